This design comes from an exercise in tuning for small area, a short achievable clock period and few clock cycles per item on the open sky130 flow, not from production work.
At most, simulation tests tie the RTL to the original design; equivalence was not proved.
The runs stand in the order in which they began. Some may have run side by side, so a run need not build on the results above it, and the first need not be the original design.
The series may have gaps, and a smaller design here may also do less where the tests do not look.
Function not checked in runs 4 to 10: the RTL went through the layout flow alone.
Power and IR drop assume default switching activity.

<file path="flow/run.sh">
#!/bin/bash
# synth_recipe.tcl (not shown) runs the flow's synth.tcl, then flattens the netlist and writes it again
# the make line also repeats each setting of config.mk as NAME=value (left out here)
make -C /OpenROAD-flow-scripts/flow DESIGN_CONFIG=/design/flow/config.mk WORK_HOME=/design/flow/orfs CLKGATE_MAP_FILE= SYNTH_SCRIPT=/design/flow/synth_recipe.tcl finish
</file>
<file path="flow/config.mk">
export PLATFORM = sky130hd
export DESIGN_NAME = MGU
export DESIGN_NICKNAME = MGU
export VERILOG_FILES = /design/flow/design.v
export SDC_FILE = /design/flow/constraint.sdc
export NUM_CORES = 4
export LEC_CHECK = 0
export CAP_MARGIN = 20
export CORE_AREA = 10 10 290 290
export DIE_AREA = 0 0 300 300
export PLACE_DENSITY = 0.6
export SLEW_MARGIN = 20
</file>
<file path="flow/constraint.sdc">
create_clock -name core_clock -period 4.0 [get_ports {clk}]
set_input_delay 0.8000 -clock core_clock [delete_from_list [all_inputs] [get_ports {clk}]]
set_output_delay 0.8000 -clock core_clock [all_outputs]
set_load 0.01 [all_outputs]
</file>
<file path="flow/design.v">
`timescale 1ns / 10ps
module MGU #(
	parameter VPropWidth   = 32,   
	parameter EIndexWidth  = 32,   
	parameter EDegreeWidth = 30,   
	parameter DataWidth    = 512,  
	parameter MsgWidth     = 64,   
	parameter VMUDataWidth = 94    
)(
    input 						 clk,             
	input 						 resetn,          
	output reg    [MsgWidth-1:0] FIFO_data_msg,   
	output reg                   FIFO_write_msg,  
    input                        FIFO_full_msg,  
	input     [VMUDataWidth-1:0] FIFO_data_vmu_a,   
	output reg                   FIFO_read_vmu_a,   
	input                        FIFO_empty_vmu_a,  
	input                        FIFO_read_valid_vmu_a,
	input     [VMUDataWidth-1:0] FIFO_data_vmu_b,   
	output reg                   FIFO_read_vmu_b,   
	input                        FIFO_empty_vmu_b,  
	input                        FIFO_read_valid_vmu_b,
	output reg [EIndexWidth-1:0] read_addr,       
	input	     [DataWidth-1:0] read_data,       
	output reg	   			     start_rd,        
	input                        end_rd           
);
reg     [DataWidth-1:0] store_read_data;  
reg               [2:0] current_edge;     
wire              [3:0] next_edge;        
reg  [EDegreeWidth-1:0] completed_edges;
wire [EDegreeWidth-1:0] completed_edges_plusone;
reg  [EDegreeWidth-1:0] total_edges;
reg    [VPropWidth-1:0] new_value;        
reg    [VPropWidth-1:0] prop;             
wire             [15:0] weight[7:0];     
wire             [47:0] neighbor[7:0];   
reg              [15:0] active_weight;
reg              [47:0] active_neighbor;
wire  [EIndexWidth-1:0] next_addr;        
reg                     fifo_a;
genvar i;
assign next_edge               = current_edge + 1'b1;
assign completed_edges_plusone = completed_edges + 1'b1;
assign next_addr               = {read_addr[31:20], (read_addr[19:6] + 1'b1), 6'b000000};
generate 
for (i=0; i < 8; i=i+1) begin
assign weight[i] = {store_read_data[55+(64*i):48+(64*i)], store_read_data[63+(64*i):56+(64*i)]};  
assign neighbor[i] = {store_read_data[7+(64*i):0+(64*i)], store_read_data[15+(64*i):8+(64*i)], store_read_data[23+(64*i):16+(64*i)],
                      store_read_data[31+(64*i):24+(64*i)], store_read_data[39+(64*i):32+(64*i)], store_read_data[47+(64*i):40+(64*i)]};  
end
endgenerate
reg [3:0] state;
localparam [3:0]
    IDLE          = 4'd0,
    READ          = 4'd1,
    READ_WAIT     = 4'd2,
    STORE_READ    = 4'd3,
    CHECK_EDGES   = 4'd4,
    COMPUTE       = 4'd5,
    PROPOGATE     = 4'd6;
localparam [2:0]
    ONE           = 3'd0,
    TWO           = 3'd1,
    THREE         = 3'd2,
    FOUR          = 3'd3,
    FIVE          = 3'd4,
    SIX           = 3'd5,
    SEVEN         = 3'd6,
    EIGHT         = 3'd7;
always @(posedge clk)
begin
if (~resetn)  
begin
    FIFO_read_vmu_a <= 1'b0;
    FIFO_read_vmu_b <= 1'b0;
    FIFO_write_msg <= 1'b0;
    FIFO_data_msg <= {MsgWidth{1'b0}};
    read_addr      <= {EIndexWidth{1'b0}};
    start_rd       <= 1'b0;
    state          <= IDLE;
end
else
begin
    case(state)
    IDLE:          
	begin
	    FIFO_write_msg      <= 1'b0;
	    FIFO_data_msg <= {MsgWidth{1'b0}};
		if(~FIFO_empty_vmu_a)  
		begin
		    FIFO_read_vmu_a  <= 1'b1;
		    fifo_a           <= 1'b1;
		    state            <= READ;
		end
		else if (~FIFO_empty_vmu_b)
		begin
		    FIFO_read_vmu_b  <= 1'b1;
		    fifo_a           <= 1'b0;
		    state            <= READ;
		end
	end
	READ:          
	begin
	   FIFO_read_vmu_a      <= 1'b0;
	   FIFO_read_vmu_b      <= 1'b0;
	   if (FIFO_read_valid_vmu_a || FIFO_read_valid_vmu_b) begin
		start_rd            <= 1'b1;
		if(fifo_a) begin
            prop                <= FIFO_data_vmu_a[93:62];
            read_addr           <= {12'h44a, FIFO_data_vmu_a[46:33], 6'b000000};  
            current_edge        <= FIFO_data_vmu_a[32:30];  
            total_edges         <= FIFO_data_vmu_a[29:0];
	    end
	    else begin
            prop                <= FIFO_data_vmu_b[93:62];
            read_addr           <= {12'h44a, FIFO_data_vmu_b[46:33], 6'b000000};  
            current_edge        <= FIFO_data_vmu_b[32:30];  
            total_edges         <= FIFO_data_vmu_b[29:0];
	    end
	    completed_edges     <= {EDegreeWidth{1'b0}};
		state               <= READ_WAIT;
		end
	end
	READ_WAIT:     
	begin
	    FIFO_write_msg      <= 1'b0;
	    FIFO_data_msg <= {MsgWidth{1'b0}};
		start_rd            <= 1'b0;
		if (end_rd) state   <= STORE_READ;
	end
	STORE_READ:
	begin
	    store_read_data <= read_data;
		state           <= CHECK_EDGES;
	end
    CHECK_EDGES:
    begin
            FIFO_write_msg  <= 1'b0;
            FIFO_data_msg <= {MsgWidth{1'b0}};
            state           <= COMPUTE;
            case(current_edge[2:0])
            ONE:
            begin
                active_weight <= weight[0];
                active_neighbor <= neighbor[0];
            end
            TWO:
            begin
                active_weight <= weight[1];
                active_neighbor <= neighbor[1];
            end 
            THREE:
            begin
                active_weight <= weight[2];
                active_neighbor <= neighbor[2];
            end 
            FOUR:
            begin
                active_weight <= weight[3];
                active_neighbor <= neighbor[3];
            end 
            FIVE:
            begin
                active_weight <= weight[4];
                active_neighbor <= neighbor[4];
            end 
            SIX:
            begin
                active_weight <= weight[5];
                active_neighbor <= neighbor[5];
            end 
            SEVEN:
            begin
                active_weight <= weight[6];
                active_neighbor <= neighbor[6];
            end 
            EIGHT:
            begin
                active_weight <= weight[7];
                active_neighbor <= neighbor[7];
            end
            default:
            begin
                state       <= IDLE;  
            end
            endcase
    end
    COMPUTE:
    begin
        new_value           <= prop + active_weight;
        state               <= PROPOGATE;
    end
    PROPOGATE:
    begin
        if(~FIFO_full_msg) begin
        FIFO_data_msg       <= {active_neighbor[32:0], new_value[30:0]};
        FIFO_write_msg      <= 1'b1;
        if (completed_edges_plusone == total_edges)
        begin
            state           <= IDLE;  
        end
        else if (next_edge[3] == 1'b1)
        begin
            start_rd        <= 1'b1;
            read_addr       <= next_addr; 
            current_edge    <= 3'b000;
            completed_edges <= completed_edges_plusone;
            state           <= READ_WAIT;
        end
        else 
        begin 
            current_edge    <= next_edge;
            completed_edges <= completed_edges_plusone;
            state           <= CHECK_EDGES;
        end
        end
    end
    default: state <= IDLE;
    endcase
end
end
endmodule
</file>
==> results.cfg, run 1 <==
[detailed_routing]
drtAntennaViolNets = 0
drtIter0Drc = 1438
drt_pass1_iterations = 6
drc = 0
wire_per_inst_um = 25.7
routed_wl_um = 93300
vias = 18500
via_per_inst = 5.10

[clock_network]
post_cts_buffers = 0
clkSinkCount = 653
ctsHtreeMaxLevel = 3
tritoncts = yes
clk_path_buf_depth = 3
postCtsHoldBufs = 0
post_cts_resized = 0
path_clk_slew_ps = 60
clock_latency_ps = 630
cts_made_buffers = 73
root_buffer = clkbuf_16

[placement]
dp_hpwl_um = 69700
port_buffers = 641
globalplace.congestion = 0.865

[global_routing]
met1_usage = 0.249
grt_pass1_vias = 19200
grtUsageMet2 = 0.337
grt_max_degree = 103
grt_use_total = 0.199
grt_overflow_total = 0
antenna_found_initial = 32
grt_pass1_wl_um = 133000
busiest_layer = met2
grt_util_met3 = 0.0611

[critical_path]
critPathLaunchType = flip-flop
crit_required_ps = 4330
slowest_delay_ps = 450
worstPathMaxFanout = 33
worst-setup-path-type = reg -> reg
endpoint_kind = flip-flop
cp.arrival_ps = 4000
cp_slowest_cell = nor4_1
path_cells = ha_1 -> nand3_2 -> nor3_1 -> mux2_2 -> a31oi_1 -> o2111ai_1 -> nor4_1 -> buf_4 -> and2_2 -> o21ai_0 -> and3_1 -> buf_12
reg2reg_slack_ps = 330

[pwr]
worst_ir_drop_vdd_mv = 0.351
cellPowerDensity_nw_per_um2 = 432
p_leak_nw = 12.3

[worst_hold_path]
hold_path_class = reg -> reg

[synthesis]
ys_seq_area_frac = 0.689
synthArstFlopShare = 0
yosys_warnings = 1
ys_seq_elements = 653
syn_inst = 1877
synth_area_um2 = 27200
ys_types = 80
ys.flop_type = edfxtp_1
synth-edff-count = 567
avgSynthCellArea_um2 = 14.5

[floorplanning]
dieArea_um2 = 90000
initial_core_util = 0.351
die_width_um = 300
ios = 808
core_um2 = 77600
die_h_um = 300
num_rows = 102

[sta]
timing.final.crit_share = 0.918
tns_ps = 0
hold_slack_ps = 485
worst_pin_slew_ps = 971
timing.clock.skew_ps = 40.3
max_slew_margin = 0.352
setup_viol = 0
period_needed_ps = 3670
finalHoldViolations = 0
clock.fmax_ghz = 0.272
slew_viol_final = 0
rsz0062_at_grt = false

[layout]
fill_cells = 6797
area_growth_syn_to_layout_pct = 36.7
drive_gt1_frac = 0.132
final_common_cell = clkdlybuf4s50_1
fin_nets = 3248
final_cell_mix = clkdlybuf4s50_1 (640), edfxtp_1 (567), mux2_2 (159)

[flow_run]
maxCapViolations = 0

[outcome]
status = complete, no violations
[layer usage]
metal	vias to the layer above	share of wire
li1	8467	-
met1	9088	0.41
met2	773	0.49
met3	131	0.085
met4	24	0.015
met5	-	0.0020
[cell families after synthesis]
kind of cell | synth area share
other | 0.000138
XOR/XNOR | 0.0278
buffers and inverters | 0.0271
flip-flops | 0.689
adder cells (fa/ha/maj) | 0.0118
AO/OA/AOI/OAI | 0.0841
AND/OR/NAND/NOR | 0.0874
multiplexers | 0.0728
[worst max-delay path, delay by kind of cell (launching register included)]
| kind | cells | cell delay (ps) |
|---|---|---|
| AO/OA/AOI/OAI | 3 | 480 |
| adder cells (fa/ha/maj) | 1 | 240 |
| buffers and inverters | 2 | 390 |
| flip-flops | 1 | 430 |
| multiplexers | 1 | 400 |
| AND/OR/NAND/NOR | 5 | 1440 |
[cell usage after synthesis, drive strengths merged (2+ instances only)]
| cell | n | share of area |
|---|---|---|
| nor2b | 69 | 0.016 |
| o2111ai | 5 | 0.0016 |
| ha | 24 | 0.011 |
| buf | 44 | 0.011 |
| xnor2 | 57 | 0.018 |
| o211ai | 7 | 0.0019 |
| o31a | 2 | 0.00064 |
| and2 | 12 | 0.0028 |
| inv | 26 | 0.0036 |
| nand4 | 11 | 0.0039 |
| dfxtp | 86 | 0.063 |
| and4 | 5 | 0.0016 |
| a21o | 11 | 0.0031 |
| nor3b | 4 | 0.0011 |
| o221ai | 2 | 0.00064 |
| a41oi | 49 | 0.016 |
| nand2 | 155 | 0.021 |
| xnor3 | 3 | 0.0025 |
| nor2 | 131 | 0.018 |
| a222oi | 49 | 0.018 |
| o31ai | 2 | 0.00055 |
| or3 | 6 | 0.0014 |
| a21boi | 3 | 0.00083 |
| or2 | 3 | 0.00069 |
| xor2 | 19 | 0.0061 |
| a31oi | 9 | 0.0021 |
| nand3 | 29 | 0.0059 |
| o22ai | 3 | 0.00069 |
| a22oi | 66 | 0.018 |
| nor3 | 21 | 0.0044 |
| or4 | 3 | 0.00083 |
| o21bai | 4 | 0.0011 |
| o21ai | 39 | 0.0072 |
| mux2 | 159 | 0.066 |
| a211oi | 3 | 0.00083 |
| o311ai | 8 | 0.0026 |
| edfxtp | 567 | 0.63 |
| nor4 | 7 | 0.0023 |
| mux2i | 19 | 0.0070 |
| a32oi | 2 | 0.00064 |
| a21oi | 28 | 0.0051 |
| clkbuf | 85 | 0.012 |
| and3 | 23 | 0.0056 |
[sequential cells by signal (all words and copies together) (netlist names)]
| name | cells |
|---|---|
| FIFO_read_vmu_b | 1 |
| total_edges | 30 |
| start_rd | 1 |
| completed_edges | 30 |
| active_weight | 16 |
| fifo_a | 1 |
| FIFO_data_msg | 64 |
| state | 3 |
| store_read_data | 392 |
| read_addr | 15 |
| prop | 31 |
| new_value | 31 |
| FIFO_write_msg | 1 |
| current_edge | 3 |
| FIFO_read_vmu_a | 1 |
| active_neighbor | 33 |
[area by class of cell]
class	instances	area (um2)	share of cell area
sequential	653	18700	0.504
multi-input combinational	1081	7840	0.211
timing repair buffer	680	6810	0.183
clock buffer	94	1980	0.0532
tap	1040	1300	0.0350
clock inverter	40	418	0.0112
inverter	26	97.6	0.00262
antenna	11	27.5	0.000740
[stage by stage]
stage | std cells | worst slack (ps) | utilization | cell area [um2] | power (mW)
6_report | 3625 | 327 | 0.480 | 37200 | 16.1
5_1_grt | 3617 | 42.4 | 0.479 | 37200 | 16.7
4_1_cts | 3614 | 295 | 0.479 | 37200 | 16.3
3_5_place_dp | 3480 | 308 | 0.448 | 34800 | 9.57
3_3_place_gp | 3480 | 249 | 0.448 | 34800 | 9.55
2_1_floorplan | 1890 | -233 | - | 27300 | 8.59
[final timing paths]
check,from,to,cells past startpoint
max,completed_edges[0],completed_edges[29],12
min,FIFO_read_vmu_a,FIFO_read_vmu_a,2
max reg2reg,completed_edges[0],completed_edges[29],12
min reg2reg,FIFO_read_vmu_a,FIFO_read_vmu_a,2
[power breakdown]
part	internal, mW	switching, mW	leakage (nW)
Clock	3.82	2.83	1.17
Sequential	7.63	0.128	5.82
Combinational	0.883	0.772	5.30
Testbench counts, summed over its fixed seeds: cycles 42,662, messages 9,789.
==> run 2: changes to the inputs <==
==> flow/design.v (replaced) <==
`timescale 1ns / 10ps
module MGU #(
	parameter VPropWidth   = 32,
	parameter EIndexWidth  = 32,
	parameter EDegreeWidth = 30,
	parameter DataWidth    = 512,
	parameter MsgWidth     = 64,
	parameter VMUDataWidth = 94
)(
    input 						 clk,
	input 						 resetn,
	output reg    [MsgWidth-1:0] FIFO_data_msg,
	output                       FIFO_write_msg,
    input                        FIFO_full_msg,
	input     [VMUDataWidth-1:0] FIFO_data_vmu_a,
	output                       FIFO_read_vmu_a,
	input                        FIFO_empty_vmu_a,
	input                        FIFO_read_valid_vmu_a,
	input     [VMUDataWidth-1:0] FIFO_data_vmu_b,
	output                       FIFO_read_vmu_b,
	input                        FIFO_empty_vmu_b,
	input                        FIFO_read_valid_vmu_b,
	output       [EIndexWidth-1:0] read_addr,
	input	     [DataWidth-1:0] read_data,
	output	   			         start_rd,
	input                        end_rd
);
localparam [1:0] S_RST = 2'd0, S_IDLE = 2'd1, S_WAIT = 2'd2, S_DATA = 2'd3;
reg  [1:0]  state;
reg  [30:0] prop;        
reg  [13:0] blk;         
reg  [7:0]  slot;        
reg  [29:0] rem;         
reg         msg_v;       
reg         full_q;      
wire        rv  = FIFO_read_valid_vmu_a | FIFO_read_valid_vmu_b;
wire [93:0] rec = ({94{FIFO_read_valid_vmu_a}} & FIFO_data_vmu_a) |
                  ({94{FIFO_read_valid_vmu_b}} & FIFO_data_vmu_b);
wire data    = (state == S_DATA);
wire cap     = data & (~msg_v | ~full_q);    
wire rem1    = (rem == 30'd1);
wire rem2    = (rem == 30'd2);
wire newrec  = rv & state[0];                
wire nextblk = cap & slot[7] & ~rem1;
assign FIFO_write_msg = msg_v & ~full_q;
assign start_rd       = newrec | nextblk;
assign read_addr      = {12'h44a, rv ? rec[46:33] : blk + 14'd1, 6'b000000};
wire msg_v_n = cap | (msg_v & full_q);
wire cap_n   = ~FIFO_full_msg | ~msg_v_n;
wire last_n  = (data & cap & ~slot[7] & rem2) |
               (data & ~cap & rem1) |
               ((state == S_WAIT) & end_rd & rem1);
wire want    = resetn & (((state == S_IDLE) & ~rv) | (last_n & cap_n));
assign FIFO_read_vmu_a = want & ~FIFO_empty_vmu_a;
assign FIFO_read_vmu_b = want & FIFO_empty_vmu_a & ~FIFO_empty_vmu_b;
reg [63:0] e;
integer i;
always @* begin
    e = 64'd0;
    for (i = 0; i < 8; i = i + 1)
        e = e | ({64{slot[i]}} & read_data[64*i +: 64]);
end
wire [15:0] weight   = {e[55:48], e[63:56]};
wire [32:0] neighbor = {e[8], e[23:16], e[31:24], e[39:32], e[47:40]};
wire [16:0] sum_lo   = {1'b0, prop[15:0]} + {1'b0, weight};
wire [14:0] sum_hi   = sum_lo[16] ? prop[30:16] + 15'd1 : prop[30:16];
always @(posedge clk) begin
    full_q <= FIFO_full_msg;
    if (cap)
        FIFO_data_msg <= {neighbor, sum_hi, sum_lo[15:0]};
    if (newrec) begin
        prop <= rec[92:62];
        blk  <= rec[46:33];
        slot <= 8'd1 << rec[32:30];
        rem  <= rec[29:0];
    end else if (cap) begin
        rem  <= rem - 30'd1;
        slot <= {slot[6:0], slot[7]};
        if (slot[7]) blk <= blk + 14'd1;
    end
    if (~resetn) begin
        state <= S_RST;
        msg_v <= 1'b0;
    end else begin
        msg_v <= msg_v_n;
        case (state)
        S_RST:  state <= S_IDLE;
        S_IDLE: if (rv) state <= S_WAIT;
        S_WAIT: if (end_rd) state <= S_DATA;
        S_DATA: if (cap & (slot[7] | rem1)) state <= (rem1 & ~rv) ? S_IDLE : S_WAIT;
        endcase
    end
end
endmodule
==> results.cfg, run 2 <==
[layout]
drive_gt1_frac = 0.0738
area_growth_syn_to_layout_pct = 84.3
top_regs = FIFO_data_msg: 64 flops, prop: 31 flops, rem: 30 flops
top_register = FIFO_data_msg
final_cell_mix = clkdlybuf4s50_1 (632), a22oi_1 (203), edfxtp_1 (147)
fin_nets = 2330
largest_reg_flops = 64
final_cells = 2669
final_common_cell = clkdlybuf4s50_1

[critical_path]
crit_top_cell = or4_4
critPathLaunchType = flip-flop
slowest_delay_ps = 580
crit_family = simple AND/OR/NAND/NOR gates
path_cells = or4_4 -> or4_4 -> and4b_2 -> a21boi_2 -> o21ai_2 -> nor3b_2 -> clkdlybuf4s15_2
crit_required_ps = 3200
worst-path-buf-inv = 1
cp_slowest_cell = or4_4
reg2reg_slack_ps = 200
cp.arrival_ps = 3040
worst-setup-path-type = reg -> out
endpoint_kind = output pin
worstPathMaxFanout = 4

[floorplanning]
num_rows = 102
die_width_um = 300
core_um2 = 77600
ios = 808
die_h_um = 300
initial_core_util = 0.129
dieArea_um2 = 90000

[detailed_routing]
drtIter0Drc = 822
wire_per_inst_um = 28.2
drc = 0
drtAntennaViolNets = 0
vias = 11700
wl_met1_um = 30100
top_layer = met5
via_per_inst = 4.37
routed_wl_um = 75300
wl_met3_um = 7420
wl_met2_um = 35300
drt_pass1_iterations = 7

[sta]
timing.final.crit_share = 0.960
clock.fmax_ghz = 0.260
tns_ps = 0
timing.clock.skew_ps = 15.1
worst_pin_slew_ps = 975
final.setup.worst_slack_ps = 161
period_needed_ps = 3840
setup_viol = 0
rsz0062_at_grt = false
slew_viol_final = 0
max_slew_margin = 0.350
finalHoldViolations = 0

[placement]
place_ws_ps = -115
port_buffers = 637
placed_cells = 2618
globalplace.congestion = 0.895
dp_hpwl_um = 63800

[global_routing]
grt_overflow_total = 0
grt_pass1_wl_um = 101000
antenna_found_initial = 50
grt_use_total = 0.160
grt_pass1_vias = 12300
grt_max_degree = 68

[synthesis]
synth-edff-count = 147
synthArstFlopShare = 0
synth.most_common_cell = a22oi_1
ys_seq_area_frac = 0.449
netlist_top_cells_area = edfxtp_1 (44%), a22oi_1 (15%), a22o_1 (4.4%)
ys_seq_elements = 151
ys_types = 64
synth_top_area_share = 0.441
syn_inst = 966
yosys_warnings = 1
yosys-top-cells-count = a22oi_1 (203), edfxtp_1 (147), clkbuf_1 (68), nand4_1 (62), a22o_1 (50)
synth_area_um2 = 10000
ys.flop_type = edfxtp_1
avgSynthCellArea_um2 = 10.4
synth_top_area_cell = edfxtp_1

[pwr]
finalPower_mw = 5.94
cellPowerDensity_nw_per_um2 = 322
p_leak_nw = 6.32
worst_ir_drop_vdd_mv = 0.322

[clock_network]
path_clk_slew_ps = 80
clk_path_buf_depth = 2
cts_made_buffers = 17
clock_latency_ps = 480
ctsHtreeMaxLevel = 4
root_buffer = clkbuf_16
clkSinkCount = 151
tritoncts = yes

[outcome]
status = complete, no violations

[flow_run]
maxCapViolations = 0

[worst_hold_path]
hold_path_class = reg -> reg
-- run 2: cell count changes after synthesis, moves of 54 or more --
cell / change
a22oi_1: +137
dfxtp_1: -82
edfxtp_1: -420
mux2_2: -158
nand2_1: -110
nand4_1: +54
nor2_1: -105
nor2b_1: -66
-- run 2: logic make-up (layout without fill, tap and decap cells) --
logic type | count (synthesis) | after routing | share of synthesized area
compound gates | 408 | 408 | 0.295
xor+xnor | 61 | 61 | 0.0533
fa+ha+maj | 22 | 22 | 0.0282
buf+inv | 107 | 738 | 0.0474
flops | 151 | 151 | 0.449
mux | 11 | 11 | 0.0111
other cells | 2 | 34 | 0.000750
simple gates | 204 | 204 | 0.116
-- run 2: worst paths after layout --
| kind | startpoint | to | depth (start not counted) |
|---|---|---|---|
| hold reg to reg | prop[30] | FIFO_data_msg[30] | 1 |
| setup / recovery | rem[18] | FIFO_read_vmu_b | 7 |
| hold / removal | prop[30] | FIFO_data_msg[30] | 1 |
| setup reg to reg | slot[7] | FIFO_data_msg[16] | 13 |
-- run 2: power by group --
part / total, mW / internal (mW) / switching (mW)
Clock: 1.79 / 0.988 / 0.800
Sequential: 2.08 / 1.95 / 0.133
Combinational: 2.07 / 1.04 / 1.02
-- run 2: stage by stage --
stage | util | hold WS (ps) | area [um2]
2_1_floorplan | - | 526 | 10100
3_3_place_gp | 0.229 | 555 | 17800
3_5_place_dp | 0.229 | 563 | 17800
4_1_cts | 0.237 | 565 | 18400
5_1_grt | 0.238 | 580 | 18400
6_report | 0.238 | 562 | 18500
-- run 2: worst register-to-register path: cells and delay by family, from the launching register on --
family	cells	cell delay [ps]
and+or+nand+nor	3	340
adders and majority gates	1	370
xor gates and xnor gates	1	140
buffers and inverters	4	910
DFF	1	610
AOI/OAI and AO/OA	4	1170
-- run 2: per-layer routing --
layer  vias to the layer above  GRT usage
li1                       5210          -
met1                      5671      0.185
met2                       620      0.264
met3                       125     0.0640
met4                        42     0.0563
met5                         -          0
-- run 2: cell type report --
cell class | instances | area [um2]
clock buffers | 19 | 433
inverters | 6 | 22.5
fillers | 8327 | 59100
flip-flops and latches | 151 | 4490
well taps | 1040 | 1300
diodes | 16 | 40.0
repair buffers | 700 | 6870
multi-input cells | 724 | 5130
clock inverters | 13 | 168
-- run 2: repair_timing --
action                                 CTS  global route
setup buffers                            0             3
setup endpoints to repair                3             2
gates resized for setup                  6             1
endpoints found under the hold margin    0             0
hold buffers                             0             0
Testbench counts for the RTL of run 2, summed over its fixed seeds: cycles 16,922, messages 9,789.
==> run 3: changes to the inputs <==
==> flow/flow/run.sh (new file) <==
#!/bin/bash
# Standard layout, except that the port buffers use the smallest buffer cell.
set -euo pipefail
export BUFFER_PORTS_ARGS="-buffer_cell sky130_fd_sc_hd__buf_1"
bash standard.sh finish > standard_make.log 2>&1
==> flow/standard.sh (new file) <==
#!/bin/bash
# synth_recipe.tcl (not shown) runs the flow's synth.tcl, then flattens the netlist and writes it again
# the make line also repeats each setting of config.mk as NAME=value (left out here)
make -C /OpenROAD-flow-scripts/flow DESIGN_CONFIG=/design/flow/config.mk WORK_HOME=/design/flow/orfs CLKGATE_MAP_FILE= SYNTH_SCRIPT=/design/flow/synth_recipe.tcl "${@:-finish}"
removed: flow/run.sh
==> results.cfg, run 3 <==
[outcome]
status = complete, no violations

[critical_path]
slowest_delay_ps = 590
endpoint_kind = output pin
worst-path-buf-inv = 1
crit_family = simple AND/OR/NAND/NOR gates
worst-setup-path-type = reg -> out
critPathLaunchType = flip-flop
path_cells = or4_4 -> or4_4 -> and4b_2 -> a21boi_2 -> o21ai_1 -> nor3b_2 -> buf_1
crit_top_cell = or4_4
cp_slowest_cell = or4_4
crit_required_ps = 3200
worstPathMaxFanout = 4
cp.arrival_ps = 3020

[synthesis]
synthArstFlopShare = 0
yosys-top-cells-count = a22oi_1 (203), edfxtp_1 (147), clkbuf_1 (68), nand4_1 (62), a22o_1 (50)
synth_area_um2 = 10000
netlist_top_cells_area = edfxtp_1 (44%), a22oi_1 (15%), a22o_1 (4.4%)
yosys_warnings = 1
ys_types = 64
ys.flop_type = edfxtp_1
ys_seq_elements = 151
avgSynthCellArea_um2 = 10.4
synth.most_common_cell = a22oi_1
syn_inst = 966
synth_top_area_share = 0.441
ys_seq_area_frac = 0.449
synth_top_area_cell = edfxtp_1
synth-edff-count = 147

[clock_network]
root_buffer = clkbuf_16
ctsHtreeMaxLevel = 4
clkSinkCount = 151
clk_path_buf_depth = 2
clock_latency_ps = 490
tritoncts = yes
post_cts_buffers = 0
path_clk_slew_ps = 80
cts_made_buffers = 17

[sta]
clock.fmax_ghz = 0.262
period_needed_ps = 3820
slew_viol_final = 0
timing.clock.skew_ps = 15.0
max_slew_margin = 0.280
tns_ps = 0
timing.final.crit_share = 0.955
worst_pin_slew_ps = 1080
finalHoldViolations = 0
final.setup.worst_slack_ps = 180
rsz0062_at_grt = false
setup_viol = 0

[pwr]
p_leak_nw = 4.53
worst_ir_drop_vdd_mv = 0.304
cellPowerDensity_nw_per_um2 = 384

[global_routing]
grt_overflow_total = 0
grtUsageMet2 = 0.253
grt_pass1_vias = 11800
grt_max_degree = 66
grt_use_total = 0.155
antenna_found_initial = 59
met1_usage = 0.181
busiest_layer = met2
grt_pass1_wl_um = 96700
grt_util_met3 = 0.0627

[detailed_routing]
drtIter0Drc = 817
routed_wl_um = 72900
via_per_inst = 4.38
drc = 0
wire_per_inst_um = 27.4
vias = 11600
drt_pass1_iterations = 6
drtAntennaViolNets = 0

[layout]
largest_reg_flops = 64
final_cell_mix = buf_1 (635), a22oi_1 (203), edfxtp_1 (147)
area_growth_syn_to_layout_pct = 44.0
final_cells = 2658
fin_nets = 2318
top_regs = FIFO_data_msg: 64 flops, prop: 31 flops, rem: 30 flops
drive_gt1_frac = 0.0693
final_common_cell = buf_1
design_area_um2 = 14400
final_core_util = 0.186
top_register = FIFO_data_msg

[placement]
place_ws_ps = -119
placed_cells = 2609
dp_hpwl_um = 62300
port_buffers = 637
postPlaceCellArea_um2 = 13700
globalplace.congestion = 0.926

[worst_hold_path]
hold_path_class = in -> reg

[floorplanning]
dieArea_um2 = 90000
ios = 808
core_um2 = 77600
initial_core_util = 0.129
die_h_um = 300
die_width_um = 300
num_rows = 102

[flow_run]
maxCapViolations = 0
==> run 3: cell counts after synthesis <==
No cell type changed its count.
==> run 3: per-layer routing <==
layer,vias up,part of all wire,wire length (um)
met3,125,0.11,7760
met5,-,0.0038,276
met1,5605,0.40,28900
met4,48,0.028,2010
li1,5178,-,-
met2,685,0.47,34000
==> run 3: where the power goes <==
group	leakage, nW	switching, mW	internal, mW	total [mW]
Clock	0.294	0.838	0.997	1.83
Sequential	1.37	0.117	1.95	2.07
Combinational	2.86	1.02	0.616	1.63
Total	4.53	1.97	3.56	5.53
==> run 3: final timing paths <==
check	endpoint	slack (ps)	startpoint	cells after the start
max	FIFO_read_vmu_b	180	rem[18]	7
min	full_q	470	FIFO_full_msg	1
max reg2reg	FIFO_data_msg[30]	220	slot[0]	13
min reg2reg	FIFO_data_msg[30]	570	prop[30]	1
==> run 3: worst register-to-register path, stage by stage, from the launching register on <==
cell      delay [ps]
edfxtp_1         430
buf_4            240
a22oi_1          370
nand4_1          160
ha_1             260
fa_1             460
a211o_1          300
a21oi_1          170
buf_4            160
nor3_1            60
o31ai_2          330
buf_4            250
a21oi_1          160
xor2_1           190
==> run 3: cell families after synthesis <==
family / after synthesis / share of synthesized area
AOI/OAI and AO/OA: 408 / 0.295
xor gates and xnor gates: 61 / 0.0533
adders and majority gates: 22 / 0.0282
buffers and inverters: 107 / 0.0474
DFF: 151 / 0.449
muxes: 11 / 0.0111
other: 2 / 0.000750
and+or+nand+nor: 204 / 0.116
==> run 3: what timing repair did <==
item / 4_1_cts / 5_1_grt
setup endpoints to repair: 2 / 2
pin swaps: 0 / 0
hold buffers: 0 / 0
resized for setup: 1 / 2
==> run 3: final cells by class <==
type | count | area (um2)
antenna | 17 | 42.5
fill | 8839 | 63200
multi-input combinational | 724 | 5140
tap | 1040 | 1300
inverter | 6 | 22.5
timing repair buffer | 688 | 2810
clock buffer | 17 | 425
clock inverter | 15 | 190
sequential | 151 | 4490
==> run 3: through the flow <==
step	total power, mW	hold slack (ps)
after floorplan	2.94	526
after global placement	3.73	556
final	5.53	466
after detailed placement	3.74	556
after global routing	5.83	428
after CTS	5.63	403
==> run 4: changes to the inputs <==
--- a/flow/design.v
+++ b/flow/design.v
@@ -28,7 +28,9 @@
 localparam [1:0] S_RST = 2'd0, S_IDLE = 2'd1, S_WAIT = 2'd2, S_DATA = 2'd3;
 reg  [1:0]  state;
 reg  [30:0] prop;        
-reg  [13:0] blk;         
+reg  [13:0] nblk;        
+reg         rem1;        
+reg         rem2;        
 reg  [7:0]  slot;        
 reg  [29:0] rem;         
 reg         msg_v;       
@@ -38,13 +40,11 @@
                   ({94{FIFO_read_valid_vmu_b}} & FIFO_data_vmu_b);
 wire data    = (state == S_DATA);
 wire cap     = data & (~msg_v | ~full_q);    
-wire rem1    = (rem == 30'd1);
-wire rem2    = (rem == 30'd2);
 wire newrec  = rv & state[0];                
 wire nextblk = cap & slot[7] & ~rem1;
 assign FIFO_write_msg = msg_v & ~full_q;
 assign start_rd       = newrec | nextblk;
-assign read_addr      = {12'h44a, rv ? rec[46:33] : blk + 14'd1, 6'b000000};
+assign read_addr      = {12'h44a, rec[46:33] | ({14{~rv}} & nblk), 6'b000000};
 wire msg_v_n = cap | (msg_v & full_q);
 wire cap_n   = ~FIFO_full_msg | ~msg_v_n;
 wire last_n  = (data & cap & ~slot[7] & rem2) |
@@ -70,13 +70,17 @@
         FIFO_data_msg <= {neighbor, sum_hi, sum_lo[15:0]};
     if (newrec) begin
         prop <= rec[92:62];
-        blk  <= rec[46:33];
+        nblk <= rec[46:33] + 14'd1;
+        rem1 <= (rec[29:0] == 30'd1);
+        rem2 <= (rec[29:0] == 30'd2);
         slot <= 8'd1 << rec[32:30];
         rem  <= rec[29:0];
     end else if (cap) begin
         rem  <= rem - 30'd1;
         slot <= {slot[6:0], slot[7]};
-        if (slot[7]) blk <= blk + 14'd1;
+        rem1 <= rem2;
+        rem2 <= (rem == 30'd3);
+        if (slot[7]) nblk <= nblk + 14'd1;
     end
     if (~resetn) begin
         state <= S_RST;
==> flow/config.mk (replaced) <==
export PLATFORM = sky130hd
export DESIGN_NAME = MGU
export DESIGN_NICKNAME = MGU
export VERILOG_FILES = /design/flow/design.v
export SDC_FILE = /design/flow/constraint.sdc
export NUM_CORES = 4
export LEC_CHECK = 0
export ABC_CLOCK_PERIOD_IN_PS = 2500
export CAP_MARGIN = 20
export CORE_AREA = 5 5 195 195
export DIE_AREA = 0 0 200 200
export PLACE_DENSITY = 0.6
export SETUP_SLACK_MARGIN = 1.5
export SLEW_MARGIN = 20
==> results.cfg, run 4 <==
[synthesis]
synthArstFlopShare = 0
ys_types = 64
syn_inst = 980
synth_top_area_cell = edfxtp_1
synth_top_area_share = 0.439
ys_seq_elements = 153
synth.most_common_cell = a22oi_1
synth-edff-count = 149
netlist_top_cells_area = edfxtp_1 (44%), a22oi_1 (15%), a22o_1 (4.6%)
yosys-top-cells-count = a22oi_1 (210), edfxtp_1 (149), clkbuf_1 (68), nand4_1 (59), a22o_1 (54)
ys.flop_type = edfxtp_1
avgSynthCellArea_um2 = 10.4
yosys_warnings = 1
synth_area_um2 = 10200
ys_seq_area_frac = 0.447

[floorplanning]
die_h_um = 200
initial_core_util = 0.286
num_rows = 69
die_width_um = 200

[outcome]
status = stopped before the end
haltStage = I/O pin placement
toolErrorMsg = [ERROR PPL-0024] Number of IO pins (808) exceeds maximum number of available positions (718). Increase the die perimeter from 800.00um to 1098.88um.
## run 4: cell count changes after synthesis, moves of 10 or more
cell | before | now
xor2_1 | 36 | 16
nor4_1 | 3 | 16
xnor2_1 | 25 | 48
o21ai_0 | 42 | 30
mux2i_1 | 10 | 0
a21oi_1 | 46 | 36
## run 4: logic make-up after synthesis
logic type	after synthesis	synth area share
AOI/OAI and AO/OA	402	0.290
xor gates and xnor gates	64	0.0550
adders and majority gates	21	0.0265
buffers and inverters	108	0.0487
DFF	153	0.447
muxes	1	0.00111
other	2	0.000737
and+or+nand+nor	229	0.131
==> run 5: changes to the inputs <==
==> flow/config.mk (replaced) <==
export PLATFORM = sky130hd
export DESIGN_NAME = MGU
export DESIGN_NICKNAME = MGU
export VERILOG_FILES = /design/flow/design.v
export SDC_FILE = /design/flow/constraint.sdc
export NUM_CORES = 4
export LEC_CHECK = 0
export CAP_MARGIN = 20
export CORE_AREA = 10 10 290 290
export DIE_AREA = 0 0 300 300
export PLACE_DENSITY = 0.6
export SETUP_SLACK_MARGIN = 1.0
export SLEW_MARGIN = 20
==> results.cfg, run 5 <==
[outcome]
status = complete, no violations

[floorplanning]
initial_core_util = 0.131
dieArea_um2 = 90000
core_um2 = 77600
die_width_um = 300
die_h_um = 300
ios = 808
num_rows = 102

[detailed_routing]
wl_met3_um = 8200
wl_met2_um = 34600
routed_wl_um = 73300
top_layer = met5
wire_per_inst_um = 27.3
drt_pass1_iterations = 5
wl_met1_um = 28100
drc = 0
drtAntennaViolNets = 0
vias = 11700
via_per_inst = 4.36
drtIter0Drc = 919

[layout]
drive_gt1_frac = 0.115
top_regs = FIFO_data_msg: 64 flops, prop: 31 flops, rem: 30 flops
final_cell_mix = buf_1 (634), a22oi_1 (182), edfxtp_1 (149)
fin_nets = 2353
area_growth_syn_to_layout_pct = 49.0
top_register = FIFO_data_msg
final_cells = 2690
final_core_util = 0.196
fill_cells = 8746
design_area_um2 = 15200
final_common_cell = buf_1
largest_reg_flops = 64

[sta]
slew_viol_final = 0
finalHoldViolations = 0
worst_pin_slew_ps = 940
timing.clock.skew_ps = 20.7
period_needed_ps = 3170
timing.final.crit_share = 0.794
max_slew_margin = 0.373
setup_viol = 0
tns_ps = 0
clock.fmax_ghz = 0.315
rsz0062_at_grt = true

[placement]
port_buffers = 637
placed_cells = 2618
globalplace.congestion = 0.899
dp_hpwl_um = 61900
postPlaceCellArea_um2 = 13900

[pwr]
cellPowerDensity_nw_per_um2 = 371
combinationalPowerShare = 0.326
p_leak_nw = 4.67
switching_power_mw = 2.08
swShare = 0.368
clockPowerShare = 0.304
finalPower_mw = 5.64
worst_ir_drop_vdd_mv = 0.294
power.internal_mw = 3.56
seqPwrFrac = 0.370

[clock_network]
tritoncts = yes
path_clk_slew_ps = 80
ctsHtreeMaxLevel = 4
cts_made_buffers = 17
clkSinkCount = 153
clock_latency_ps = 490
root_buffer = clkbuf_16
postCtsHoldBufs = 0
clk_path_buf_depth = 2

[global_routing]
grt_overflow_total = 0
grt_pass1_vias = 11900
antenna_found_initial = 62
grt_use_total = 0.154
grt_max_degree = 74
grt_pass1_wl_um = 96400

[critical_path]
worst-path-buf-inv = 3
worstPathMaxFanout = 8
crit_family = compound AO/OA/AOI/OAI gates
worst-setup-path-type = reg -> reg
cp.arrival_ps = 3420
slowest_delay_ps = 400
cp_slowest_cell = fa_2
endpoint_kind = flip-flop
critPathLaunchType = flip-flop
path_cells = buf_6 -> a22oi_2 -> buf_4 -> nand4_1 -> ha_4 -> fa_2 -> a211oi_4 -> o21ai_4 -> a31oi_4 -> o211ai_4 -> buf_12 -> mux2_2
crit_required_ps = 4240

[synthesis]
netlist_top_cells_area = edfxtp_1 (44%), a22oi_1 (15%), a22o_1 (4.6%)
yosys-top-cells-count = a22oi_1 (210), edfxtp_1 (149), clkbuf_1 (68), nand4_1 (59), a22o_1 (54)
ys.flop_type = edfxtp_1
ys_seq_area_frac = 0.447
yosys_warnings = 1
synth_top_area_share = 0.439
ys_seq_elements = 153
ys_types = 64
synthArstFlopShare = 0
synth-edff-count = 149
syn_inst = 980
synth_top_area_cell = edfxtp_1
synth.most_common_cell = a22oi_1
avgSynthCellArea_um2 = 10.4
synth_area_um2 = 10200

[flow_run]
maxCapViolations = 0

[worst_hold_path]
hold_path_class = in -> reg
run 5: cell counts after synthesis:
No cell type changed its count.
run 5: path summary, 6_finish.rpt:
path | startpoint | endpoint | slack (ps) | cells past startpoint
worst max register to register | slot[3] | FIFO_data_msg[17] | 830 | 12
worst min register to register | state[1] | msg_v | 550 | 2
worst min-delay path | FIFO_full_msg | full_q | 470 | 1
worst max-delay path | slot[3] | FIFO_data_msg[17] | 830 | 12
run 5: repair_timing:
item | 4_1_cts | 5_1_grt
gates resized for setup | 32 | 57
endpoints found under the setup margin | 68 | 24
cloned | 0 | 1
buffers inserted | 20 | 6
pin swaps | 9 | 26
run 5: cell type report:
| class | count | area (um2) | area share |
|---|---|---|---|
| inverters | 9 | 33.8 | 0.00223 |
| well taps | 1040 | 1300 | 0.0857 |
| flip-flops and latches | 153 | 4560 | 0.300 |
| repair buffers | 708 | 3030 | 0.200 |
| clock inverters | 15 | 168 | 0.0110 |
| multi-input cells | 735 | 5630 | 0.371 |
| clock buffers | 17 | 425 | 0.0280 |
| diodes | 13 | 32.5 | 0.00214 |
run 5: layer usage:
metal,GRT usage,vias up
met2,0.256,655
met1,0.180,5602
met3,0.0591,135
met5,0,-
li1,-,5295
met4,0.0486,48
run 5: worst register-to-register path, delay by kind of cell (launching register included):
| family | cells | cell delay (ps) |
|---|---|---|
| and+or+nand+nor | 1 | 130 |
| muxes | 1 | 260 |
| adders and majority gates | 2 | 620 |
| AOI/OAI and AO/OA | 5 | 1040 |
| buffers and inverters | 3 | 500 |
| DFF | 1 | 380 |
run 5: per-stage QoR:
step,hold WS (ps),worst slack [ps]
floorplan,499,1000
global placement,537,207
detailed placement,540,191
CTS,421,817
global route,456,683
finish,472,825
run 5: cell families after synthesis:
family                     share of synthesized area
AOI/OAI and AO/OA                              0.290
and+or+nand+nor                                0.131
DFF                                            0.447
buffers and inverters                         0.0487
xor gates and xnor gates                      0.0550
adders and majority gates                     0.0265
other                                       0.000737
muxes                                        0.00111
run 5: power by group through the flow:
stage	clock network, mW	logic (mW)	registers, mW
2_1_floorplan	0	0.913	2.09
3_3_place_gp	0	1.61	2.16
3_5_place_dp	0	1.62	2.16
4_1_cts	1.79	1.75	2.08
5_1_grt	1.84	2.01	2.11
6_report	1.71	1.84	2.09
==> run 6: changes to the inputs <==
--- a/flow/config.mk
+++ b/flow/config.mk
@@ -5,9 +5,10 @@
 export SDC_FILE = /design/flow/constraint.sdc
 export NUM_CORES = 4
 export LEC_CHECK = 0
+export ABC_CLOCK_PERIOD_IN_PS = 2500
 export CAP_MARGIN = 20
 export CORE_AREA = 10 10 290 290
 export DIE_AREA = 0 0 300 300
 export PLACE_DENSITY = 0.6
-export SETUP_SLACK_MARGIN = 1.0
+export SETUP_SLACK_MARGIN = 1.5
 export SLEW_MARGIN = 20
==> results.cfg, run 6 <==
[synthesis]
synth_top_area_share = 0.439
synth_mux_area_frac = 0.00111
synth_top_family_by_area = compound AO/OA/AOI/OAI gates
synth_compound_area_frac = 0.290
synth_area_um2 = 10200
ys.flop_type = edfxtp_1
netlist_top_cells_area = edfxtp_1 (44%), a22oi_1 (15%), a22o_1 (4.6%)
yosys_warnings = 1
synth_fa_ha_area_frac = 0.0265
synthArstFlopShare = 0
syn_inst = 980
synth-xor-area-share = 0.0550
synth_top_area_cell = edfxtp_1
ys_seq_area_frac = 0.447
ys_types = 64
synth-edff-count = 149
yosys-top-cells-count = a22oi_1 (210), edfxtp_1 (149), clkbuf_1 (68), nand4_1 (59), a22o_1 (54)
ys_seq_elements = 153
avgSynthCellArea_um2 = 10.4
synth.most_common_cell = a22oi_1
synth-simple-area-share = 0.131

[floorplanning]
num_rows = 102
core_um2 = 77600
ios = 808
initial_core_util = 0.131
dieArea_um2 = 90000
die_width_um = 300
die_h_um = 300

[detailed_routing]
drtIter0Drc = 929
via_per_inst = 4.44
drt_pass1_iterations = 5
drtAntennaViolNets = 0
wire_per_inst_um = 28.0
vias = 12000
drc = 0
routed_wl_um = 75900

[sta]
worst_pin_slew_ps = 863
slew_viol_final = 0
rsz0062_at_grt = true
clock.fmax_ghz = 0.322
setup_viol = 0
timing.final.crit_share = 0.776
finalHoldViolations = 0
tns_ps = 0
timing.clock.skew_ps = 22.4
hold_slack_ps = 524
max_slew_margin = 0.425
period_needed_ps = 3100

[critical_path]
crit_required_ps = 4230
cp_slowest_cell = edfxtp_1
cp.arrival_ps = 3330
crit_family = compound AO/OA/AOI/OAI gates
reg2reg_slack_ps = 900
worstPathMaxFanout = 6
worst-setup-path-type = reg -> reg
path_cells = buf_4 -> a22oi_2 -> nand4_1 -> ha_4 -> fa_2 -> a211oi_4 -> o21ai_4 -> a31oi_4 -> o211ai_2 -> buf_6 -> buf_6 -> nand4_1 -> xnor2_1
endpoint_kind = flip-flop
critPathLaunchType = flip-flop
worst-path-buf-inv = 3
slowest_delay_ps = 370

[layout]
fill_cells = 8697
largest_reg_flops = 64
final_common_cell = buf_1
final_cell_mix = buf_1 (626), a22oi_1 (188), edfxtp_1 (149)
drive_gt1_frac = 0.128
fin_nets = 2360
top_regs = FIFO_data_msg: 64 flops, prop: 31 flops, rem: 30 flops
area_growth_syn_to_layout_pct = 52.1
top_register = FIFO_data_msg
final_cells = 2709

[pwr]
worst_ir_drop_vdd_mv = 0.301
cellPowerDensity_nw_per_um2 = 375
p_leak_nw = 4.82
finalPower_mw = 5.81

[clock_network]
tritoncts = yes
postCtsHoldBufs = 0
path_clk_slew_ps = 70
cts_made_buffers = 17
clk_path_buf_depth = 2
ctsHtreeMaxLevel = 4
clock_latency_ps = 490
root_buffer = clkbuf_16
clkSinkCount = 153

[flow_run]
maxCapViolations = 0

[global_routing]
grt_use_total = 0.160
grt_overflow_total = 0
grt_pass1_wl_um = 99300
antenna_found_initial = 64
grt_max_degree = 74
grt_pass1_vias = 12100

[worst_hold_path]
hold_path_class = in -> reg

[placement]
port_buffers = 637
globalplace.congestion = 0.940
placed_cells = 2603
dp_hpwl_um = 61900

[outcome]
status = complete, no violations
==> run 6: changes by cell type in the layout (fill, tap and decap cells not counted), moves of 8 or more <==
cell	delta
buf_4	-9
buf_6	+11
buf_1	-8
diode_2	+12
==> run 6: timing repair <==
item                                    4_1_cts  5_1_grt
pin swaps                                    43       29
resized for setup                            86       42
endpoints found under the setup margin      107       34
gates cloned                                  5        0
setup buffers                                35        9
==> run 6: worst paths after layout <==
kind                      start                 to  depth (start not counted)
setup / recovery        slot[3]  FIFO_data_msg[24]                         13
hold / removal    FIFO_full_msg             full_q                          1
setup reg to reg        slot[3]  FIFO_data_msg[24]                         13
hold reg to reg        state[1]              msg_v                          2
==> run 6: logic make-up (layout without fill, tap and decap cells) <==
group / Yosys count / count (layout)
AOI/OAI and AO/OA: 402 / 402
xor gates and xnor gates: 64 / 64
adders and majority gates: 21 / 21
buffers and inverters: 108 / 756
DFF: 153 / 153
muxes: 1 / 1
other: 2 / 43
and+or+nand+nor: 229 / 229
==> run 6: through the flow <==
stage               setup slack [ps]   util  area [um2]
finish                           895  0.200       15500
global route                     770  0.199       15500
floorplan                       1070      -       10400
CTS                              836  0.196       15200
detailed placement               331  0.178       13800
global placement                 394  0.178       13800
==> run 6: where the power goes <==
part | switching (mW) | leakage (nW) | internal [mW]
clock network | 0.871 | 0.294 | 0.893
registers | 0.108 | 1.40 | 1.98
logic | 1.16 | 3.13 | 0.805
==> run 6: cell type report <==
type                    instances  area (um2)  share of cell area
multi-input cells             735        5660               0.365
flip-flops and latches        153        4560               0.294
repair buffers                715        3280               0.212
well taps                    1040        1300              0.0839
clock buffers                  17         425              0.0274
clock inverters                15         175              0.0113
diodes                         25        62.6             0.00404
inverters                       9        33.8             0.00218
==> run 6: layer usage <==
layer  global-route usage  wire [um]  vias to the layer above
met5                    0        213                        -
met2                0.264      35800                      720
met1                0.182      29000                     5811
li1                     -          -                     5321
met3               0.0637       8250                      150
met4               0.0620       2550                       34
==> run 7: changes to the inputs <==
--- a/flow/design.v
+++ b/flow/design.v
@@ -62,12 +62,30 @@
 end
 wire [15:0] weight   = {e[55:48], e[63:56]};
 wire [32:0] neighbor = {e[8], e[23:16], e[31:24], e[39:32], e[47:40]};
-wire [16:0] sum_lo   = {1'b0, prop[15:0]} + {1'b0, weight};
-wire [14:0] sum_hi   = sum_lo[16] ? prop[30:16] + 15'd1 : prop[30:16];
+reg  [15:0] gg, tt;
+reg  [16:0] cc;
+reg  [14:0] ones;        
+integer l, k;
+always @* begin
+    gg = prop[15:0] & weight;
+    tt = prop[15:0] | weight;
+    for (l = 0; l < 4; l = l + 1)
+        for (k = 0; k < 16; k = k + 1)
+            if (k[l]) begin
+                gg[k] = gg[k] | (tt[k] & gg[((k >> l) << l) - 1]);
+                tt[k] = tt[k] & tt[((k >> l) << l) - 1];
+            end
+    cc = {gg, 1'b0};
+    ones[0] = 1'b1;
+    for (k = 1; k < 15; k = k + 1)
+        ones[k] = ones[k-1] & prop[16+k-1];
+end
+wire [15:0] sum_lo = prop[15:0] ^ weight ^ cc[15:0];
+wire [14:0] sum_hi = prop[30:16] ^ ({15{cc[16]}} & ones);
 always @(posedge clk) begin
     full_q <= FIFO_full_msg;
     if (cap)
-        FIFO_data_msg <= {neighbor, sum_hi, sum_lo[15:0]};
+        FIFO_data_msg <= {neighbor, sum_hi, sum_lo};
     if (newrec) begin
         prop <= rec[92:62];
         nblk <= rec[46:33] + 14'd1;
==> flow/config.mk (replaced) <==
export PLATFORM = sky130hd
export DESIGN_NAME = MGU
export DESIGN_NICKNAME = MGU
export VERILOG_FILES = /design/flow/design.v
export SDC_FILE = /design/flow/constraint.sdc
export NUM_CORES = 4
export LEC_CHECK = 0
export CAP_MARGIN = 20
export CORE_AREA = 10 10 290 290
export DIE_AREA = 0 0 300 300
export PLACE_DENSITY = 0.6
export SETUP_SLACK_MARGIN = 1.0
export SLEW_MARGIN = 20
==> results.cfg, run 7 <==
[pwr]
cellPowerDensity_nw_per_um2 = 350
p_leak_nw = 5.21
worst_ir_drop_vdd_mv = 0.272

[detailed_routing]
drtAntennaViolNets = 0
via_per_inst = 4.37
drtIter0Drc = 841
drt_pass1_iterations = 5
drc = 0
vias = 12000
wire_per_inst_um = 24.6
routed_wl_um = 67400

[floorplanning]
initial_core_util = 0.134
num_rows = 102
core_um2 = 77600
die_width_um = 300
dieArea_um2 = 90000
ios = 808
die_h_um = 300

[clock_network]
clk_path_buf_depth = 2
root_buffer = clkbuf_16
clock_latency_ps = 480
cts_made_buffers = 17
ctsHtreeMaxLevel = 4
path_clk_slew_ps = 80
tritoncts = yes
clkSinkCount = 153

[critical_path]
rr_endpoint = FIFO_data_msg[8]
endpoint_kind = flip-flop
reg2reg_slack_ps = 630
rr_worst_depth = 14
rr_startpoint = slot[7]
crit_required_ps = 4350
worst-setup-path-type = reg -> reg
cp.arrival_ps = 3720
worstPathMaxFanout = 10
critPathLaunchType = flip-flop

[layout]
top_register = FIFO_data_msg
final_core_util = 0.202
fin_nets = 2419
drive_gt1_frac = 0.119
final_cell_mix = buf_1 (633), a22oi_1 (203), edfxtp_1 (149)
top_regs = FIFO_data_msg: 64 flops, prop: 31 flops, rem: 30 flops
largest_reg_flops = 64
area_growth_syn_to_layout_pct = 51.2
final_common_cell = buf_1

[sta]
max_slew_margin = 0.514
slew_viol_final = 0
rsz0062_at_grt = true
finalHoldViolations = 0
period_needed_ps = 3370
timing.final.crit_share = 0.842
worst_pin_slew_ps = 726
timing.clock.skew_ps = 17.1
setup_viol = 0
clock.fmax_ghz = 0.297
tns_ps = 0

[worst_hold_path]
hold_depth = 1
hold_path_class = in -> reg
whs_endpoint = full_q
min_from = FIFO_full_msg

[global_routing]
grt_pass1_vias = 12200
grt_use_total = 0.139
grt_max_degree = 59
grt_overflow_total = 0
antenna_found_initial = 34
grt_pass1_wl_um = 89400

[synthesis]
synth-edff-count = 149
netlist_top_cells_area = edfxtp_1 (43%), a22oi_1 (15%), a22o_1 (4.4%)
ys.flop_type = edfxtp_1
avgSynthCellArea_um2 = 10.3
synthArstFlopShare = 0
ys_seq_area_frac = 0.439
synth_top_area_share = 0.432
synth.most_common_cell = a22oi_1
syn_inst = 1009
ys_seq_elements = 153
ys_types = 58
synth_top_area_cell = edfxtp_1
yosys-top-cells-count = a22oi_1 (214), edfxtp_1 (149), nand4_1 (54), clkbuf_1 (53), a22o_1 (52)
yosys_warnings = 1
synth_area_um2 = 10400

[placement]
port_buffers = 637
globalplace.congestion = 0.936
dp_hpwl_um = 55500

[flow_run]
maxCapViolations = 0

[outcome]
status = complete, no violations
## run 7: cell types whose count changed after synthesis, sizes merged, moves of 10 or more
cell | previous run | this run
xnor2 | 48 | 38
inv | 9 | 46
nor2 | 31 | 41
clkbuf | 68 | 53
ha | 20 | 33
o21ai | 32 | 22
## run 7: where the power goes
group / switching, mW / leakage [nW] / internal, mW
Combinational: 1.01 / 3.53 / 0.725
Sequential: 0.0937 / 1.39 / 1.95
Clock: 0.820 / 0.289 / 0.883
Total: 1.92 / 5.21 / 3.56
## run 7: cells by family after synthesis
| group | count (synthesis) | share of synthesized area |
|---|---|---|
| simple gates | 226 | 0.123 |
| buf+inv | 140 | 0.0582 |
| flops | 153 | 0.439 |
| compound gates | 388 | 0.278 |
| xor+xnor | 60 | 0.0507 |
| fa+ha+maj | 37 | 0.0476 |
| mux | 3 | 0.00290 |
| other cells | 2 | 0.000724 |
## run 7: final cells by class
| cell class | instances | area (um2) |
|---|---|---|
| sequential | 153 | 4560 |
| antenna | 9 | 22.5 |
| clock inverter | 15 | 159 |
| multi-input combinational | 732 | 5680 |
| tap | 1040 | 1300 |
| inverter | 47 | 178 |
| timing repair buffer | 723 | 3350 |
| clock buffer | 17 | 425 |
| fill | 8651 | 61900 |
## run 7: repair_timing
item / in CTS / in global routing
pin swaps: 21 / 30
hold buffers: 0 / 0
resized for setup: 38 / 59
setup buffers: 27 / 10
gates cloned: 2 / 3
setup endpoints to repair: 26 / 27
## run 7: through the flow
stage          setup WS, ps  hold slack, ps  instance area [um2]  total power, mW  std cells
3_5_place_dp           12.3             554                14200             3.58       2653
2_1_floorplan           849             522                10500             2.87       1025
6_report                634             495                15700             5.48       2736
5_1_grt                 510             469                15700             5.79       2733
4_1_cts                 561             439                15200             5.49       2714
3_3_place_gp            167             543                14200             3.56       2653
## run 7: worst max-delay path, cell delays in order (launching register included)
cell and delay, ps:
edfxtp_1 470, buf_12 190, buf_4 150, buf_12 140, a22oi_1 180, nand4_1 160, ha_1 240, or2_2 330
o211a_1 260, or2_4 260, a21oi_4 140, nor2_2 60, nor2_2 110, fa_2 470, inv_1 60
## run 7: worst max-delay path by stage
stage,end,start,slack (ps),cells after the start
6_report,FIFO_data_msg[8],slot[7],630,14
2_1_floorplan,FIFO_read_vmu_b,state[0],850,8
3_5_place_dp,FIFO_data_msg[27],slot[4],10,10
3_3_place_gp,FIFO_data_msg[27],slot[4],170,10
4_1_cts,FIFO_data_msg[8],slot[0],560,13
5_1_grt,FIFO_data_msg[27],slot[7],510,13
## run 7: per-layer routing
metal	GRT usage	vias up	routed length, um
li1	-	5347	-
met3	0.0487	111	6170
met1	0.162	5748	26900
met2	0.229	745	31900
met5	0	-	63
met4	0.0592	12	2390
==> run 8: changes to the inputs <==
==> flow/flow/run.sh (replaced) <==
#!/bin/bash
# Standard layout, except that the port buffers use the smallest buffer cell
# and synthesis leaves adders to ABC instead of mapping them to adder cells.
set -euo pipefail
export BUFFER_PORTS_ARGS="-buffer_cell sky130_fd_sc_hd__buf_1"
bash standard.sh ADDER_MAP_FILE= finish > standard_make.log 2>&1
==> results.cfg, run 8 <==
[critical_path]
crit_required_ps = 4230
crit_family = compound AO/OA/AOI/OAI gates
endpoint_kind = flip-flop
worstPathMaxFanout = 4
critPathLaunchType = flip-flop
cp.arrival_ps = 3480
path_cells = buf_4 -> a22oi_1 -> nand4_1 -> maj3_2 -> a2111oi_4 -> nand4b_1 -> buf_4 -> buf_6 -> a31oi_4 -> or2_1 -> xor2_1
crit_top_cell = buf_4
slowest_delay_ps = 480
worst-setup-path-type = reg -> reg
worst-path-buf-inv = 3
cp_slowest_cell = maj3_2

[detailed_routing]
via_per_inst = 4.37
drc = 0
vias = 11900
drtAntennaViolNets = 0
drtIter0Drc = 913
wire_per_inst_um = 26.8
routed_wl_um = 72800
drt_pass1_iterations = 7

[layout]
fin_nets = 2351
fill_cells = 8759
final_cell_mix = buf_1 (634), a22oi_1 (202), edfxtp_1 (149)
largest_reg_flops = 64
area_growth_syn_to_layout_pct = 52.0
top_regs = FIFO_data_msg: 64 flops, prop: 31 flops, rem: 30 flops
drive_gt1_frac = 0.118
final_common_cell = buf_1
top_register = FIFO_data_msg

[flow_run]
maxCapViolations = 0

[synthesis]
synth_fa_ha_area_frac = 0.00793
ys_seq_area_frac = 0.451
yosys_warnings = 1
ys_seq_elements = 153
netlist_top_cells_area = edfxtp_1 (44%), a22oi_1 (16%), a22o_1 (5.0%)
ys.flop_type = edfxtp_1
yosys-top-cells-count = a22oi_1 (219), edfxtp_1 (149), nand2_1 (59), a22o_1 (58), nand4_1 (56)
synth_compound_area_frac = 0.305
synth_area_um2 = 10100
synthArstFlopShare = 0
ys_types = 69
syn_inst = 980
synth_top_family_by_area = compound AO/OA/AOI/OAI gates
synth_top_area_share = 0.443
avgSynthCellArea_um2 = 10.3
synth_top_area_cell = edfxtp_1
synth.most_common_cell = a22oi_1
synth-xor-area-share = 0.0590
synth-edff-count = 149
synth_mux_area_frac = 0.00297
synth-simple-area-share = 0.125

[floorplanning]
initial_core_util = 0.130
ios = 808
num_rows = 102
die_h_um = 300
dieArea_um2 = 90000
die_width_um = 300
core_um2 = 77600

[sta]
timing.final.crit_share = 0.813
clock.fmax_ghz = 0.307
timing.clock.skew_ps = 18.4
setup_viol = 0
rsz0062_at_grt = true
tns_ps = 0
worst_pin_slew_ps = 691
slew_viol_final = 0
max_slew_margin = 0.538
period_needed_ps = 3250
finalHoldViolations = 0

[global_routing]
grt_pass1_wl_um = 94700
grt_use_total = 0.151
grt_max_degree = 64
grt_overflow_total = 0
antenna_found_initial = 55
grt_pass1_vias = 12000

[placement]
dp_hpwl_um = 60800
globalplace.congestion = 0.931
port_buffers = 637

[clock_network]
cts_made_buffers = 17
tritoncts = yes
root_buffer = clkbuf_16
path_clk_slew_ps = 70
ctsHtreeMaxLevel = 4
postCtsHoldBufs = 0
clkSinkCount = 153
clk_path_buf_depth = 2
clock_latency_ps = 490

[worst_hold_path]
hold_path_class = in -> reg

[pwr]
worst_ir_drop_vdd_mv = 0.277
cellPowerDensity_nw_per_um2 = 368
p_leak_nw = 4.87
finalPower_mw = 5.64

[outcome]
status = complete, no violations
==> run 8: final timing paths <==
check	end	cells past startpoint	slack, ps	from
min reg2reg	FIFO_data_msg[30]	1	550	prop[30]
max reg2reg	FIFO_data_msg[13]	11	750	slot[6]
min	full_q	1	500	FIFO_full_msg
max	FIFO_data_msg[13]	11	750	slot[6]
==> run 8: metal layers <==
layer / track usage / vias to the layer above / part of all wire
li1: - / 5322 / -
met1: 0.175 / 5683 / 0.40
met5: 0 / - / 0.0016
met4: 0.0645 / 18 / 0.042
met2: 0.245 / 696 / 0.46
met3: 0.0578 / 140 / 0.098
==> run 8: layout make-up <==
class / count / area (um2) / area share
diodes: 16 / 40.0 / 0.00261
clock buffers: 17 / 425 / 0.0277
clock inverters: 15 / 211 / 0.0138
inverters: 13 / 48.8 / 0.00318
multi-input cells: 738 / 5470 / 0.356
flip-flops and latches: 153 / 4560 / 0.297
well taps: 1040 / 1300 / 0.0848
repair buffers: 720 / 3300 / 0.215
==> run 8: worst register-to-register path, cell delays in order (launching register included) <==
cell and delay, ps:
edfxtp_1 430, buf_4 180, a22oi_1 270, nand4_1 270
maj3_2 480, a2111oi_4 410, nand4b_1 220, buf_4 140
buf_6 120, a31oi_4 90, or2_1 230, xor2_1 160
==> run 8: cell families (layout without fill, tap and decap cells) <==
| family | Yosys count | in the layout |
|---|---|---|
| buffers and inverters | 105 | 765 |
| and+or+nand+nor | 230 | 230 |
| AOI/OAI and AO/OA | 411 | 411 |
| muxes | 3 | 3 |
| xor gates and xnor gates | 68 | 68 |
| other | 2 | 34 |
| adders and majority gates | 8 | 8 |
| DFF | 153 | 153 |
==> run 8: through the flow <==
stage	worst slack, ps	hold WS (ps)	std cells	util	area [um2]
3_3_place_gp	201	534	2614	0.178	13800
2_1_floorplan	810	523	996	-	10200
3_5_place_dp	179	542	2614	0.178	13800
4_1_cts	769	438	2674	0.192	14900
5_1_grt	691	486	2703	0.198	15300
6_report	747	499	2712	0.198	15300
==> run 8: power breakdown <==
group / leakage (nW) / switching (mW) / total, mW / internal (mW)
Clock: 0.315 / 0.819 / 1.88 / 1.06
Combinational: 3.16 / 1.01 / 1.72 / 0.714
Sequential: 1.39 / 0.0942 / 2.05 / 1.95
==> run 8: timing repair <==
action,in CTS,in global routing
gates resized for setup,52,47
cloned,1,2
setup endpoints to repair,43,41
setup buffers,27,20
pin swaps,17,32
==> run 9: changes to the inputs <==
==> flow/design.v (replaced) <==
`timescale 1ns / 10ps
module MGU #(
	parameter VPropWidth   = 32,
	parameter EIndexWidth  = 32,
	parameter EDegreeWidth = 30,
	parameter DataWidth    = 512,
	parameter MsgWidth     = 64,
	parameter VMUDataWidth = 94
)(
    input 						 clk,
	input 						 resetn,
	output reg    [MsgWidth-1:0] FIFO_data_msg,
	output                       FIFO_write_msg,
    input                        FIFO_full_msg,
	input     [VMUDataWidth-1:0] FIFO_data_vmu_a,
	output                       FIFO_read_vmu_a,
	input                        FIFO_empty_vmu_a,
	input                        FIFO_read_valid_vmu_a,
	input     [VMUDataWidth-1:0] FIFO_data_vmu_b,
	output                       FIFO_read_vmu_b,
	input                        FIFO_empty_vmu_b,
	input                        FIFO_read_valid_vmu_b,
	output       [EIndexWidth-1:0] read_addr,
	input	     [DataWidth-1:0] read_data,
	output	   			         start_rd,
	input                        end_rd
);
localparam [1:0] S_RST = 2'd0, S_IDLE = 2'd1, S_WAIT = 2'd2, S_DATA = 2'd3;
reg  [1:0]  state;
reg  [30:0] prop;        
reg  [13:0] nblk;        
reg  [29:0] rem;         
reg         rem1;        
reg         rem2;        
reg  [7:0]  slot;        
reg  [7:0]  slot_n;      
reg         msg_v;       
reg         full_q;      
wire        rv  = FIFO_read_valid_vmu_a | FIFO_read_valid_vmu_b;
wire [93:0] rec = ({94{FIFO_read_valid_vmu_a}} & FIFO_data_vmu_a) |
                  ({94{FIFO_read_valid_vmu_b}} & FIFO_data_vmu_b);
wire idle    = (state == S_IDLE);
wire wait_rd = (state == S_WAIT);
wire data    = (state == S_DATA);
wire cap     = data & (~msg_v | ~full_q);    
wire newrec  = rv & state[0];                
wire nextblk = cap & slot[7] & ~rem1;
assign FIFO_write_msg = msg_v & ~full_q;
assign start_rd       = newrec | nextblk;
assign read_addr      = {12'h44a, rec[46:33] | ({14{~rv}} & nblk), 6'b000000};
wire last_d  = data & (cap ? (~slot[7] & rem2) : rem1);
wire last_w  = wait_rd & rem1 & ~(msg_v & full_q);
wire want    = resetn & ((idle & ~rv) |
                         (~FIFO_full_msg & last_d) |
                         (end_rd & last_w) |
                         (end_rd & wait_rd & rem1 & ~FIFO_full_msg));
assign FIFO_read_vmu_a = want & ~FIFO_empty_vmu_a;
assign FIFO_read_vmu_b = want & FIFO_empty_vmu_a & ~FIFO_empty_vmu_b;
reg [15:0] weight;
reg [32:0] neighbor;
integer i;
always @* begin
    weight   = 16'd0;
    neighbor = 33'd0;
    for (i = 0; i < 8; i = i + 1) begin
        weight   = weight | ({16{slot[i]}} &
                   {read_data[64*i+48 +: 8], read_data[64*i+56 +: 8]});
        neighbor = neighbor | ({33{~slot_n[i]}} &
                   {read_data[64*i+8], read_data[64*i+16 +: 8], read_data[64*i+24 +: 8],
                    read_data[64*i+32 +: 8], read_data[64*i+40 +: 8]});
    end
end
wire [16:0] sum_lo = {1'b0, prop[15:0]} + {1'b0, weight};
wire [14:0] sum_hi = sum_lo[16] ? prop[30:16] + 15'd1 : prop[30:16];
always @(posedge clk) begin
    full_q <= FIFO_full_msg;
    if (cap)
        FIFO_data_msg <= {neighbor, sum_hi, sum_lo[15:0]};
    if (newrec) begin
        prop   <= rec[92:62];
        nblk   <= rec[46:33];
        rem    <= rec[29:0];
        rem1   <= (rec[29:0] == 30'd1);
        rem2   <= (rec[29:0] == 30'd2);
        slot   <= 8'd1 << rec[32:30];
        slot_n <= ~(8'd1 << rec[32:30]);
    end else begin
        if (wait_rd & end_rd)
            nblk <= nblk + 14'd1;
        if (cap) begin
            rem    <= rem - 30'd1;
            rem1   <= rem2;
            rem2   <= (rem == 30'd3);
            slot   <= {slot[6:0], slot[7]};
            slot_n <= {slot_n[6:0], slot_n[7]};
        end
    end
    if (~resetn) begin
        state <= S_RST;
        msg_v <= 1'b0;
    end else begin
        msg_v <= cap | (msg_v & full_q);
        case (state)
        S_RST:  state <= S_IDLE;
        S_IDLE: if (rv) state <= S_WAIT;
        S_WAIT: if (end_rd) state <= S_DATA;
        S_DATA: if (cap & (slot[7] | rem1)) state <= (rem1 & ~rv) ? S_IDLE : S_WAIT;
        endcase
    end
end
endmodule
==> flow/flow/run.sh (replaced) <==
#!/bin/bash
# Standard layout, except that the port buffers use the smallest buffer cell.
set -euo pipefail
export BUFFER_PORTS_ARGS="-buffer_cell sky130_fd_sc_hd__buf_1"
bash standard.sh finish > standard_make.log 2>&1
--- a/flow/config.mk
+++ b/flow/config.mk
@@ -9,5 +9,5 @@
 export CORE_AREA = 10 10 290 290
 export DIE_AREA = 0 0 300 300
 export PLACE_DENSITY = 0.6
-export SETUP_SLACK_MARGIN = 1.0
+export SETUP_SLACK_MARGIN = 1.6
 export SLEW_MARGIN = 20
==> results.cfg, run 9 <==
[outcome]
status = complete, no violations

[layout]
largest_reg_flops = 64
area_growth_syn_to_layout_pct = 48.9
fill_cells = 8628
seqCellArea_um2 = 4790
multiInputGateArea_um2 = 5660
drive_gt1_frac = 0.119
final_cell_mix = buf_1 (618), inv_1 (275), edfxtp_1 (157)
top_register = FIFO_data_msg
fin_nets = 2725
final_common_cell = buf_1
top_regs = FIFO_data_msg: 64 flops, prop: 31 flops, rem: 30 flops

[sta]
max_slew_margin = 0.305
period_needed_ps = 3430
timing.final.crit_share = 0.857
slew_viol_final = 0
rsz0062_at_grt = true
timing.clock.skew_ps = 19.1
clock.fmax_ghz = 0.292
tns_ps = 0
worst_pin_slew_ps = 1040
finalHoldViolations = 0
final.setup.worst_slack_ps = 572
setup_viol = 0

[critical_path]
critPathLaunchType = flip-flop
crit_required_ps = 4230
rr_startpoint = slot[3]
slowest_delay_ps = 450
rr_endpoint = FIFO_data_msg[17]
reg2reg_slack_ps = 570
cp-startpoint = slot[3]
worstPathMaxFanout = 13
cp.arrival_ps = 3650
path_cells = buf_8 -> a22oi_2 -> nand4_1 -> ha_2 -> fa_2 -> a211oi_2 -> nor2_2 -> a221o_2 -> o31ai_4 -> buf_12 -> mux2_1
cp_slowest_cell = edfxtp_1
endpoint_kind = flip-flop
rr_worst_depth = 11
worst-setup-path-type = reg -> reg

[synthesis]
synth_top_area_cell = edfxtp_1
yosys-top-cells-count = inv_1 (276), edfxtp_1 (157), o22ai_1 (134), a22oi_1 (69), clkbuf_1 (67)
ys_seq_elements = 161
yosys_warnings = 1
ys.flop_type = edfxtp_1
netlist_top_cells_area = edfxtp_1 (41%), inv_1 (9.0%), o22ai_1 (7.3%)
synthArstFlopShare = 0
syn_inst = 1302
synth_top_area_share = 0.412
avgSynthCellArea_um2 = 8.79
synth_area_um2 = 11500
synth-edff-count = 157
ys_seq_area_frac = 0.419
synth.most_common_cell = inv_1
ys_types = 62

[floorplanning]
num_rows = 102
core_um2 = 77600
dieArea_um2 = 90000
ios = 808
die_width_um = 300
die_h_um = 300
initial_core_util = 0.148

[global_routing]
grt_overflow_total = 0
grt_use_total = 0.144
grt_pass1_wl_um = 93600
antenna_found_initial = 17
grt_pass1_vias = 13100
grt_max_degree = 52

[detailed_routing]
drc = 0
drtAntennaViolNets = 0
drt_pass1_iterations = 5
wl_met3_um = 5860
wl_met1_um = 28900
top_layer = met5
wire_per_inst_um = 22.9
wl_met2_um = 33100
drtIter0Drc = 1068
vias = 13100
routed_wl_um = 69600
via_per_inst = 4.31

[placement]
port_buffers = 637
globalplace.congestion = 0.950
place_ws_ps = 99.7
dp_hpwl_um = 54900

[clock_network]
cts_made_buffers = 17
clkSinkCount = 161
postCtsHoldBufs = 0
tritoncts = yes
clk_path_buf_depth = 2
root_buffer = clkbuf_16
path_clk_slew_ps = 80
ctsHtreeMaxLevel = 4
clock_latency_ps = 490

[flow_run]
maxCapViolations = 0

[worst_hold_path]
hold_path_class = in -> reg
hold_depth = 1
min_from = FIFO_full_msg
whs_endpoint = full_q

[pwr]
p_leak_nw = 6.60
finalPower_mw = 9.60
cellPowerDensity_nw_per_um2 = 563
worst_ir_drop_vdd_mv = 0.490
run 9: worst max-delay path by stage:
stage	to	cells past startpoint
6_report	FIFO_data_msg[17]	11
3_3_place_gp	FIFO_data_msg[17]	11
5_1_grt	FIFO_data_msg[17]	11
4_1_cts	FIFO_data_msg[17]	11
3_5_place_dp	FIFO_data_msg[17]	11
2_1_floorplan	FIFO_data_msg[25]	11
run 9: kinds of logic (layout without fill, tap and decap cells):
logic type	count (synthesis)	count (layout)	synth area share
adder cells (fa/ha/maj)	25	25	0.0280
AND/OR/NAND/NOR	260	260	0.124
AO/OA/AOI/OAI	412	412	0.249
multiplexers	2	2	0.00186
flip-flops	161	161	0.419
other	2	21	0.000656
buffers and inverters	377	1064	0.130
XOR/XNOR	63	63	0.0482
run 9: area by class of cell:
cell class	instances	area share
Sequential cell	161	0.281
Antenna cell	3	0.000440
Clock inverter	15	0.00851
Clock buffer	17	0.0249
Timing Repair Buffer	755	0.216
Multi-Input combinational cell	780	0.332
Inverter	277	0.0612
Tap cell	1040	0.0763
run 9: where the power goes:
group	internal (mW)	switching, mW	leakage [nW]
sequential	2.61	0.474	1.47
combinational	2.03	2.76	4.85
clock	0.827	0.896	0.282
total	5.47	4.13	6.60
run 9: repair_timing:
action,4_1_cts,5_1_grt
setup endpoints to repair,97,58
resized for setup,77,47
hold endpoints to repair,0,0
buffers inserted,45,25
cloned,4,1
pin swaps,29,38
run 9: worst max-delay path: cells and delay by family, from the launching register on:
kind                     cells  cell delay (ps)
flip-flops                   1              450
AO/OA/AOI/OAI                4             1050
adder cells (fa/ha/maj)      2              660
AND/OR/NAND/NOR              2              350
buffers and inverters        2              340
multiplexers                 1              320
run 9: through the flow:
step	hold slack (ps)	std cells	area (um2)	utilization
finish	460	3048	17100	0.220
global route	419	3046	17000	0.220
CTS	389	3019	16600	0.214
detailed placement	552	2938	15300	0.197
global placement	544	2938	15300	0.197
floorplan	519	1318	11600	-
run 9: per-layer routing:
metal  global-route usage  vias up
li1                     -     6071
met1                0.176     6242
met2                0.244      704
met3               0.0430      102
met4               0.0399        6
met5                    0        -
==> run 10: changes to the inputs <==
--- a/flow/config.mk
+++ b/flow/config.mk
@@ -9,5 +9,5 @@
 export CORE_AREA = 10 10 290 290
 export DIE_AREA = 0 0 300 300
 export PLACE_DENSITY = 0.6
-export SETUP_SLACK_MARGIN = 1.6
+export SETUP_SLACK_MARGIN = 1.0
 export SLEW_MARGIN = 20
==> results.cfg, run 10 <==
[global_routing]
grt_max_degree = 52
busiest_layer = met2
grt_use_total = 0.141
grt_util_met3 = 0.0428
grt_pass1_wl_um = 92000
antenna_found_initial = 10
grt_overflow_total = 0
grt_pass1_vias = 13200
grtUsageMet2 = 0.240
met1_usage = 0.171

[critical_path]
critPathLaunchType = flip-flop
cp.arrival_ps = 3590
rr_startpoint = slot[4]
crit_required_ps = 4210
reg2reg_slack_ps = 630
cp-startpoint = slot[4]
worstPathMaxFanout = 12
rr_endpoint = FIFO_data_msg[24]
worst-setup-path-type = reg -> reg
crit_end = FIFO_data_msg[24]
endpoint_kind = flip-flop
rr_worst_depth = 13

[synthesis]
synth-xor-area-share = 0.0482
synth_top_family_by_area = compound AO/OA/AOI/OAI gates
synth_fa_ha_area_frac = 0.0280
synth_top_area_share = 0.412
synth_area_um2 = 11500
avgSynthCellArea_um2 = 8.79
synthArstFlopShare = 0
synth-edff-count = 157
ys.flop_type = edfxtp_1
synth_mux_area_frac = 0.00186
ys_seq_area_frac = 0.419
yosys-top-cells-count = inv_1 (276), edfxtp_1 (157), o22ai_1 (134), a22oi_1 (69), clkbuf_1 (67)
synth_top_area_cell = edfxtp_1
netlist_top_cells_area = edfxtp_1 (41%), inv_1 (9.0%), o22ai_1 (7.3%)
yosys_warnings = 1
synth_compound_area_frac = 0.249
synth-simple-area-share = 0.124
ys_seq_elements = 161
synth.most_common_cell = inv_1
syn_inst = 1302
ys_types = 62

[pwr]
finalPower_mw = 9.40
p_leak_nw = 6.27
worst_ir_drop_vdd_mv = 0.305
cellPowerDensity_nw_per_um2 = 570

[layout]
fill_cells = 8662
final_cells = 3021
area_growth_syn_to_layout_pct = 44.2
drive_gt1_frac = 0.0951
largest_reg_flops = 64
top_register = FIFO_data_msg
top_regs = FIFO_data_msg: 64 flops, prop: 31 flops, rem: 30 flops
fin_nets = 2696
final_common_cell = buf_1
final_cell_mix = buf_1 (634), inv_1 (274), edfxtp_1 (157)
seqCellArea_um2 = 4800
multiInputGateArea_um2 = 5520

[floorplanning]
num_rows = 102
die_h_um = 300
core_um2 = 77600
dieArea_um2 = 90000
initial_core_util = 0.148
ios = 808
die_width_um = 300

[clock_network]
clock_latency_ps = 490
root_buffer = clkbuf_16
tritoncts = yes
postCtsHoldBufs = 0
cts_made_buffers = 17
path_clk_slew_ps = 80
clkSinkCount = 161
ctsHtreeMaxLevel = 4
clk_path_buf_depth = 2

[detailed_routing]
wire_per_inst_um = 22.5
drc = 0
drtIter0Drc = 836
drt_pass1_iterations = 5
drtAntennaViolNets = 0
routed_wl_um = 67900
via_per_inst = 4.26
vias = 12900

[flow_run]
maxCapViolations = 0

[sta]
period_needed_ps = 3370
hold_slack_ps = 463
timing.clock.skew_ps = 20.6
slew_viol_final = 0
tns_ps = 0
setup_viol = 0
clock.fmax_ghz = 0.296
timing.final.crit_share = 0.844
finalHoldViolations = 0
worst_pin_slew_ps = 812
max_slew_margin = 0.459
rsz0062_at_grt = true

[placement]
placed_cells = 2943
port_buffers = 637
dp_hpwl_um = 54600
globalplace.congestion = 0.971

[worst_hold_path]
hold_path_class = in -> reg

[outcome]
status = complete, no violations
## run 10: cell counts after synthesis
No cell type changed its count.
## run 10: routing by layer
metal | wire, um | vias to the layer above
met5 | 36 | -
met4 | 1300 | 6
met3 | 5230 | 80
met2 | 32700 | 649
met1 | 28600 | 6112
li1 | - | 6025
## run 10: how the worst min path moves through the flow
| stage | slack (ps) | cells past startpoint | from | to |
|---|---|---|---|---|
| after CTS | 390 | 1 | FIFO_full_msg | full_q |
| after floorplan | 520 | 2 | state[1] | state[1] |
| after global routing | 420 | 1 | FIFO_full_msg | full_q |
| final | 460 | 1 | FIFO_full_msg | full_q |
| after global placement | 540 | 2 | state[1] | state[1] |
| after detailed placement | 550 | 1 | slot[5] | slot[6] |
## run 10: what timing repair did
item	CTS	global route
resized for setup	53	31
buffers inserted	33	8
pin swaps	21	21
endpoints found under the setup margin	24	39
gates cloned	0	0
## run 10: final cells by class
type	count	share of cell area
Inverter	277	0.0632
Tap cell	1040	0.0788
Multi-Input combinational cell	780	0.334
Clock buffer	18	0.0260
Clock inverter	14	0.0103
Sequential cell	161	0.291
Antenna cell	5	0.000758
Timing Repair Buffer	726	0.196
## run 10: critical path, cell delays in order (launching register included)
cell	delay (ps)
edfxtp_1	400
buf_6	160
buf_6	120
a22oi_2	130
nand4_1	250
ha_2	280
fa_2	350
a211oi_2	220
nor2_2	80
a221o_2	450
o31ai_4	260
buf_6	190
nor3_1	60
xor2_1	140
## run 10: logic make-up (layout without fill, tap and decap cells)
kind of cell | count (synthesis) | count (layout)
mux | 2 | 2
compound gates | 412 | 412
flops | 161 | 161
simple gates | 260 | 260
other cells | 2 | 23
xor+xnor | 63 | 63
fa+ha+maj | 25 | 25
buf+inv | 377 | 1035
## run 10: power by group
| group | internal, mW | total [mW] | switching, mW |
|---|---|---|---|
| Clock | 0.945 | 1.81 | 0.870 |
| Combinational | 1.85 | 4.60 | 2.75 |
| Sequential | 2.61 | 2.99 | 0.377 |
| Total | 5.41 | 9.40 | 3.99 |
## run 10: stage by stage
step	util	area [um2]	setup WS (ps)
4_1_cts	0.210	16300	583
3_3_place_gp	0.196	15200	165
6_report	0.213	16500	625
2_1_floorplan	-	11500	799
3_5_place_dp	0.196	15200	123
5_1_grt	0.213	16500	449

## what the ideal ports hide
In the flow no input, the clock included, has a driving cell. The finished layouts below were timed again as built, in two steps.
Step 1: set_driving_cell puts a clkbuf_16 on clk and a buf_2 on each other input, an assumption about the parent block.
Step 2 also shifts input and output timing later by t, the mid clock arrival at the registers, as if the neighbouring blocks saw the same clock.
Slacks: ideal ports / drivers / drivers and shift; pairs: ideal ports / drivers.
run | shift t [ns] | slack for setup (ns) | clock arrival spread, ns | slew at the worst register clock pin (ns) | worst slew at a driven data input, ns
run 1 | 0.675 | 0.327 / 0.327 / 0.327 | 0.046 / 0.046 | 0.06 / 0.06 | 0.20
run 2 | 0.530 | 0.161 / 0.109 / -0.088 | 0.017 / 0.018 | 0.08 / 0.08 | 0.22
run 3 | 0.528 | 0.180 / 0.131 / -0.088 | 0.015 / 0.015 | 0.08 / 0.08 | 0.28
run 5 | 0.528 | 0.825 / 0.825 / 0.410 | 0.026 / 0.026 | 0.09 / 0.09 | 0.25
run 6 | 0.532 | 0.895 / 0.895 / 0.512 | 0.028 / 0.027 | 0.09 / 0.09 | 0.26
run 7 | 0.524 | 0.634 / 0.634 / 0.334 | 0.021 / 0.020 | 0.08 / 0.08 | 0.28
run 8 | 0.538 | 0.747 / 0.747 / 0.429 | 0.022 / 0.021 | 0.08 / 0.08 | 0.28
run 9 | 0.534 | 0.572 / 0.560 / 0.025 | 0.019 / 0.019 | 0.09 / 0.09 | 0.25
run 10 | 0.533 | 0.625 / 0.625 / 0.187 | 0.026 / 0.026 | 0.09 / 0.09 | 0.23
With both steps, setup timing fails in run 2 and run 3, where it was met with ideal ports. The setup slack of run 9, which loses most, moves by -0.012 ns with the drivers and by -0.547 ns with both steps.
